Context: an optimization exercise on an open-source flow, tuned for small area. The choices shown serve that exercise and are no tape-out recipe. Only simulation tests tie the RTL to the original design; equivalence was not proved. The runs stand in the order in which they began. Some may have run side by side, so a run need not build on the results above it, and the first need not be the original design. Some runs may be left out. An edit can pass the tests and still lose a function that they never use. The clock port is modelled as an ideal driver; clocking choices that lean on that would not hold on a real chip.

[flow/run.sh]
#!/bin/bash
# synth_recipe.tcl (not shown) runs the flow's synth.tcl, then flattens the netlist and writes it again
# the make line also repeats each setting of config.mk as NAME=value (left out here)
make -C /OpenROAD-flow-scripts/flow DESIGN_CONFIG=/design/flow/config.mk WORK_HOME=/design/flow/orfs CLKGATE_MAP_FILE= SYNTH_SCRIPT=/design/flow/synth_recipe.tcl finish
[flow/config.mk]
export PLATFORM = sky130hd
export DESIGN_NAME = ld19_rx_top
export DESIGN_NICKNAME = ld19_rx_top
export VERILOG_FILES = /design/flow/design.v
export SDC_FILE = /design/flow/constraint.sdc
export NUM_CORES = 4
export LEC_CHECK = 0
export CAP_MARGIN = 20
export CORE_MARGIN = 2
export CORE_UTILIZATION = 40
export SLEW_MARGIN = 20
[flow/constraint.sdc]
create_clock -name core_clock -period 10.0 [get_ports {sysclk}]
set_input_delay 2.0000 -clock core_clock [delete_from_list [all_inputs] [get_ports {sysclk}]]
set_output_delay 2.0000 -clock core_clock [all_outputs]
set_load 0.01 [all_outputs]
[flow/design.v]
`timescale 1ns / 1ps
module ld19_rx_top( uart_rx, sysclk, rst, led, led0_r, led0_g, led0_b );
    input uart_rx;
    input sysclk;
    input rst;
    output [1:0] led;
    output led0_r;
    output led0_g;
    output led0_b;
    localparam [4:0] INIT = 5'd8, INIT_HIGH = 5'd9, RDY = 5'd10,
                     H0 = 5'd11, H19 = 5'd30, H20 = 5'd31;
    localparam [4:0] TSTART = 5'd5, TEND = 5'd31;
    localparam [7:0] header = 8'h54;
    reg [4:0] ph;
    reg [4:0] tm;
    reg       mm;
    wire run  = (ph >= H0);
    wire tick = (tm == TEND);
    wire ev   = (ph == H19) && (tm == TSTART + 5'd1);
    wire [4:0] rel  = ph - 5'd13;
    wire samp = tick && (ph >= 5'd13) && (ph <= 5'd27) && ph[0];
    wire expb = header[rel[3:1]];
    always @(posedge sysclk) begin
        tm <= (!run || tick) ? TSTART : tm + 1'b1;
        if (rst)
            ph <= INIT;
        else if (ph == INIT) begin
            if (uart_rx) ph <= INIT_HIGH;
        end else if (ph == INIT_HIGH || ph == RDY) begin
            if (!uart_rx) ph <= ph + 1'b1;
        end else if (tick)
            ph <= (ph == H20) ? RDY : ph + 1'b1;
        if (rst || ev)
            mm <= 1'b0;
        else if (samp && (uart_rx != expb))
            mm <= 1'b1;
    end
    reg [8:0] pb;      
    reg [2:0] pk;      
    reg [2:0] se;      
    reg       tog;
    always @(posedge sysclk) begin
        if (rst) begin
            pb <= 9'd0;
            pk <= 3'd0;
            se <= 3'd0;
            tog <= 1'b0;
        end else if (ev) begin
            if (pk == 3'd6) begin
                pk <= 3'd0;
                se <= 3'd0;
                tog <= ~tog;
            end else if (pk == 3'd5)
                pk <= 3'd6;
            else if (pb == 9'd300) begin
                pk <= pk + 1'b1;
                pb <= 9'd0;
            end else begin
                pb <= pb + 1'b1;
                if (pb == 9'd0 && mm)
                    se <= (se == 3'd0) ? 3'd2 : se + 1'b1;
            end
        end
    end
    assign led = (pk == 3'd6) ? se[2:1] : 2'b00;
    assign led0_r = tog;
    assign led0_g = 1'b1;
    assign led0_b = 1'b1;
endmodule
==> notes.md, run 1 <==
### Global route
• **pin count of the biggest net entering global routing** 17
• **via count of the first global-routing pass** 1,259
• **remaining global-route overflow** 0
• **global-route wire length before repair** 5330 µm
• **initial antenna violation count** 0
• **total track usage** 14.9%

### STA
• **setup TNS** 0 ps
• **number of hold-slack violations in the final timing report** 0
• **Max-Slew Margin vs Limit** 56.3%
• **final number of setup-violating endpoints** 0
• **Worst Clk Skew** 6.24 ps
• **final worst path period share** 37.3%
• **Final Critical Period** 3730 ps
• **Least-Margin Pin Slew** 655 ps
• **Achievable Freq** 268 MHz
• **RSZ-0062 raised after global routing** no
• **number of pins exceeding their max-slew limit in the final report** 0

### Critical path
• **CP cell instances** nand2_1 > nor2_1 > and2_1 > clkdlybuf4s50_1
• **capture point of the critical path** led[1]
• **Slowest-stage cell, CP** clkdlybuf4s50_1
• **type of the worst setup path** reg -> out
• **crit path capture type** primary output
• **slack of the worst reg-to-reg path** 7710 ps
• **largest fanout on the critical path** 8
• **Top Family by Delay on Critical Path** buffers and inverters
• **critical path arrival** 1730 ps
• **critical path startpoint category** flip-flop
• **required time of the critical path** 8000 ps
• **FF-to-FF Start** ph[0]
• **destination of the worst register-to-register timing path** pb[6]
• **Worst setup startpoint** pk[2]
• **critical path buffer and inverter count** 1
• **number of cells on the critical path** 4
• **worst reg2reg path depth** 6
• **Largest stage delay, worst path** 520 ps

### Detailed routing
• **number of design rule violations left after detail routing** 0
• **via count** 1,281
• **total wire length** 2980 µm
• **antenna violation net count after detailed routing** 0
• **Via density** 5.27
• **DR iter-0 viols** 79
• **first-pass iteration count of the detailed router** 4
• **wire per inst** 12.2 µm

### Synthesis
• **number of storage elements in the synthesis netlist** 27
• **post-synth design cell area** 0.00164 mm²
• **number of unique standard cell types used by synthesis** 51
• **cell accounting for the most synthesized area** dfxtp_1
• **sequential-to-total area share from yosys stat** 33.0%
• **Avg Synthesized Cell Area** 8.59 µm²
• **Primary FF master, synth** dfxtp_1
• **area share of the largest cell type after synthesis** 33.0%
• **post-synthesis async set-or-reset flop share** 0%
• **Syn Inst Count** 191
• **Post-synth EDFFs** 0
• **cell types with the largest area share after synthesis** dfxtp_1 (33%), ha_1 (9.9%), nor2_1 (5.0%), xor2_1 (4.8%), nand2_1 (3.9%)
• **number of warnings issued by yosys** 1

### Die
• **height of the die** 68.0 µm
• **die area** 0.00463 mm²
• **number of top-level pins** 8
• **initial cell density of the core** 41.3%
• **Die Wd** 68.0 µm
• **placeable core region** 0.00397 mm²
• **site row count** 23

### Flow run
• **MaxCap Viol Count** 0

### Clock network
• **clock latency on the worst-skew pair** 270 ps
• **total number of clock tree sinks** 27
• **CTS tree** built
• **Clk Tree Root Cell** clkbuf_8
• **maximum clock insertion buffer count** 2
• **Clk pin slew, worst setup/hold paths** 90 ps
• **cts repair resizes** 0
• **Post-CTS Repair Setup Buffers** 0
• **CTS Hold Bufs** 0
• **Max H-tree Level** 1
• **TritonCTS buffer count** 3

### Finish
• **area growth from synthesis to final layout** 7.09%
• **Fillers** 386
• **commonest non-fill, non-tap cell in the layout** dfxtp_1
• **total inserted antenna cells** 0
• **most frequent cells in the layout** dfxtp_1 (27), nor2_1 (22), nand2_1 (17), ha_1 (13), inv_1 (12)
• **share of final-layout standard cells stronger than drive strength 1** 8.81%
• **# nets final** 210

### Place
• **Post-DP HPWL** 2280 µm
• **Final GP Congestion** 0.811
• **Port Buf Inserts** 5

### Status
• **status** finished clean

### Worst hold path
• **hold-critical path depth** 1
• **path category of the worst min-delay check** reg -> reg

-- metal layers --
layer	vias up	global-route usage, %	share of wire [%]
met3	4	3.95	3.4
met2	14	26.1	47
li1	664	-	-
met5	-	0	0
met4	0	3.00	0.71
met1	599	18.2	49
-- per-stage QoR --
| stage | hold slack (ps) | setup WS [ps] | utilization (%) | instances | area (µm²) |
|---|---|---|---|---|---|
| after global placement | 400 | 6490 | 43.1 | 239 | 1710 |
| after detailed placement | 407 | 6450 | 43.1 | 239 | 1710 |
| after global routing | 459 | 6170 | 44.2 | 243 | 1760 |
| after CTS | 428 | 6270 | 44.2 | 243 | 1760 |
| final | 425 | 6270 | 44.2 | 243 | 1760 |
| after floorplan | 388 | 7060 | - | 192 | 1640 |
-- worst min-delay path by stage --
stage | from | endpoint | slack, ps
floorplan | tm[0] | tm[0] | 390
global placement | tm[0] | tm[0] | 400
detailed placement | tm[0] | tm[0] | 410
CTS | tm[0] | tm[0] | 430
global route | tm[0] | tm[0] | 460
finish | tm[0] | tm[0] | 420
-- cells in the mapped netlist (4+ instances only) --
master,n
ha_1,13
nand3_1,8
inv_1,12
a21oi_1,9
xor2_1,9
dfxtp_1,27
o21ai_0,5
nor2_1,22
nor3_1,4
nand2_1,17
-- kinds of logic after synthesis --
logic type | synth area share, %
AO/OA/AOI/OAI | 16.2
AND/OR/NAND/NOR | 28.8
adder cells (fa/ha/maj) | 9.92
buffers and inverters | 5.49
flip-flops | 33.0
other | 0.229
XOR/XNOR | 6.41
-- sequential cells by signal, summed over array words and instances (netlist names) --
| name | flops |
|---|---|
| mm | 1 |
| pb | 9 |
| ph | 5 |
| pk | 3 |
| se | 3 |
| tm | 5 |
| tog | 1 |
-- layout make-up --
| cell class | instances | area (µm²) | share of cell area (%) |
|---|---|---|---|
| clock buffer | 4 | 45.0 | 2.56 |
| inverter | 12 | 45.0 | 2.56 |
| multi-input combinational | 145 | 1010 | 57.7 |
| sequential | 27 | 541 | 30.8 |
| tap | 50 | 62.6 | 3.56 |
| timing repair buffer | 5 | 50.0 | 2.85 |
Power of run 1 is not shown: the default activity estimate is doubtful for this run.
==> run 2: changes to the inputs <==
==> flow/design.v (replaced) <==
`timescale 1ns / 1ps
module ld19_rx_top( uart_rx, sysclk, rst, led, led0_r, led0_g, led0_b );
    input uart_rx;
    input sysclk;
    input rst;
    output [1:0] led;
    output led0_r;
    output led0_g;
    output led0_b;
    localparam [4:0] INIT = 5'd8, INIT_HIGH = 5'd9, RDY = 5'd10,
                     H0 = 5'd11, H19 = 5'd30, H20 = 5'd31;
    localparam [4:0] TSTART = 5'd0, TEND = 5'd19, TEV = 5'd1;
    localparam [7:0] header = 8'h54;
    reg [4:0] ph;
    reg [4:0] tm;
    reg       mm;
    wire run  = (ph >= H0);
    wire tick = (tm == TEND);
    wire ev   = (ph == H19) && (tm == TEV);
    wire [4:0] rel  = ph - 5'd13;
    wire samp = tick && (ph >= 5'd13) && (ph <= 5'd27) && ph[0];
    wire expb = header[rel[3:1]];
    always @(posedge sysclk) begin
        tm <= (!run || tick) ? TSTART : {tm[3:0], ~(tm[4] ^ tm[2])};
        if (rst)
            ph <= INIT;
        else if (ph == INIT) begin
            if (uart_rx) ph <= INIT_HIGH;
        end else if (ph == INIT_HIGH || ph == RDY) begin
            if (!uart_rx) ph <= ph + 1'b1;
        end else if (tick)
            ph <= (ph == H20) ? RDY : ph + 1'b1;
        if (rst || ev)
            mm <= 1'b0;
        else if (samp && (uart_rx != expb))
            mm <= 1'b1;
    end
    reg [8:0] pb;
    reg [2:0] pk;
    reg [2:0] se;
    reg       tog;
    wire       pb0  = (pb[7:0] == 8'd0);
    wire       pend = pb[8] & pb[7] & !pb[6] & !pb[3] & pb[2] & pb[1] & pb[0];
    wire [8:0] pbn  = {pb[7:0], ~(pb[8] ^ pb[4])};
    wire       pk5  = !pk[2] & pk[1] & !pk[0];
    wire       pk6  = pk[2] & !pk[1] & !pk[0];
    wire [2:0] pkn  = {pk[1:0], ~(pk[2] ^ pk[1])};
    wire [2:0] sen  = {se[1:0], ~se[2]};
    wire [1:0] lvl  = {se[2], se[2] ? ~se[1] : se[0]};
    always @(posedge sysclk) begin
        if (rst) begin
            pb <= 9'd0;
            pk <= 3'd0;
            se <= 3'd0;
            tog <= 1'b0;
        end else if (ev) begin
            if (pk6 || pend) pb <= 9'd0; else pb <= pbn;
            if (pk6 || pk5 || pend) pk <= pkn;
            if (pk6) se <= 3'd0; else if (pb0 && mm && !pk5) se <= sen;
            if (pk6) tog <= ~tog;
        end
    end
    assign led = pk6 ? lvl : 2'b00;
    assign led0_r = tog;
    assign led0_g = 1'b1;
    assign led0_b = 1'b1;
endmodule
==> flow/flow/run.sh (new file) <==
#!/bin/bash
# Own layout flow: the standard flow (standard.sh) with these changes:
#  - synthesis: the same ORFS synthesis script (my_synth.tcl wraps it like
#    synth_recipe.tcl), but ABC maps with several area-oriented scripts
#    (abc/*.abc) and the smallest result is kept; yosys's full-adder
#    extraction is skipped (ADDER_MAP_FILE empty);
#  - port buffers use the smallest buffer cell;
#  - the clock is distributed by a single clock buffer (clkbuf.tcl, run
#    before CTS) instead of a two-level tree.
# Each tool's full output is in orfs/logs/sky130hd/ld19_rx_top/base/; make's own
# output is in standard.log.
W=$(pwd)
export MY_ABC_DIR=$W/flow/abc
bash standard.sh \
  SYNTH_SCRIPT=$W/flow/my_synth.tcl \
  ADDER_MAP_FILE= \
  "BUFFER_PORTS_ARGS=-buffer_cell sky130_fd_sc_hd__buf_1" \
  PRE_CTS_TCL=$W/flow/clkbuf.tcl \
  "CTS_ARGS=-sink_clustering_enable -repair_clock_nets -clk_nets sysclk" \
  finish > standard.log 2>&1
==> flow/flow/abc/a1.abc (new file) <==
strash; &get -n; &fraig -x; &put; scorr; dc2; strash; &get -n; &dch -f; &nf -R 1000; &put
==> flow/flow/abc/a2.abc (new file) <==
strash; dch; map -a; topo
==> flow/flow/abc/a3.abc (new file) <==
strash; dc2; strash; dch -f; map -a; mfs2; strash; dch -f; map -a; topo
==> flow/flow/abc/a4.abc (new file) <==
strash; ifraig; scorr; dc2; strash; dch -f; amap; topo
==> flow/flow/abc/a5.abc (new file) <==
strash; balance; rewrite; refactor; balance; rewrite; rewrite -z; balance; refactor -z; rewrite -z; balance; dch -f; map -a; topo
==> flow/flow/abc/a6.abc (new file) <==
strash; balance; rewrite; refactor; balance; rewrite; rewrite -z; balance; refactor -z; rewrite -z; balance; balance; resub -K 6; rewrite; resub -K 6 -N 2; refactor; resub -K 8; balance; resub -K 8 -N 2; rewrite; resub -K 10; rewrite -z; resub -K 10 -N 2; balance; resub -K 12; refactor -z; resub -K 12 -N 2; rewrite -z; balance; &get -n; &dch -f; &nf -R 1000; &put
==> flow/flow/abc/a7.abc (new file) <==
strash; balance; resub -K 6; rewrite; resub -K 6 -N 2; refactor; resub -K 8; balance; resub -K 8 -N 2; rewrite; resub -K 10; rewrite -z; resub -K 10 -N 2; balance; resub -K 12; refactor -z; resub -K 12 -N 2; rewrite -z; balance; balance; resub -K 6; rewrite; resub -K 6 -N 2; refactor; resub -K 8; balance; resub -K 8 -N 2; rewrite; resub -K 10; rewrite -z; resub -K 10 -N 2; balance; resub -K 12; refactor -z; resub -K 12 -N 2; rewrite -z; balance; dch -f; map -a; topo
==> flow/flow/abc/d0_20.abc (new file) <==
strash; &get -n; &deepsyn -J 20 -S 0; &put; &get -n; &dch -f; &nf -R 1000; &put
==> flow/flow/abc/d0_50.abc (new file) <==
strash; &get -n; &deepsyn -J 50 -S 0; &put; &get -n; &dch -f; &nf -R 1000; &put
==> flow/flow/abc/d3_20.abc (new file) <==
strash; &get -n; &deepsyn -J 20 -S 3; &put; &get -n; &dch -f; &nf -R 1000; &put
==> flow/flow/abc/d3_50.abc (new file) <==
strash; &get -n; &deepsyn -J 50 -S 3; &put; &get -n; &dch -f; &nf -R 1000; &put
==> flow/flow/abc/d5_20.abc (new file) <==
strash; &get -n; &deepsyn -J 20 -S 5; &put; &get -n; &dch -f; &nf -R 1000; &put
==> flow/flow/abc/d5_50.abc (new file) <==
strash; &get -n; &deepsyn -J 50 -S 5; &put; &get -n; &dch -f; &nf -R 1000; &put
==> flow/flow/abc/e0_20.abc (new file) <==
strash; &get -n; &deepsyn -J 20 -S 0; &put; &get -n; &nf -R 1000; &put
==> flow/flow/abc/e0_50.abc (new file) <==
strash; &get -n; &deepsyn -J 50 -S 0; &put; &get -n; &nf -R 1000; &put
==> flow/flow/abc/e3_20.abc (new file) <==
strash; &get -n; &deepsyn -J 20 -S 3; &put; &get -n; &nf -R 1000; &put
==> flow/flow/abc/e3_50.abc (new file) <==
strash; &get -n; &deepsyn -J 50 -S 3; &put; &get -n; &nf -R 1000; &put
==> flow/flow/abc/e5_20.abc (new file) <==
strash; &get -n; &deepsyn -J 20 -S 5; &put; &get -n; &nf -R 1000; &put
==> flow/flow/abc/e5_50.abc (new file) <==
strash; &get -n; &deepsyn -J 50 -S 5; &put; &get -n; &nf -R 1000; &put
==> flow/flow/clkbuf.tcl (new file) <==
# PRE_CTS hook: drive every clock sink from one clock buffer, placed at the
# sinks' centroid (detailed placement in cts.tcl legalizes it). The clock
# port then feeds only this buffer, and clock_tree_synthesis (run with
# -clk_nets sysclk) finds no further net to build a tree on.
set block [ord::get_db_block]
set db [ord::get_db]
set clk [$block findNet sysclk]
set master [$db findMaster sky130_fd_sc_hd__clkbuf_16]
set newnet [odb::dbNet_create $block clknet_root]
$newnet setSigType CLOCK
set inst [odb::dbInst_create $block $master clkbuf_root]
set sx 0; set sy 0; set n 0
foreach it [$clk getITerms] {
  set i [$it getInst]
  set bb [$i getBBox]
  incr sx [expr {([$bb xMin]+[$bb xMax])/2}]
  incr sy [expr {([$bb yMin]+[$bb yMax])/2}]
  incr n
  $it disconnect
  $it connect $newnet
}
$inst setLocation [expr {$sx/$n}] [expr {$sy/$n}]
$inst setPlacementStatus PLACED
[$inst findITerm A] connect $clk
[$inst findITerm X] connect $newnet
puts "clkbuf.tcl: one clock buffer drives $n sinks"
==> flow/flow/my_synth.tcl (new file) <==
# The standard synthesis (synth_recipe.tcl), except that ABC's technology
# mapping tries several area-oriented scripts and keeps the smallest result.
proc synth {args} { yosys synth -nofsm -noshare {*}$args }
proc abc {args} {
  set i [lsearch -exact $args -script]
  if {$i >= 0} { set args [lreplace $args $i [expr {$i+1}]] }
  set i [lsearch -exact $args -D]
  if {$i >= 0} { set args [lreplace $args $i [expr {$i+1}]] }
  set lib [lindex $args [expr {[lsearch -exact $args -liberty] + 1}]]
  set scripts [lsort [glob $::env(MY_ABC_DIR)/*.abc]]
  yosys design -save preabc
  set best ""
  set besta 1e99
  foreach s $scripts {
    yosys design -load preabc
    if {[catch {yosys abc -script $s {*}$args} err]} { puts "ABC script $s failed"; continue }
    yosys opt_clean
    yosys tee -q -o $::env(RESULTS_DIR)/abc_try.txt stat -liberty $lib
    set f [open $::env(RESULTS_DIR)/abc_try.txt r]; set t [read $f]; close $f
    if {[regexp {Chip area for module [^:]*: ([0-9.]+)} $t -> a]} {
      puts "ABC script $s: area $a"
      if {$a < $besta} { set besta $a; set best $s; yosys design -save bestabc }
    }
  }
  puts "ABC best script $best: area $besta"
  yosys design -load bestabc
}
source $::env(SCRIPTS_DIR)/synth.tcl
# left out here: clear keep_hierarchy, flatten, clean up, hide names made inside functions, write 1_2_yosys.v
==> flow/standard.sh (new file) <==
#!/bin/bash
# synth_recipe.tcl (not shown) runs the flow's synth.tcl, then flattens the netlist and writes it again
# the make line also repeats each setting of config.mk as NAME=value (left out here)
make -C /OpenROAD-flow-scripts/flow DESIGN_CONFIG=/design/flow/config.mk WORK_HOME=/design/flow/orfs CLKGATE_MAP_FILE= SYNTH_SCRIPT=/design/flow/synth_recipe.tcl "${@:-finish}"
--- a/flow/config.mk
+++ b/flow/config.mk
@@ -6,6 +6,6 @@
 export NUM_CORES = 4
 export LEC_CHECK = 0
 export CAP_MARGIN = 20
-export CORE_MARGIN = 2
-export CORE_UTILIZATION = 40
+export CORE_AREA = 2.3 2.7 67.7 67.3
+export DIE_AREA = 0 0 70 70
 export SLEW_MARGIN = 20
removed: flow/run.sh
==> notes.md, run 2 <==
### Status
• **status** finished clean

### Place
• **Final GP Congestion** 0.750, -7.6%
• **Post-DP HPWL** 1410 µm, -38%
• **Port Buf Inserts** 5, unchanged

### Detailed routing
• **first-pass iteration count of the detailed router** 4, unchanged
• **routed length on met3** 55 µm, -45%
• **Via density** 5.03, -4.6%
• **DR iter-0 viols** 47, -41%
• **top sig layer** met4
• **wire per inst** 11.4 µm, -6.7%
• **met1 WL** 885 µm, -40%
• **antenna violation net count after detailed routing** 0, unchanged
• **total wire length** 1910 µm, -36%
• **routed wl met2** 940 µm, -32%
• **number of design rule violations left after detail routing** 0, unchanged
• **via count** 840, -34%

### Flow run
• **MaxCap Viol Count** 0, unchanged

### Finish
• **commonest non-fill, non-tap cell in the layout** dfxtp_1
• **Post-Route Utilization** 28.4%, -16 points
• **# nets final** 122, -42%
• **share of final-layout standard cells stronger than drive strength 1** 1.71%, -7.1 points
• **area growth from synthesis to final layout** 9.68%
• **largest register by flop count** pb
• **most frequent cells in the layout** dfxtp_1 (27), nor2_1 (17), a22o_1 (12), a21oi_1 (6)
• **total inserted antenna cells** 0, unchanged
• **flip-flop count of the largest register after layout** 9, unchanged
• **Regs by FF count** pb: 9 flops, ph: 5 flops, tm: 5 flops
• **Fillers** 442, +15%

### Synthesis
• **number of warnings issued by yosys** 1, unchanged
• **Primary FF master, synth** dfxtp_1
• **post-synthesis async set-or-reset flop share** 0%, unchanged
• **number of unique standard cell types used by synthesis** 29, -43%
• **number of storage elements in the synthesis netlist** 27, unchanged
• **most frequent cell after synthesis** dfxtp_1
• **post-synth design cell area** 0.00106 mm², -35%
• **cell accounting for the most synthesized area** dfxtp_1
• **Synth top cells by count** dfxtp_1 (27), nor2_1 (17), a22o_1 (12)
• **cell types with the largest area share after synthesis** dfxtp_1 (51%), a22o_1 (9.9%), nor2_1 (6.0%), xnor2_1 (4.1%), a21oi_1 (2.8%)
• **Syn Inst Count** 111, -42%
• **Post-synth EDFFs** 0, unchanged
• **sequential-to-total area share from yosys stat** 51.0%, +18 points
• **area share of the largest cell type after synthesis** 51.0%, +18 points
• **Avg Synthesized Cell Area** 9.55 µm², +11%

### STA
• **Final Critical Period** 3370 ps, -355 ps
• **Max-Slew Margin vs Limit** 58.0%, +1.8 points
• **number of pins exceeding their max-slew limit in the final report** 0, unchanged
• **number of hold-slack violations in the final timing report** 0, unchanged
• **Achievable Freq** 297 MHz, +11%
• **Least-Margin Pin Slew** 628 ps, -26.5 ps
• **Worst Clk Skew** 2.42 ps, -3.83 ps
• **setup TNS** 0 ps, unchanged
• **final number of setup-violating endpoints** 0, unchanged
• **RSZ-0062 raised after global routing** no
• **final worst path period share** 33.7%, -3.6 points

### Die
• **Die Wd** 70 µm, +2.9%
• **die area** 0.00490 mm², +5.9%
• **initial cell density of the core** 25.9%, -15 points
• **placeable core region** 0.00409 mm², +2.9%
• **height of the die** 70 µm, +2.9%
• **number of top-level pins** 8, unchanged
• **site row count** 23, unchanged

### Clock network
• **clock latency on the worst-skew pair** 160 ps, -110 ps
• **cts repair resizes** 0, unchanged
• **Clk pin slew, worst setup/hold paths** 100 ps, about the same
• **CTS Hold Bufs** 0, unchanged
• **Post-CTS Repair Setup Buffers** 0, unchanged

### Critical path
• **crit path capture type** primary output
• **required time of the critical path** 8000 ps, about the same
• **largest fanout on the critical path** 4, -4
• **critical path startpoint category** flip-flop
• **type of the worst setup path** reg -> out
• **critical path arrival** 1370 ps, -360 ps

### Global route
• **total track usage** 7.69%, -7.2 points
• **remaining global-route overflow** 0, unchanged
• **global-route wire length before repair** 3350 µm, -37%
• **pin count of the biggest net entering global routing** 28, +11
• **initial antenna violation count** 0, unchanged
• **via count of the first global-routing pass** 766, -39%

### Worst hold path
• **path category of the worst min-delay check** reg -> reg

-- run 2: cell count changes in the layout (fill, tap and decap cells not counted), sizes merged, moves of 7 or more --
cell and change:
ha -13, nand2 -14, o21ai -7, a22o +12, inv -12, nor2 -7
xor2 -8
-- run 2: critical path, cell delays in order, from the launching register on --
cell and delay (ps):
dfxtp_1 410, or3b_1 420, a211oi_1 210, buf_1 170
-- run 2: per-stage QoR --
stage	worst slack, ps	hold slack, ps	std cells	cell area [µm²]
2_1_floorplan	6860	429	112	1060
5_1_grt	6540	509	167	1160
3_3_place_gp	6760	446	166	1140
6_report	6630	480	167	1160
3_5_place_dp	6710	469	166	1140
4_1_cts	6700	472	167	1160
-- run 2: layout make-up --
| type | count | area (µm²) | share of cell area (%) |
|---|---|---|---|
| plain buffers | 1 | 25.0 | 2.15 |
| inverters | 3 | 11.3 | 0.969 |
| flip-flops and latches | 27 | 541 | 46.5 |
| repair buffers | 6 | 26.3 | 2.26 |
| well taps | 50 | 62.6 | 5.38 |
| multi-input cells | 80 | 497 | 42.7 |
-- run 2: path summary, 6_finish.rpt --
path,from,endpoint,slack [ps],cells past startpoint
max,pk[2],led[0],6630,3
min reg2reg,tm[3],tm[4],480,1
min,tm[3],tm[4],480,1
max reg2reg,ph[1],pb[8],7800,6
-- run 2: logic make-up (layout without fill, tap and decap cells) --
group	count (synthesis)	count (layout)	share of synthesized area [%]
other	1	2	0.354
xor gates and xnor gates	6	6	4.96
muxes	1	1	0.945
and+or+nand+nor	45	45	22.0
buffers and inverters	5	10	2.48
AOI/OAI and AO/OA	26	26	18.3
DFF	27	27	51.0
-- run 2: layer usage --
layer  global-route usage [%]  up-vias
met3                    0.433        2
met2                     14.3       13
met4                    0.855        0
met5                        0        -
met1                     10.1      408
li1                         -      417
Power of run 2 is not shown: the default activity estimate is doubtful for this run.
==> run 3: changes to the inputs <==
--- a/flow/config.mk
+++ b/flow/config.mk
@@ -5,7 +5,7 @@
 export SDC_FILE = /design/flow/constraint.sdc
 export NUM_CORES = 4
 export LEC_CHECK = 0
-export CAP_MARGIN = 20
+export CAP_MARGIN = 0
 export CORE_AREA = 2.3 2.7 67.7 67.3
 export DIE_AREA = 0 0 70 70
-export SLEW_MARGIN = 20
+export SLEW_MARGIN = 0
==> notes.md, run 3 <==
### Status
• **status** finished clean

### Critical path
• **critical path arrival** 1370 ps, about the same
• **type of the worst setup path** reg -> out
• **critical path buffer and inverter count** 1, unchanged
• **CP cell instances** or3b_1 > a211oi_1 > buf_1
• **critical path startpoint category** flip-flop
• **largest fanout on the critical path** 4, unchanged
• **required time of the critical path** 8000 ps, about the same
• **crit path capture type** primary output
• **Top Family by Delay on Critical Path** simple AND/OR/NAND/NOR gates
• **Slowest-stage cell, CP** or3b_1
• **Largest stage delay, worst path** 420 ps, about the same

### Finish
• **# nets final** 122, unchanged
• **area growth from synthesis to final layout** 9.68%, unchanged
• **final design instance area without fill** 0.00116 mm², unchanged
• **flip-flop count of the largest register after layout** 9, unchanged
• **total inserted antenna cells** 0, unchanged
• **share of final-layout standard cells stronger than drive strength 1** 1.71%, unchanged
• **most frequent cells in the layout** dfxtp_1 (27), nor2_1 (17), a22o_1 (12), a21oi_1 (6)
• **Finished Layout Cells** 167, unchanged
• **largest register by flop count** pb
• **Regs by FF count** pb: 9 flops, ph: 5 flops, tm: 5 flops
• **Fillers** 442, unchanged
• **commonest non-fill, non-tap cell in the layout** dfxtp_1

### Detailed routing
• **antenna violation net count after detailed routing** 0, unchanged
• **total wire length** 1910 µm, unchanged
• **number of design rule violations left after detail routing** 0, unchanged
• **via count** 840, unchanged
• **wire per inst** 11.4 µm, unchanged
• **Via density** 5.03, unchanged
• **DR iter-0 viols** 47, unchanged
• **first-pass iteration count of the detailed router** 4, unchanged

### STA
• **final worst path period share** 33.7%, unchanged
• **number of pins exceeding their max-slew limit in the final report** 0, unchanged
• **final number of setup-violating endpoints** 0, unchanged
• **setup TNS** 0 ps, unchanged
• **Worst Clk Skew** 2.42 ps, unchanged
• **Least-Margin Pin Slew** 628 ps, unchanged
• **number of hold-slack violations in the final timing report** 0, unchanged
• **Final Critical Period** 3370 ps, unchanged
• **RSZ-0062 raised after global routing** no
• **Achievable Freq** 297 MHz, unchanged
• **Max-Slew Margin vs Limit** 58.0%, unchanged

### Die
• **die area** 0.00490 mm², unchanged
• **initial cell density of the core** 25.9%, unchanged
• **Die Wd** 70 µm, unchanged
• **site row count** 23, unchanged
• **number of top-level pins** 8, unchanged
• **placeable core region** 0.00409 mm², unchanged
• **height of the die** 70 µm, unchanged

### Place
• **# placed instances** 166, unchanged
• **total cell area at the placement stage** 0.00114 mm², unchanged
• **Final GP Congestion** 0.750, unchanged
• **Port Buf Inserts** 5, unchanged
• **Post-DP HPWL** 1410 µm, unchanged

### Clock network
• **cts repair resizes** 0, unchanged
• **clock latency on the worst-skew pair** 160 ps, about the same
• **Clk pin slew, worst setup/hold paths** 100 ps, about the same
• **CTS Hold Bufs** 0, unchanged
• **Post-CTS Repair Setup Buffers** 0, unchanged

### Synthesis
• **number of warnings issued by yosys** 1, unchanged
• **most frequent cell after synthesis** dfxtp_1
• **cell types with the largest area share after synthesis** dfxtp_1 (51%), a22o_1 (9.9%), nor2_1 (6.0%), xnor2_1 (4.1%), a21oi_1 (2.8%)
• **area share of the largest cell type after synthesis** 51.0%, unchanged
• **number of storage elements in the synthesis netlist** 27, unchanged
• **sequential-to-total area share from yosys stat** 51.0%, unchanged
• **Syn Inst Count** 111, unchanged
• **Primary FF master, synth** dfxtp_1
• **post-synth design cell area** 0.00106 mm², unchanged
• **cell accounting for the most synthesized area** dfxtp_1
• **post-synthesis async set-or-reset flop share** 0%, unchanged
• **Synth top cells by count** dfxtp_1 (27), nor2_1 (17), a22o_1 (12)
• **Avg Synthesized Cell Area** 9.55 µm², unchanged
• **number of unique standard cell types used by synthesis** 29, unchanged
• **Post-synth EDFFs** 0, unchanged

### Global route
• **via count of the first global-routing pass** 766, unchanged
• **remaining global-route overflow** 0, unchanged
• **pin count of the biggest net entering global routing** 28, unchanged
• **global-route wire length before repair** 3350 µm, unchanged
• **global route hottest layer** met2
• **total track usage** 7.69%, unchanged
• **initial antenna violation count** 0, unchanged
• **Global Route met2 Usage** 14.3%, unchanged
• **met3 global-route usage** 0.433%, unchanged
• **global routing usage on met1** 10.1%, unchanged

### Flow run
• **MaxCap Viol Count** 0, unchanged

### Worst hold path
• **path category of the worst min-delay check** reg -> reg

-- run 3: cell counts in the layout (fill, tap and decap cells not counted) --
Identical to the previous run, type by type.
-- run 3: cell families after synthesis --
family	synth area share, %
simple gates	22.0
flops	51.0
compound gates	18.3
xor+xnor	4.96
buf+inv	2.48
mux	0.945
other cells	0.354
-- run 3: layout make-up --
type	count	area, µm²	share of cell area (%)
Buffer	1	25.0	2.15
Tap cell	50	62.6	5.38
Multi-Input combinational cell	80	497	42.7
Inverter	3	11.3	0.969
Timing Repair Buffer	6	26.3	2.26
Sequential cell	27	541	46.5
-- run 3: worst paths after layout --
check	startpoint	cells past startpoint	slack (ps)	to
worst min register to register	tm[3]	1	480	tm[4]
worst max-delay path	pk[2]	3	6630	led[0]
worst min-delay path	tm[3]	1	480	tm[4]
worst max register to register	ph[1]	6	7800	pb[8]
-- run 3: through the flow --
stage          util [%]  hold slack, ps  setup slack [ps]
2_1_floorplan         -             429              6860
3_3_place_gp       27.8             446              6760
3_5_place_dp       27.8             469              6710
4_1_cts            28.4             472              6700
5_1_grt            28.4             509              6540
6_report           28.4             480              6630
-- run 3: per-layer routing --
layer	wire [µm]	up-vias
li1	-	417
met1	885	408
met2	940	13
met3	55	2
met4	27	0
met5	0	-
Power of run 3 is not shown: the default activity estimate is doubtful for this run.
==> run 4: changes to the inputs <==
--- a/flow/flow/run.sh
+++ b/flow/flow/run.sh
@@ -14,6 +14,7 @@
 bash standard.sh \
   SYNTH_SCRIPT=$W/flow/my_synth.tcl \
   ADDER_MAP_FILE= \
+  SYNTH_INSBUF=0 \
   "BUFFER_PORTS_ARGS=-buffer_cell sky130_fd_sc_hd__buf_1" \
   PRE_CTS_TCL=$W/flow/clkbuf.tcl \
   "CTS_ARGS=-sink_clustering_enable -repair_clock_nets -clk_nets sysclk" \
--- a/flow/config.mk
+++ b/flow/config.mk
@@ -5,7 +5,8 @@
 export SDC_FILE = /design/flow/constraint.sdc
 export NUM_CORES = 4
 export LEC_CHECK = 0
-export CAP_MARGIN = 0
+export CAP_MARGIN = 20
 export CORE_AREA = 2.3 2.7 67.7 67.3
 export DIE_AREA = 0 0 70 70
-export SLEW_MARGIN = 0
+export GPL_TIMING_DRIVEN = 0
+export SLEW_MARGIN = 20
==> notes.md, run 4 <==
### Critical path
• **slack of the worst reg-to-reg path** 7600 ps, -200 ps
• **FF-to-FF Start** ph[1]
• **worst reg2reg path depth** 4, -2
• **largest fanout on the critical path** 4, unchanged
• **critical path startpoint category** flip-flop
• **critical path arrival** 1390 ps, +20 ps
• **required time of the critical path** 8000 ps, about the same
• **type of the worst setup path** reg -> out
• **crit path capture type** primary output
• **destination of the worst register-to-register timing path** pb[1]

### Place
• **Post-DP HPWL** 1350 µm, -4.0%
• **Final GP Congestion** 0.755, +0.64%
• **Port Buf Inserts** 5, unchanged
• **total cell area at the placement stage** 0.00114 mm², -0.11%

### Global route
• **total track usage** 7.90%, +0.22 points
• **remaining global-route overflow** 0, unchanged
• **pin count of the biggest net entering global routing** 28, unchanged
• **initial antenna violation count** 0, unchanged
• **via count of the first global-routing pass** 773, +0.91%
• **global-route wire length before repair** 3480 µm, +3.7%

### Flow run
• **MaxCap Viol Count** 0, unchanged

### Synthesis
• **Synth top cells by count** dfxtp_1 (27), nor2_1 (17), a22o_1 (12)
• **Primary FF master, synth** dfxtp_1
• **cell accounting for the most synthesized area** dfxtp_1
• **most frequent cell after synthesis** dfxtp_1
• **cell types with the largest area share after synthesis** dfxtp_1 (52%), a22o_1 (10%), nor2_1 (6.1%), xnor2_1 (4.2%), a21oi_1 (2.9%)
• **Avg Synthesized Cell Area** 9.58 µm², +0.39%
• **sequential-to-total area share from yosys stat** 51.7%, +0.73 points
• **number of storage elements in the synthesis netlist** 27, unchanged
• **area share of the largest cell type after synthesis** 51.7%, +0.73 points
• **Post-synth EDFFs** 0, unchanged
• **Syn Inst Count** 109, -1.8%
• **number of unique standard cell types used by synthesis** 28, -3.4%
• **number of warnings issued by yosys** 1, unchanged
• **post-synth design cell area** 0.00104 mm², -1.4%
• **post-synthesis async set-or-reset flop share** 0%, unchanged

### STA
• **final number of setup-violating endpoints** 0, unchanged
• **setup TNS** 0 ps, unchanged
• **final worst path period share** 33.9%, +0.19 points
• **Max-Slew Margin vs Limit** 46.0%, -12 points
• **Worst Clk Skew** 3.73 ps, +1.32 ps
• **Final Critical Period** 3390 ps, +19.1 ps
• **Achievable Freq** 295 MHz, -0.56%
• **RSZ-0062 raised after global routing** no
• **Least-Margin Pin Slew** 807 ps, +179 ps
• **hold slack final** 472 ps, -7.84 ps
• **number of pins exceeding their max-slew limit in the final report** 0, unchanged
• **number of hold-slack violations in the final timing report** 0, unchanged

### Clock network
• **cts repair resizes** 0, unchanged
• **Clk pin slew, worst setup/hold paths** 100 ps, about the same
• **CTS Hold Bufs** 0, unchanged
• **clock latency on the worst-skew pair** 160 ps, about the same
• **Post-CTS Repair Setup Buffers** 0, unchanged

### Worst hold path
• **sink of the worst hold path** tm[1]
• **hold-critical path depth** 1, unchanged
• **Worst Hold Launch** tm[0]
• **path category of the worst min-delay check** reg -> reg

### Finish
• **# nets final** 121, -0.82%
• **Post-Route Utilization** 28.4%, -0.031 points
• **area taken by flip-flops and latches** 541 µm², unchanged
• **Regs by FF count** pb: 9 flops, ph: 5 flops, tm: 5 flops
• **flip-flop count of the largest register after layout** 9, unchanged
• **Fillers** 457, +3.4%
• **share of final-layout standard cells stronger than drive strength 1** 1.72%, +0.015 points
• **most frequent cells in the layout** dfxtp_1 (27), nor2_1 (17), a22o_1 (12), a21oi_1 (6)
• **total inserted antenna cells** 0, unchanged
• **commonest non-fill, non-tap cell in the layout** dfxtp_1
• **area growth from synthesis to final layout** 11.1%
• **final design instance area without fill** 0.00116 mm², -0.11%
• **largest register by flop count** pb
• **area of the multi-input gates** 503 µm², +1.3%

### Die
• **Die Wd** 70 µm, unchanged
• **number of top-level pins** 8, unchanged
• **placeable core region** 0.00409 mm², unchanged
• **die area** 0.00490 mm², unchanged
• **height of the die** 70 µm, unchanged
• **site row count** 23, unchanged
• **initial cell density of the core** 25.6%, -0.37 points

### Status
• **status** finished clean

### Detailed routing
• **wire per inst** 11.2 µm, -2.2%
• **DR iter-0 viols** 14, -70%
• **first-pass iteration count of the detailed router** 4, unchanged
• **Via density** 4.80, -4.7%
• **via count** 796, -5.2%
• **total wire length** 1860 µm, -2.8%
• **antenna violation net count after detailed routing** 0, unchanged
• **number of design rule violations left after detail routing** 0, unchanged

[run 4: cell types whose count changed in the layout (fill, tap and decap cells not counted), sizes merged]
cell | before | now
buf | 6 | 5
[run 4: worst max-delay path, stage by stage (launching register included)]
cell      delay, ps
dfxtp_1         380
or3b_1          410
a211oi_1        260
buf_1           180
[run 4: logic make-up after synthesis]
family	after synthesis	synth area share, %
buf+inv	3	1.08
flops	27	51.7
simple gates	45	22.3
xor+xnor	6	5.03
other cells	1	0.359
compound gates	26	18.6
mux	1	0.958
[run 4: per-layer routing]
layer	GRT usage [%]	share of wire, %
met1	11.5	50
met2	13.2	45
met3	0.433	3.4
met4	1.07	1.6
met5	0	0
[run 4: worst max-delay path by stage]
| stage | cells past startpoint | to | slack (ps) | from |
|---|---|---|---|---|
| 3_3_place_gp | 3 | pb[5] | 6260 | rst |
| 5_1_grt | 3 | led[0] | 6500 | pk[2] |
| 4_1_cts | 6 | se[1] | 6620 | rst |
| 6_report | 3 | led[0] | 6610 | pk[2] |
| 2_1_floorplan | 2 | pb[0] | 6860 | rst |
| 3_5_place_dp | 6 | se[2] | 6630 | rst |
[run 4: area by class of cell]
class                   count  share of cell area [%]
plain buffers               1                    2.16
inverters                   3                   0.970
multi-input cells          80                    43.3
flip-flops and latches     27                    46.6
well taps                  50                    5.39
repair buffers              5                    1.62
[run 4: through the flow]
step	cells	worst slack, ps
2_1_floorplan	110	6860
3_3_place_gp	165	6260
3_5_place_dp	165	6630
4_1_cts	166	6620
5_1_grt	166	6500
6_report	166	6610
Power of run 4 is not shown: the default activity estimate is doubtful for this run.
==> run 5: changes to the inputs <==
--- a/flow/flow/clkbuf.tcl
+++ b/flow/flow/clkbuf.tcl
@@ -5,7 +5,7 @@
 set block [ord::get_db_block]
 set db [ord::get_db]
 set clk [$block findNet sysclk]
-set master [$db findMaster sky130_fd_sc_hd__clkbuf_16]
+set master [$db findMaster sky130_fd_sc_hd__buf_12]
 set newnet [odb::dbNet_create $block clknet_root]
 $newnet setSigType CLOCK
 set inst [odb::dbInst_create $block $master clkbuf_root]
==> notes.md, run 5 <==
### Global route
• **pin count of the biggest net entering global routing** 28, unchanged
• **total track usage** 7.90%, unchanged
• **remaining global-route overflow** 0, unchanged
• **via count of the first global-routing pass** 773, unchanged
• **initial antenna violation count** 0, unchanged
• **global-route wire length before repair** 3480 µm, unchanged

### Synthesis
• **Primary FF master, synth** dfxtp_1
• **cell types with the largest area share after synthesis** dfxtp_1 (52%), a22o_1 (10%), nor2_1 (6.1%), xnor2_1 (4.2%), a21oi_1 (2.9%)
• **most frequent cell after synthesis** dfxtp_1
• **Synth top cells by count** dfxtp_1 (27), nor2_1 (17), a22o_1 (12)
• **area share of the largest cell type after synthesis** 51.7%, unchanged
• **Post-synth EDFFs** 0, unchanged
• **number of warnings issued by yosys** 1, unchanged
• **number of unique standard cell types used by synthesis** 28, unchanged
• **cell accounting for the most synthesized area** dfxtp_1
• **post-synthesis async set-or-reset flop share** 0%, unchanged
• **Avg Synthesized Cell Area** 9.58 µm², unchanged
• **sequential-to-total area share from yosys stat** 51.7%, unchanged
• **number of storage elements in the synthesis netlist** 27, unchanged
• **post-synth design cell area** 0.00104 mm², unchanged
• **Syn Inst Count** 109, unchanged

### Critical path
• **destination of the worst register-to-register timing path** pb[1]
• **Worst setup startpoint** pk[2]
• **critical path startpoint category** flip-flop
• **required time of the critical path** 8000 ps, about the same
• **Largest stage delay, worst path** 410 ps, about the same
• **worst reg2reg path depth** 4, unchanged
• **capture point of the critical path** led[0]
• **CP cell instances** or3b_1 > a211oi_1 > buf_1
• **Slowest-stage cell, CP** or3b_1
• **FF-to-FF Start** ph[1]
• **type of the worst setup path** reg -> out
• **critical path arrival** 1370 ps, -20 ps
• **slack of the worst reg-to-reg path** 7600 ps, about the same
• **crit path capture type** primary output
• **largest fanout on the critical path** 4, unchanged

### Status
• **status** finished clean

### Die
• **Die Wd** 70 µm, unchanged
• **site row count** 23, unchanged
• **placeable core region** 0.00409 mm², unchanged
• **initial cell density of the core** 25.6%, unchanged
• **number of top-level pins** 8, unchanged
• **die area** 0.00490 mm², unchanged
• **height of the die** 70 µm, unchanged

### Finish
• **area taken by flip-flops and latches** 541 µm², unchanged
• **largest register by flop count** pb
• **commonest non-fill, non-tap cell in the layout** dfxtp_1
• **share of final-layout standard cells stronger than drive strength 1** 1.72%, unchanged
• **Fillers** 457, unchanged
• **total inserted antenna cells** 0, unchanged
• **flip-flop count of the largest register after layout** 9, unchanged
• **most frequent cells in the layout** dfxtp_1 (27), nor2_1 (17), a22o_1 (12), a21oi_1 (6)
• **Regs by FF count** pb: 9 flops, ph: 5 flops, tm: 5 flops
• **# nets final** 121, unchanged
• **area growth from synthesis to final layout** 10.7%
• **area of the multi-input gates** 503 µm², unchanged
• **Post-Route Utilization** 28.3%, -0.12 points

### Worst hold path
• **path category of the worst min-delay check** reg -> reg

### STA
• **number of pins exceeding their max-slew limit in the final report** 0, unchanged
• **Final Critical Period** 3370 ps, -25.0 ps
• **hold slack final** 473 ps, +0.678 ps
• **setup TNS** 0 ps, unchanged
• **number of hold-slack violations in the final timing report** 0, unchanged
• **Max-Slew Margin vs Limit** 46.0%, about the same
• **final worst path period share** 33.7%, -0.25 points
• **Least-Margin Pin Slew** 807 ps, +0.139 ps
• **RSZ-0062 raised after global routing** no
• **final number of setup-violating endpoints** 0, unchanged
• **Achievable Freq** 297 MHz, +0.74%
• **Worst Clk Skew** 2.33 ps, -1.40 ps

### Detailed routing
• **antenna violation net count after detailed routing** 0, unchanged
• **via count** 799, +0.38%
• **first-pass iteration count of the detailed router** 4, unchanged
• **DR iter-0 viols** 14, unchanged
• **total wire length** 1850 µm, about the same
• **wire per inst** 11.2 µm, about the same
• **Via density** 4.81, +0.38%
• **number of design rule violations left after detail routing** 0, unchanged

### Place
• **Final GP Congestion** 0.755, unchanged
• **Port Buf Inserts** 5, unchanged
• **Post-DP HPWL** 1350 µm, unchanged

### Clock network
• **Post-CTS Repair Setup Buffers** 0, unchanged
• **CTS Hold Bufs** 0, unchanged
• **Clk pin slew, worst setup/hold paths** 100 ps, about the same
• **clock latency on the worst-skew pair** 130 ps, -30 ps
• **cts repair resizes** 0, unchanged

### Flow run
• **MaxCap Viol Count** 0, unchanged

-- run 5: cell counts after synthesis --
No cell type changed its count.
-- run 5: how the worst min path moves through the flow --
stage | startpoint | end | cells after the start
after floorplan | tm[3] | tm[4] | 1
after global placement | tm[3] | tm[4] | 1
after detailed placement | tm[0] | tm[1] | 1
after CTS | tm[0] | tm[1] | 1
after global routing | tm[3] | tm[4] | 1
final | tm[0] | tm[1] | 1
-- run 5: worst max-delay path, delay by kind of cell, from the launching register on --
family,cells,cell delay [ps]
compound gates,1,260
buf+inv,1,180
simple gates,1,410
flops,1,390
-- run 5: through the flow --
step           worst slack (ps)  area, µm²  std cells
5_1_grt                    6520       1160        166
3_5_place_dp               6630       1140        165
3_3_place_gp               6260       1130        165
6_report                   6630       1160        166
4_1_cts                    6620       1160        166
2_1_floorplan              6860       1050        110
-- run 5: final cells by class --
class | instances | area share (%)
sequential | 27 | 46.8
timing repair buffer | 5 | 1.62
multi-input combinational | 80 | 43.5
buffer | 1 | 1.73
tap | 50 | 5.41
inverter | 3 | 0.974
-- run 5: kinds of logic (layout without fill, tap and decap cells) --
family / after synthesis / count (layout) / synth area share (%)
xor gates and xnor gates: 6 / 6 / 5.03
DFF: 27 / 27 / 51.7
buffers and inverters: 3 / 9 / 1.08
other: 1 / 2 / 0.359
muxes: 1 / 1 / 0.958
AOI/OAI and AO/OA: 26 / 26 / 18.6
and+or+nand+nor: 45 / 45 / 22.3
-- run 5: metal layers --
| metal | GRT usage (%) | share of wire [%] | vias to the layer above |
|---|---|---|---|
| met3 | 0.433 | 3.4 | 2 |
| li1 | - | - | 411 |
| met4 | 1.07 | 1.6 | 0 |
| met5 | 0 | 0 | - |
| met1 | 11.5 | 49 | 374 |
| met2 | 13.2 | 46 | 12 |
Power of run 5 is not shown: the default activity estimate is doubtful for this run.
==> run 6: changes to the inputs <==
--- a/flow/design.v
+++ b/flow/design.v
@@ -7,30 +7,30 @@
     output led0_r;
     output led0_g;
     output led0_b;
-    localparam [4:0] INIT = 5'd8, INIT_HIGH = 5'd9, RDY = 5'd10,
-                     H0 = 5'd11, H19 = 5'd30, H20 = 5'd31;
-    localparam [4:0] TSTART = 5'd0, TEND = 5'd19, TEV = 5'd1;
-    localparam [7:0] header = 8'h54;
     reg [4:0] ph;
     reg [4:0] tm;
     reg       mm;
-    wire run  = (ph >= H0);
-    wire tick = (tm == TEND);
-    wire ev   = (ph == H19) && (tm == TEV);
-    wire [4:0] rel  = ph - 5'd13;
-    wire samp = tick && (ph >= 5'd13) && (ph <= 5'd27) && ph[0];
-    wire expb = header[rel[3:1]];
+    wire run  = (ph[2]) | (ph[4]) | (ph[0] & ph[1]);
+    wire isinit = (!ph[0] & !ph[1] & !ph[2] & !ph[4]);
+    wire waitlow = (!ph[0] & ph[1] & !ph[2] & !ph[4]) | (ph[0] & !ph[1] & !ph[2] & !ph[4]);
+    wire h20  = (ph[0] & ph[1] & ph[2] & ph[3] & ph[4]);
+    wire h19  = (!ph[0] & ph[1] & ph[2] & ph[3] & ph[4]);
+    wire tick = (tm[0] & tm[1] & tm[2] & tm[4]);
+    wire tev  = (tm[0] & tm[2] & tm[3]);
+    wire ev   = h19 && tev;
+    wire samp = tick && ((ph[0] & !ph[3]) | (ph[0] & !ph[2] & ph[4]) | (ph[0] & ph[2] & !ph[4]));
+    wire expb = (!ph[1] & ph[4]);
     always @(posedge sysclk) begin
-        tm <= (!run || tick) ? TSTART : {tm[3:0], ~(tm[4] ^ tm[2])};
+        tm <= (!run || tick) ? 5'd22 : {tm[3:0], ~(tm[4] ^ tm[2])};
         if (rst)
-            ph <= INIT;
-        else if (ph == INIT) begin
-            if (uart_rx) ph <= INIT_HIGH;
-        end else if (ph == INIT_HIGH || ph == RDY) begin
+            ph <= 5'd8;
+        else if (isinit) begin
+            if (uart_rx) ph <= ph + 1'b1;
+        end else if (waitlow) begin
             if (!uart_rx) ph <= ph + 1'b1;
         end else if (tick)
-            ph <= (ph == H20) ? RDY : ph + 1'b1;
-        if (rst || ev)
+            ph <= h20 ? 5'd10 : ph + 1'b1;
+        if (!run)
             mm <= 1'b0;
         else if (samp && (uart_rx != expb))
             mm <= 1'b1;
--- a/flow/flow/clkbuf.tcl
+++ b/flow/flow/clkbuf.tcl
@@ -1,4 +1,4 @@
-# PRE_CTS hook: drive every clock sink from one clock buffer, placed at the
+# PRE_CTS hook: drive every clock sink from one clock buffer (buf_12), placed at the
 # sinks' centroid (detailed placement in cts.tcl legalizes it). The clock
 # port then feeds only this buffer, and clock_tree_synthesis (run with
 # -clk_nets sysclk) finds no further net to build a tree on.
@@ -23,4 +23,4 @@
 $inst setPlacementStatus PLACED
 [$inst findITerm A] connect $clk
 [$inst findITerm X] connect $newnet
-puts "clkbuf.tcl: one clock buffer drives $n sinks"
+puts "clkbuf.tcl: one clock buffer (buf_12) drives $n sinks"
==> notes.md, run 6 <==
### Die
• **placeable core region** 0.00409 mm², unchanged
• **die area** 0.00490 mm², unchanged
• **Die Wd** 70 µm, unchanged
• **initial cell density of the core** 25.0%, -0.58 points
• **height of the die** 70 µm, unchanged
• **site row count** 23, unchanged
• **number of top-level pins** 8, unchanged

### Synthesis
• **post-synth design cell area** 0.00102 mm², -2.3%
• **most frequent cell after synthesis** dfxtp_1
• **number of unique standard cell types used by synthesis** 28, unchanged
• **area share of the largest cell type after synthesis** 52.9%, +1.2 points
• **post-synthesis async set-or-reset flop share** 0%, unchanged
• **cell types with the largest area share after synthesis** dfxtp_1 (53%), a22o_1 (11%), nor2_1 (4.8%), nand3_1 (2.9%), a21oi_1 (2.5%)
• **cell accounting for the most synthesized area** dfxtp_1
• **Primary FF master, synth** dfxtp_1
• **Syn Inst Count** 106, -2.8%
• **number of warnings issued by yosys** 1, unchanged
• **Avg Synthesized Cell Area** 9.63 µm², +0.49%
• **number of storage elements in the synthesis netlist** 27, unchanged
• **Synth top cells by count** dfxtp_1 (27), a22o_1 (13), nor2_1 (13)
• **Post-synth EDFFs** 0, unchanged
• **sequential-to-total area share from yosys stat** 52.9%, +1.2 points

### Critical path
• **critical path arrival** 3300 ps, +1930 ps
• **Largest stage delay, worst path** 450 ps, +40 ps
• **critical path buffer and inverter count** 1, unchanged
• **CP cell instances** buf_1 > nor2_1 > nand2_1 > nor3_1 > nor2_1 > a22o_1
• **largest fanout on the critical path** 10, +6
• **Slowest-stage cell, CP** nor3_1
• **CP most frequent cell** nor2_1
• **crit path capture type** flip-flop
• **critical path startpoint category** input port
• **type of the worst setup path** in -> reg
• **Top Family by Delay on Critical Path** simple AND/OR/NAND/NOR gates
• **required time of the critical path** 10,040 ps, +2040 ps

### Clock network
• **Clk pin slew, worst setup/hold paths** 100 ps, about the same
• **cts repair resizes** 0, unchanged
• **Post-CTS Repair Setup Buffers** 0, unchanged
• **clock latency on the worst-skew pair** 130 ps, about the same
• **CTS Hold Bufs** 0, unchanged

### Finish
• **share of final-layout standard cells stronger than drive strength 1** 0.885%, -0.84 points
• **area growth from synthesis to final layout** 10.3%
• **most frequent cells in the layout** dfxtp_1 (27), nor2_1 (13), a22o_1 (13), nand3_1 (6)
• **largest register by flop count** pb
• **total inserted antenna cells** 0, unchanged
• **# nets final** 118, -2.5%
• **commonest non-fill, non-tap cell in the layout** dfxtp_1
• **Regs by FF count** pb: 9 flops, ph: 5 flops, tm: 5 flops
• **flip-flop count of the largest register after layout** 9, unchanged
• **Fillers** 431, -5.7%
• **Post-Route Utilization** 27.6%, -0.73 points

### STA
• **setup TNS** 0 ps, unchanged
• **final number of setup-violating endpoints** 0, unchanged
• **number of hold-slack violations in the final timing report** 0, unchanged
• **Max-Slew Margin vs Limit** 45.3%, -0.74 points
• **RSZ-0062 raised after global routing** no
• **Worst Clk Skew** 2.71 ps, +0.380 ps
• **Achievable Freq** 306 MHz, +3.0%
• **number of pins exceeding their max-slew limit in the final report** 0, unchanged
• **Least-Margin Pin Slew** 816 ps, +8.24 ps
• **Final Critical Period** 3270 ps, -99.5 ps
• **final worst path period share** 32.7%, -0.99 points

### Detailed routing
• **total wire length** 1920 µm, +3.5%
• **Via density** 4.91, +2.1%
• **number of design rule violations left after detail routing** 0, unchanged
• **antenna violation net count after detailed routing** 0, unchanged
• **via count** 801, +0.25%
• **first-pass iteration count of the detailed router** 4, unchanged
• **wire per inst** 11.8 µm, +5.4%
• **DR iter-0 viols** 17, +3

### Global route
• **pin count of the biggest net entering global routing** 28, unchanged
• **via count of the first global-routing pass** 780, +0.91%
• **total track usage** 7.92%, +0.012 points
• **global-route wire length before repair** 3440 µm, -1.2%
• **remaining global-route overflow** 0, unchanged
• **initial antenna violation count** 0, unchanged

### Worst hold path
• **path category of the worst min-delay check** reg -> reg

### Place
• **Port Buf Inserts** 5, unchanged
• **Final GP Congestion** 0.888, +18%
• **Post-DP HPWL** 1490 µm, +10%

### Flow run
• **MaxCap Viol Count** 0, unchanged

### Status
• **status** finished clean

-- run 6: changes by cell type after synthesis, sizes merged, moves of 2 or more --
cell / previous run / this run
nand3: 3 / 6
nor2: 17 / 13
nor2b: 4 / 1
nor3b: 0 / 2
o21ai: 1 / 4
or3b: 2 / 0
xnor2: 5 / 2
-- run 6: worst min-delay path: stages, from the launching register on --
cell     delay [ps]
dfxtp_1         340
a31oi_1          40
nor2_1           70
-- run 6: cell type report --
cell class	count	area (µm²)	share of cell area (%)
Sequential cell	27	541	48.0
Multi-Input combinational cell	77	473	42.0
Tap cell	50	62.6	5.56
Buffer	1	20.0	1.78
Timing Repair Buffer	5	18.8	1.67
Inverter	3	11.3	1.00
-- run 6: cells by family (layout without fill, tap and decap cells) --
| group | count (synthesis) | after routing | share of synthesized area [%] |
|---|---|---|---|
| AO/OA/AOI/OAI | 29 | 29 | 21.1 |
| XOR/XNOR | 4 | 4 | 3.43 |
| buffers and inverters | 3 | 9 | 1.10 |
| flip-flops | 27 | 27 | 52.9 |
| other | 1 | 2 | 0.367 |
| AND/OR/NAND/NOR | 42 | 42 | 21.1 |
-- run 6: through the flow --
step	hold WS [ps]	instances	cell area (µm²)	worst slack, ps
final	478	163	1130	6730
after CTS	462	163	1130	6570
after global routing	516	163	1130	6580
after floorplan	410	107	1020	7010
after detailed placement	462	162	1110	6570
after global placement	422	162	1110	6620
-- run 6: path summary, 6_finish.rpt --
check                            from     to  slack [ps]  depth (start not counted)
worst max register to register  ph[4]  se[1]        7850                          6
worst min register to register     mm     mm         480                          2
worst min-delay path               mm     mm         480                          2
worst max-delay path              rst  se[1]        6730                          6
-- run 6: layer usage --
metal	part of all wire, %	global-route usage (%)	wire length (µm)
met4	0.52	1.07	10
met1	47	9.83	893
met2	50	15.1	964
met3	2.6	0.577	50
met5	0	0	0
Power of run 6 is not shown: the default activity estimate is doubtful for this run.
==> run 7: changes to the inputs <==
==> flow/flow/abc/m0_100.abc (new file) <==
strash; &get -n; &deepsyn -J 100 -S 0; &put; &get -n; &dch -f; &nf -R 1000; &put; mfs3 -ae
==> flow/flow/abc/m0_20.abc (new file) <==
strash; &get -n; &deepsyn -J 20 -S 0; &put; &get -n; &dch -f; &nf -R 1000; &put; mfs3 -ae
==> flow/flow/abc/m14_100.abc (new file) <==
strash; &get -n; &deepsyn -J 100 -S 14; &put; &get -n; &dch -f; &nf -R 1000; &put; mfs3 -ae
==> flow/flow/abc/m14_20.abc (new file) <==
strash; &get -n; &deepsyn -J 20 -S 14; &put; &get -n; &dch -f; &nf -R 1000; &put; mfs3 -ae
==> flow/flow/abc/m3_100.abc (new file) <==
strash; &get -n; &deepsyn -J 100 -S 3; &put; &get -n; &dch -f; &nf -R 1000; &put; mfs3 -ae
==> flow/flow/abc/m3_20.abc (new file) <==
strash; &get -n; &deepsyn -J 20 -S 3; &put; &get -n; &dch -f; &nf -R 1000; &put; mfs3 -ae
==> flow/flow/abc/m5_100.abc (new file) <==
strash; &get -n; &deepsyn -J 100 -S 5; &put; &get -n; &dch -f; &nf -R 1000; &put; mfs3 -ae
==> flow/flow/abc/m5_20.abc (new file) <==
strash; &get -n; &deepsyn -J 20 -S 5; &put; &get -n; &dch -f; &nf -R 1000; &put; mfs3 -ae
==> notes.md, run 7 <==
### Finish
• **largest register by flop count** pb
• **area of the multi-input gates** 464 µm², -1.9%
• **total inserted antenna cells** 0, unchanged
• **Fillers** 448, +3.9%
• **# nets final** 121, +2.5%
• **most frequent cells in the layout** dfxtp_1 (27), nor2_1 (16), a22o_1 (13), nand2_1 (7), a21oi_1 (7)
• **Post-Route Utilization** 27.4%, -0.12 points
• **Regs by FF count** pb: 9 flops, ph: 5 flops, tm: 5 flops
• **commonest non-fill, non-tap cell in the layout** dfxtp_1
• **share of final-layout standard cells stronger than drive strength 1** 0.862%, -0.023 points
• **area growth from synthesis to final layout** 10.3%, about the same
• **flip-flop count of the largest register after layout** 9, unchanged
• **area taken by flip-flops and latches** 541 µm², unchanged

### Clock network
• **cts repair resizes** 0, unchanged
• **clock latency on the worst-skew pair** 140 ps, about the same
• **CTS Hold Bufs** 0, unchanged
• **Clk pin slew, worst setup/hold paths** 100 ps, about the same
• **Post-CTS Repair Setup Buffers** 0, unchanged

### Detailed routing
• **first-pass iteration count of the detailed router** 3, -1
• **wire per inst** 10.5 µm, -11%
• **total wire length** 1740 µm, -9.1%
• **antenna violation net count after detailed routing** 0, unchanged
• **number of design rule violations left after detail routing** 0, unchanged
• **via count** 755, -5.7%
• **Via density** 4.55, -7.4%
• **DR iter-0 viols** 11, -6

### Global route
• **remaining global-route overflow** 0, unchanged
• **initial antenna violation count** 0, unchanged
• **total track usage** 7.23%, -0.69 points
• **via count of the first global-routing pass** 768, -1.5%
• **global-route wire length before repair** 3190 µm, -7.2%
• **pin count of the biggest net entering global routing** 28, unchanged

### Die
• **die area** 0.00490 mm², unchanged
• **placeable core region** 0.00409 mm², unchanged
• **number of top-level pins** 8, unchanged
• **initial cell density of the core** 24.9%, -0.12 points
• **height of the die** 70 µm, unchanged
• **Die Wd** 70 µm, unchanged
• **site row count** 23, unchanged

### Status
• **status** finished clean

### Critical path
• **type of the worst setup path** reg -> out
• **destination of the worst register-to-register timing path** se[2]
• **critical path startpoint category** flip-flop
• **slack of the worst reg-to-reg path** 7860 ps, about the same
• **largest fanout on the critical path** 4, -6
• **critical path arrival** 1370 ps, -1930 ps
• **FF-to-FF Start** ph[4]
• **crit path capture type** primary output
• **required time of the critical path** 8000 ps, -2040 ps
• **worst reg2reg path depth** 6, unchanged

### Worst hold path
• **Worst Hold Launch** tm[1]
• **path category of the worst min-delay check** reg -> reg
• **sink of the worst hold path** tm[2]
• **hold-critical path depth** 1, -1

### Flow run
• **MaxCap Viol Count** 0, unchanged

### Synthesis
• **number of storage elements in the synthesis netlist** 27, unchanged
• **post-synthesis async set-or-reset flop share** 0%, unchanged
• **most frequent cell after synthesis** dfxtp_1
• **Primary FF master, synth** dfxtp_1
• **Post-synth EDFFs** 0, unchanged
• **cell types with the largest area share after synthesis** dfxtp_1 (53%), a22o_1 (11%), nor2_1 (5.9%), a21oi_1 (3.4%), nand3_1 (3.0%)
• **cell accounting for the most synthesized area** dfxtp_1
• **sequential-to-total area share from yosys stat** 53.2%, +0.26 points
• **number of warnings issued by yosys** 1, unchanged
• **area share of the largest cell type after synthesis** 53.2%, +0.26 points
• **Syn Inst Count** 109, +2.8%
• **Synth top cells by count** dfxtp_1 (27), nor2_1 (16), a22o_1 (13)
• **post-synth design cell area** 0.00102 mm², -0.49%
• **Avg Synthesized Cell Area** 9.32 µm², -3.2%
• **number of unique standard cell types used by synthesis** 24, -14%

### Place
• **Post-DP HPWL** 1330 µm, -11%
• **worst setup slack after placement** 6560 ps, -8.56 ps
• **Port Buf Inserts** 5, unchanged
• **Final GP Congestion** 0.793, -11%

### STA
• **number of pins exceeding their max-slew limit in the final report** 0, unchanged
• **number of hold-slack violations in the final timing report** 0, unchanged
• **Achievable Freq** 296 MHz, -3.2%
• **Max-Slew Margin vs Limit** 57.3%, +12 points
• **least setup slack across all paths after layout** 6630 ps, -108 ps
• **setup TNS** 0 ps, unchanged
• **Final Critical Period** 3370 ps, +108 ps
• **Least-Margin Pin Slew** 638 ps, -178 ps
• **Worst Clk Skew** 3.80 ps, +1.09 ps
• **RSZ-0062 raised after global routing** no
• **hold slack final** 455 ps, -23.2 ps
• **final number of setup-violating endpoints** 0, unchanged
• **final worst path period share** 33.7%, +1.1 points

[run 7: cell count changes after synthesis, sizes merged, moves of 2 or more]
cell | previous run | this run
a21oi | 5 | 7
nand2 | 4 | 7
nor2 | 13 | 16
nor3 | 5 | 3
nor3b | 2 | 0
[run 7: cell families after synthesis]
group                     share of synthesized area, %
and+or+nand+nor                                   19.6
AOI/OAI and AO/OA                                 21.9
DFF                                               53.2
xor gates and xnor gates                          3.45
buffers and inverters                             1.48
other                                            0.369
[run 7: worst max-delay path by stage]
stage | cells past startpoint | slack, ps | from | endpoint
2_1_floorplan | 5 | 7010 | rst | se[1]
3_3_place_gp | 6 | 6600 | rst | se[1]
3_5_place_dp | 6 | 6560 | rst | se[2]
4_1_cts | 6 | 6560 | rst | se[2]
5_1_grt | 5 | 6470 | pk[1] | led[1]
6_report | 5 | 6630 | pk[1] | led[0]
[run 7: area by class of cell]
cell class	instances	area share [%]
multi-input cells	79	41.4
repair buffers	5	1.67
flip-flops and latches	27	48.2
plain buffers	1	1.79
well taps	50	5.58
inverters	4	1.34
[run 7: stage by stage]
stage,area (µm²),std cells
after floorplan,1020,110
after global placement,1100,165
after detailed placement,1100,165
after CTS,1120,166
after global routing,1120,166
final,1120,166
[run 7: routing by layer]
metal	GRT usage, %	vias to the layer above	wire length, µm
li1	-	403	-
met2	13.5	6	825
met1	9.48	344	875
met5	0	-	0
met4	0.855	0	19
met3	0.144	2	23
[run 7: worst max-delay path: stages, from the launching register on]
cell and delay (ps):
dfxtp_1 400, xnor2_1 110, nor2_1 160, nor2b_1 240, o211a_1 180, buf_1 150
Power of run 7 is not shown: the default activity estimate is doubtful for this run.
==> run 8: changes to the inputs <==
--- a/flow/design.v
+++ b/flow/design.v
@@ -39,12 +39,12 @@
     reg [2:0] pk;
     reg [2:0] se;
     reg       tog;
-    wire       pb0  = (pb[7:0] == 8'd0);
-    wire       pend = pb[8] & pb[7] & !pb[6] & !pb[3] & pb[2] & pb[1] & pb[0];
+    wire       pb0  = !pb[0] & !pb[1] & !pb[2] & !pb[3] & !pb[4] & !pb[5] & !pb[6] & !pb[7];
+    wire       pend = pb[0] & pb[1] & pb[2] & !pb[3] & !pb[6] & pb[7] & pb[8];
     wire [8:0] pbn  = {pb[7:0], ~(pb[8] ^ pb[4])};
-    wire       pk5  = !pk[2] & pk[1] & !pk[0];
-    wire       pk6  = pk[2] & !pk[1] & !pk[0];
-    wire [2:0] pkn  = {pk[1:0], ~(pk[2] ^ pk[1])};
+    wire       pk5  = pk[2] & pk[0];
+    wire       pk6  = pk[2] & pk[1];
+    wire [2:0] pkn  = pk6 ? 3'd0 : pk + 1'b1;
     wire [2:0] sen  = {se[1:0], ~se[2]};
     wire [1:0] lvl  = {se[2], se[2] ? ~se[1] : se[0]};
     always @(posedge sysclk) begin
--- a/flow/flow/run.sh
+++ b/flow/flow/run.sh
@@ -2,7 +2,7 @@
 # Own layout flow: the standard flow (standard.sh) with these changes:
 #  - synthesis: the same ORFS synthesis script (my_synth.tcl wraps it like
 #    synth_recipe.tcl), but ABC maps with several area-oriented scripts
-#    (abc/*.abc) and the smallest result is kept; yosys's full-adder
+#    (abc_scripts.txt) and the smallest result is kept; yosys's full-adder
 #    extraction is skipped (ADDER_MAP_FILE empty);
 #  - port buffers use the smallest buffer cell;
 #  - the clock is distributed by a single clock buffer (clkbuf.tcl, run
@@ -10,7 +10,7 @@
 # Each tool's full output is in orfs/logs/sky130hd/ld19_rx_top/base/; make's own
 # output is in standard.log.
 W=$(pwd)
-export MY_ABC_DIR=$W/flow/abc
+export MY_ABC_SCRIPTS=$W/flow/abc_scripts.txt
 bash standard.sh \
   SYNTH_SCRIPT=$W/flow/my_synth.tcl \
   ADDER_MAP_FILE= \
==> flow/flow/abc_scripts.txt (new file) <==
strash; &get -n; &fraig -x; &put; scorr; dc2; strash; &get -n; &dch -f; &nf -R 1000; &put
strash; dch; map -a; topo
strash; dc2; strash; dch -f; map -a; mfs2; strash; dch -f; map -a; topo
strash; ifraig; scorr; dc2; strash; dch -f; amap; topo
strash; balance; rewrite; refactor; balance; rewrite; rewrite -z; balance; refactor -z; rewrite -z; balance; dch -f; map -a; topo
strash; balance; rewrite; refactor; balance; rewrite; rewrite -z; balance; refactor -z; rewrite -z; balance; balance; resub -K 6; rewrite; resub -K 6 -N 2; refactor; resub -K 8; balance; resub -K 8 -N 2; rewrite; resub -K 10; rewrite -z; resub -K 10 -N 2; balance; resub -K 12; refactor -z; resub -K 12 -N 2; rewrite -z; balance; &get -n; &dch -f; &nf -R 1000; &put
strash; balance; resub -K 6; rewrite; resub -K 6 -N 2; refactor; resub -K 8; balance; resub -K 8 -N 2; rewrite; resub -K 10; rewrite -z; resub -K 10 -N 2; balance; resub -K 12; refactor -z; resub -K 12 -N 2; rewrite -z; balance; balance; resub -K 6; rewrite; resub -K 6 -N 2; refactor; resub -K 8; balance; resub -K 8 -N 2; rewrite; resub -K 10; rewrite -z; resub -K 10 -N 2; balance; resub -K 12; refactor -z; resub -K 12 -N 2; rewrite -z; balance; dch -f; map -a; topo
strash; &get -n; &deepsyn -J 20 -S 0; &put; &get -n; &dch -f; &nf -R 1000; &put
strash; &get -n; &deepsyn -J 50 -S 0; &put; &get -n; &dch -f; &nf -R 1000; &put
strash; &get -n; &deepsyn -J 20 -S 3; &put; &get -n; &dch -f; &nf -R 1000; &put
strash; &get -n; &deepsyn -J 50 -S 3; &put; &get -n; &dch -f; &nf -R 1000; &put
strash; &get -n; &deepsyn -J 20 -S 5; &put; &get -n; &dch -f; &nf -R 1000; &put
strash; &get -n; &deepsyn -J 50 -S 5; &put; &get -n; &dch -f; &nf -R 1000; &put
strash; &get -n; &deepsyn -J 20 -S 0; &put; &get -n; &nf -R 1000; &put
strash; &get -n; &deepsyn -J 50 -S 0; &put; &get -n; &nf -R 1000; &put
strash; &get -n; &deepsyn -J 20 -S 3; &put; &get -n; &nf -R 1000; &put
strash; &get -n; &deepsyn -J 50 -S 3; &put; &get -n; &nf -R 1000; &put
strash; &get -n; &deepsyn -J 20 -S 5; &put; &get -n; &nf -R 1000; &put
strash; &get -n; &deepsyn -J 50 -S 5; &put; &get -n; &nf -R 1000; &put
strash; &get -n; &deepsyn -J 100 -S 0; &put; &get -n; &dch -f; &nf -R 1000; &put; mfs3 -ae
strash; &get -n; &deepsyn -J 20 -S 0; &put; &get -n; &dch -f; &nf -R 1000; &put; mfs3 -ae
strash; &get -n; &deepsyn -J 100 -S 14; &put; &get -n; &dch -f; &nf -R 1000; &put; mfs3 -ae
strash; &get -n; &deepsyn -J 20 -S 14; &put; &get -n; &dch -f; &nf -R 1000; &put; mfs3 -ae
strash; &get -n; &deepsyn -J 100 -S 3; &put; &get -n; &dch -f; &nf -R 1000; &put; mfs3 -ae
strash; &get -n; &deepsyn -J 20 -S 3; &put; &get -n; &dch -f; &nf -R 1000; &put; mfs3 -ae
strash; &get -n; &deepsyn -J 100 -S 5; &put; &get -n; &dch -f; &nf -R 1000; &put; mfs3 -ae
strash; &get -n; &deepsyn -J 20 -S 5; &put; &get -n; &dch -f; &nf -R 1000; &put; mfs3 -ae
strash; &get -n; &deepsyn -J 100 -S 10; &put; &get -n; &dch -f; &nf -R 1000; &put; mfs3 -ae
strash; &get -n; &deepsyn -J 100 -S 20; &put; &get -n; &dch -f; &nf -R 1000; &put; mfs3 -ae
strash; &get -n; &deepsyn -J 100 -S 23; &put; &get -n; &dch -f; &nf -R 1000; &put; mfs3 -ae
strash; &get -n; &deepsyn -J 100 -S 30; &put; &get -n; &dch -f; &nf -R 1000; &put; mfs3 -ae
strash; &get -n; &deepsyn -J 100 -S 35; &put; &get -n; &dch -f; &nf -R 1000; &put; mfs3 -ae
strash; &get -n; &deepsyn -J 100 -S 37; &put; &get -n; &dch -f; &nf -R 1000; &put; mfs3 -ae
strash; &get -n; &deepsyn -J 100 -S 38; &put; &get -n; &dch -f; &nf -R 1000; &put; mfs3 -ae
strash; &get -n; &deepsyn -J 100 -S 39; &put; &get -n; &dch -f; &nf -R 1000; &put; mfs3 -ae
strash; &get -n; &deepsyn -J 100 -S 46; &put; &get -n; &dch -f; &nf -R 1000; &put; mfs3 -ae
strash; &get -n; &deepsyn -J 100 -S 50; &put; &get -n; &dch -f; &nf -R 1000; &put; mfs3 -ae
strash; &get -n; &deepsyn -J 100 -S 60; &put; &get -n; &dch -f; &nf -R 1000; &put; mfs3 -ae
strash; &get -n; &deepsyn -J 100 -S 70; &put; &get -n; &dch -f; &nf -R 1000; &put; mfs3 -ae
strash; &get -n; &deepsyn -J 100 -S 80; &put; &get -n; &dch -f; &nf -R 1000; &put; mfs3 -ae
strash; &get -n; &deepsyn -J 100 -S 90; &put; &get -n; &dch -f; &nf -R 1000; &put; mfs3 -ae
--- a/flow/flow/my_synth.tcl
+++ b/flow/flow/my_synth.tcl
@@ -7,7 +7,15 @@
   set i [lsearch -exact $args -D]
   if {$i >= 0} { set args [lreplace $args $i [expr {$i+1}]] }
   set lib [lindex $args [expr {[lsearch -exact $args -liberty] + 1}]]
-  set scripts [lsort [glob $::env(MY_ABC_DIR)/*.abc]]
+  # one ABC script per line of abc_scripts.txt, passed inline ("+...",
+  # with commas standing for blanks)
+  set f [open $::env(MY_ABC_SCRIPTS) r]
+  set scripts {}
+  foreach line [split [read $f] "\n"] {
+    set line [string trim $line]
+    if {$line ne ""} { lappend scripts "+[string map {{ } ,} $line]" }
+  }
+  close $f
   yosys design -save preabc
   set best ""
   set besta 1e99
removed: flow/flow/abc/a1.abc
removed: flow/flow/abc/a2.abc
removed: flow/flow/abc/a3.abc
removed: flow/flow/abc/a4.abc
removed: flow/flow/abc/a5.abc
removed: flow/flow/abc/a6.abc
removed: flow/flow/abc/a7.abc
removed: flow/flow/abc/d0_20.abc
removed: flow/flow/abc/d0_50.abc
removed: flow/flow/abc/d3_20.abc
removed: flow/flow/abc/d3_50.abc
removed: flow/flow/abc/d5_20.abc
removed: flow/flow/abc/d5_50.abc
removed: flow/flow/abc/e0_20.abc
removed: flow/flow/abc/e0_50.abc
removed: flow/flow/abc/e3_20.abc
removed: flow/flow/abc/e3_50.abc
removed: flow/flow/abc/e5_20.abc
removed: flow/flow/abc/e5_50.abc
removed: flow/flow/abc/m0_100.abc
removed: flow/flow/abc/m0_20.abc
removed: flow/flow/abc/m14_100.abc
removed: flow/flow/abc/m14_20.abc
removed: flow/flow/abc/m3_100.abc
removed: flow/flow/abc/m3_20.abc
removed: flow/flow/abc/m5_100.abc
removed: flow/flow/abc/m5_20.abc
==> notes.md, run 8 <==
### Status
• **status** finished clean

### Detailed routing
• **number of design rule violations left after detail routing** 0, unchanged
• **wire per inst** 10.7 µm, +1.5%
• **DR iter-0 viols** 59, +48
• **antenna violation net count after detailed routing** 0, unchanged
• **via count** 761, +0.79%
• **total wire length** 1760 µm, +0.92%
• **first-pass iteration count of the detailed router** 4, +1
• **Via density** 4.61, +1.4%

### Finish
• **area taken by flip-flops and latches** 541 µm², unchanged
• **area growth from synthesis to final layout** 10.4%, about the same
• **largest register by flop count** pb
• **share of final-layout standard cells stronger than drive strength 1** 0.870%, +0.0075 points
• **Regs by FF count** pb: 9 flops, ph: 5 flops, tm: 5 flops
• **area of the multi-input gates** 458 µm², -1.3%
• **commonest non-fill, non-tap cell in the layout** dfxtp_1
• **flip-flop count of the largest register after layout** 9, unchanged
• **total inserted antenna cells** 0, unchanged
• **# nets final** 120, -0.83%
• **Fillers** 436, -2.7%
• **most frequent cells in the layout** dfxtp_1 (27), nor2_1 (14), a22o_1 (11), nand2_1 (9), nor3_1 (8)

### Die
• **initial cell density of the core** 24.6%, -0.24 points
• **placeable core region** 0.00409 mm², unchanged
• **site row count** 23, unchanged
• **die area** 0.00490 mm², unchanged
• **height of the die** 70 µm, unchanged
• **Die Wd** 70 µm, unchanged
• **number of top-level pins** 8, unchanged

### Synthesis
• **number of unique standard cell types used by synthesis** 23, -4.2%
• **Avg Synthesized Cell Area** 9.31 µm², about the same
• **area share of the largest cell type after synthesis** 53.7%, +0.53 points
• **Post-synth EDFFs** 0, unchanged
• **post-synthesis async set-or-reset flop share** 0%, unchanged
• **Syn Inst Count** 108, -0.92%
• **Primary FF master, synth** dfxtp_1
• **cell accounting for the most synthesized area** dfxtp_1
• **sequential-to-total area share from yosys stat** 53.7%, +0.53 points
• **Synth top cells by count** dfxtp_1 (27), nor2_1 (14), a22o_1 (11)
• **number of storage elements in the synthesis netlist** 27, unchanged
• **post-synth design cell area** 0.00101 mm², -0.99%
• **most frequent cell after synthesis** dfxtp_1
• **cell types with the largest area share after synthesis** dfxtp_1 (54%), a22o_1 (9.6%), nor2_1 (5.2%), nor3_1 (4.0%), a21oi_1 (3.5%)
• **number of warnings issued by yosys** 1, unchanged

### Critical path
• **Top Family by Delay on Critical Path** simple AND/OR/NAND/NOR gates
• **critical path buffer and inverter count** 1, unchanged
• **crit path capture type** flip-flop
• **critical path startpoint category** input port
• **required time of the critical path** 10,080 ps, +2080 ps
• **Worst setup startpoint** rst
• **type of the worst setup path** in -> reg
• **Largest stage delay, worst path** 720 ps, +320 ps
• **FF-to-FF Start** ph[4]
• **Slowest-stage cell, CP** nor3_1
• **CP cell instances** buf_1 > or2_0 > nor3_1 > a22o_1
• **critical path arrival** 3490 ps, +2120 ps
• **largest fanout on the critical path** 9, +5

### STA
• **final number of setup-violating endpoints** 0, unchanged
• **final worst path period share** 34.1%, +0.35 points
• **Final Critical Period** 3410 ps, +35.3 ps
• **Worst Clk Skew** 3.25 ps, -0.548 ps
• **setup TNS** 0 ps, unchanged
• **number of pins exceeding their max-slew limit in the final report** 0, unchanged
• **Max-Slew Margin vs Limit** 43.6%, -14 points
• **Achievable Freq** 293 MHz, -1.0%
• **Least-Margin Pin Slew** 840 ps, +201 ps
• **number of hold-slack violations in the final timing report** 0, unchanged
• **RSZ-0062 raised after global routing** no

### Clock network
• **CTS Hold Bufs** 0, unchanged
• **cts repair resizes** 0, unchanged
• **clock latency on the worst-skew pair** 130 ps, about the same
• **Clk pin slew, worst setup/hold paths** 100 ps, about the same
• **Post-CTS Repair Setup Buffers** 0, unchanged

### Worst hold path
• **Worst Hold Launch** tm[1]
• **path category of the worst min-delay check** reg -> reg

### Global route
• **pin count of the biggest net entering global routing** 28, unchanged
• **initial antenna violation count** 0, unchanged
• **via count of the first global-routing pass** 743, -3.3%
• **remaining global-route overflow** 0, unchanged
• **global-route wire length before repair** 3150 µm, -1.3%
• **total track usage** 7.15%, -0.073 points

### Place
• **Final GP Congestion** 0.785, -1.0%
• **Port Buf Inserts** 5, unchanged
• **Post-DP HPWL** 1350 µm, +1.5%

### Flow run
• **MaxCap Viol Count** 0, unchanged

==> run 8: layout make-up <==
class | count | share of cell area [%]
Inverter | 3 | 1.01
Sequential cell | 27 | 48.6
Buffer | 1 | 1.80
Tap cell | 50 | 5.63
Timing Repair Buffer | 5 | 1.69
Multi-Input combinational cell | 79 | 41.2
==> run 8: cell families (layout without fill, tap and decap cells) <==
kind of cell,Yosys count,after routing,share of synthesized area [%]
flops,27,27,53.7
other cells,1,2,0.373
xor+xnor,5,5,4.35
simple gates,45,45,21.0
buf+inv,3,9,1.12
compound gates,27,27,19.4
==> run 8: final timing paths <==
path | cells past startpoint | slack, ps | endpoint
setup / recovery | 4 | 6590 | pb[8]
hold / removal | 1 | 470 | tm[2]
setup reg to reg | 9 | 7400 | se[1]
hold reg to reg | 1 | 470 | tm[2]
==> run 8: through the flow <==
stage	utilization (%)	setup slack, ps	cell area [µm²]	hold WS (ps)	instances
finish	27.2	6590	1110	465	165
global route	27.2	6420	1110	486	165
CTS	27.2	6460	1110	444	165
floorplan	-	6940	1010	416	109
global placement	26.7	6500	1090	434	164
detailed placement	26.7	6470	1090	443	164
==> run 8: layer usage <==
layer | vias to the layer above | global-route usage, % | share of wire [%]
met2 | 7 | 13.5 | 49
li1 | 399 | - | -
met3 | 0 | 0.433 | 2.2
met5 | - | 0 | 0
met4 | 0 | 0.427 | 0
met1 | 355 | 9.26 | 49
Power of run 8 is not shown: the default activity estimate is doubtful for this run.
==> run 9: changes to the inputs <==
--- a/flow/design.v
+++ b/flow/design.v
@@ -7,29 +7,28 @@
     output led0_r;
     output led0_g;
     output led0_b;
-    reg [4:0] ph;
-    reg [4:0] tm;
+    reg [3:0] ph;
+    reg [5:0] tm;
     reg       mm;
-    wire run  = (ph[2]) | (ph[4]) | (ph[0] & ph[1]);
-    wire isinit = (!ph[0] & !ph[1] & !ph[2] & !ph[4]);
-    wire waitlow = (!ph[0] & ph[1] & !ph[2] & !ph[4]) | (ph[0] & !ph[1] & !ph[2] & !ph[4]);
-    wire h20  = (ph[0] & ph[1] & ph[2] & ph[3] & ph[4]);
-    wire h19  = (!ph[0] & ph[1] & ph[2] & ph[3] & ph[4]);
-    wire tick = (tm[0] & tm[1] & tm[2] & tm[4]);
-    wire tev  = (tm[0] & tm[2] & tm[3]);
-    wire ev   = h19 && tev;
-    wire samp = tick && ((ph[0] & !ph[3]) | (ph[0] & !ph[2] & ph[4]) | (ph[0] & ph[2] & !ph[4]));
-    wire expb = (!ph[1] & ph[4]);
+    wire run  = (ph[2]) | (ph[3]);
+    wire isinit = (!ph[1] & !ph[2] & !ph[3]);
+    wire waitlow = (ph[1] & !ph[2] & !ph[3]);
+    wire b10  = (ph[1] & ph[2] & ph[3]);
+    wire tick = (!tm[0] & tm[1] & !tm[2] & !tm[3] & tm[4] & tm[5]);
+    wire tev  = (tm[0] & tm[1] & !tm[2] & !tm[3] & !tm[4] & !tm[5]);
+    wire ev   = b10 && tev;
+    wire samp = tick && ((!ph[2] & ph[3]) | (!ph[0] & !ph[1] & ph[3]) | (ph[0] & ph[2] & !ph[3]) | (ph[1] & ph[2] & !ph[3]));
+    wire expb = (ph[0] & ph[1]) | (ph[0] & !ph[2]);
     always @(posedge sysclk) begin
-        tm <= (!run || tick) ? 5'd22 : {tm[3:0], ~(tm[4] ^ tm[2])};
+        tm <= !run ? 6'd11 : tick ? 6'd1 : {tm[4:0], ~(tm[5] ^ tm[4])};
         if (rst)
-            ph <= 5'd8;
+            ph <= 4'd1;
         else if (isinit) begin
             if (uart_rx) ph <= ph + 1'b1;
         end else if (waitlow) begin
             if (!uart_rx) ph <= ph + 1'b1;
         end else if (tick)
-            ph <= h20 ? 5'd10 : ph + 1'b1;
+            ph <= b10 ? 4'd3 : ph + 1'b1;
         if (!run)
             mm <= 1'b0;
         else if (samp && (uart_rx != expb))
==> flow/flow/my_synth.tcl (replaced) <==
# The standard synthesis (synth_recipe.tcl), except that ABC's technology
# mapping tries several area-oriented scripts and keeps the smallest result.
proc synth {args} { yosys synth -nofsm -noshare {*}$args }
proc abc {args} {
  set i [lsearch -exact $args -script]
  if {$i >= 0} { set args [lreplace $args $i [expr {$i+1}]] }
  set i [lsearch -exact $args -D]
  if {$i >= 0} { set args [lreplace $args $i [expr {$i+1}]] }
  set lib [lindex $args [expr {[lsearch -exact $args -liberty] + 1}]]
  set xargs ""
  for {set i 0} {$i < [llength $args]} {incr i} {
    if {[lindex $args $i] eq "-dont_use"} { append xargs " -X [lindex $args [expr {$i+1}]]" }
  }
  # one ABC script per line of abc_scripts.txt
  set f [open $::env(MY_ABC_SCRIPTS) r]
  set scripts {}
  foreach line [split [read $f] "\n"] {
    set line [string trim $line]
    if {$line ne ""} { lappend scripts $line }
  }
  close $f
  set blif $::env(RESULTS_DIR)/abc_in.blif
  yosys design -save preabc
  yosys abc -script "+write_blif,$blif;,strash;,map" {*}$args
  yosys design -load preabc
  set abcexe [file join [file dirname $::env(YOSYS_EXE)] yosys-abc]
  set best ""
  set besta 1e99
  foreach s $scripts {
    if {[catch {exec $abcexe -c "read_lib -w$xargs $lib; read_blif $blif; $s; topo; print_stats"} out]} {
      puts "ABC script failed: $s"
      continue
    }
    if {[regexp {area =([0-9.]+)} $out -> a]} {
      puts "ABC script area $a: $s"
      if {$a < $besta} { set besta $a; set best $s }
    }
  }
  puts "ABC best script (area $besta): $best"
  if {$best eq ""} {
    yosys abc -script $::env(SCRIPTS_DIR)/abc_speed.script {*}$args
  } else {
    yosys abc -script "+[string map {{ } ,} $best]" {*}$args
  }
}
source $::env(SCRIPTS_DIR)/synth.tcl
# left out here: clear keep_hierarchy, flatten, clean up, hide names made inside functions, write 1_2_yosys.v
==> notes.md, run 9 <==
### STA
• **RSZ-0062 raised after global routing** no
• **number of hold-slack violations in the final timing report** 0, unchanged
• **final worst path period share** 32.0%, -2.1 points
• **setup TNS** 0 ps, unchanged
• **Max-Slew Margin vs Limit** 54.7%, +11 points
• **Least-Margin Pin Slew** 676 ps, -163 ps
• **Final Critical Period** 3200 ps, -213 ps
• **Achievable Freq** 313 MHz, +6.7%
• **number of pins exceeding their max-slew limit in the final report** 0, unchanged
• **final number of setup-violating endpoints** 0, unchanged
• **Worst Clk Skew** 2.93 ps, -0.320 ps

### Finish
• **largest register by flop count** pb
• **Fillers** 448, +2.8%
• **total inserted antenna cells** 0, unchanged
• **flip-flop count of the largest register after layout** 9, unchanged
• **share of final-layout standard cells stronger than drive strength 1** 0.909%, +0.040 points
• **Regs by FF count** pb: 9 flops, tm: 6 flops, ph: 4 flops
• **most frequent cells in the layout** dfxtp_1 (27), nor2_1 (13), a22o_1 (11), a21oi_1 (7), o21ai_0 (7)
• **area growth from synthesis to final layout** 10.6%
• **commonest non-fill, non-tap cell in the layout** dfxtp_1
• **# nets final** 115, -4.2%

### Place
• **Post-DP HPWL** 1250 µm, -7.4%
• **Port Buf Inserts** 5, unchanged
• **Final GP Congestion** 0.808, +3.0%

### Synthesis
• **post-synthesis async set-or-reset flop share** 0%, unchanged
• **post-synth design cell area** 993 µm², -1.2%
• **cell accounting for the most synthesized area** dfxtp_1
• **area share of the largest cell type after synthesis** 54.4%, +0.68 points
• **Post-synth EDFFs** 0, unchanged
• **Syn Inst Count** 103, -4.6%
• **multiplexer fraction of the synthesized cell area** 0%, unchanged
• **number of warnings issued by yosys** 1, unchanged
• **area share of and/or/nand/nor cells after synthesis** 20.8%, -0.24 points
• **sequential-to-total area share from yosys stat** 54.4%, +0.68 points
• **adder-cell share of the synthesized area** 0%, unchanged
• **complex-gate fraction of the synthesized area** 22.3%, +2.9 points
• **Synth top cells by count** dfxtp_1 (27), nor2_1 (13), a22o_1 (11)
• **most frequent cell after synthesis** dfxtp_1
• **dominant combinational cell family by area after synthesis** compound AO/OA/AOI/OAI gates
• **cell types with the largest area share after synthesis** dfxtp_1 (54%), a22o_1 (9.7%), nor2_1 (4.9%), a21oi_1 (3.5%), o21ai_0 (3.5%)
• **Avg Synthesized Cell Area** 9.65 µm², +3.6%
• **Primary FF master, synth** dfxtp_1
• **post-synthesis xor/xnor area fraction** 1.76%, -2.6 points
• **number of storage elements in the synthesis netlist** 27, unchanged
• **number of unique standard cell types used by synthesis** 25, +8.7%

### Critical path
• **crit path capture type** flip-flop
• **critical path startpoint category** input port
• **required time of the critical path** 10,080 ps, about the same
• **worst reg2reg path depth** 6, -3
• **destination of the worst register-to-register timing path** pb[6]
• **critical path arrival** 3280 ps, -210 ps
• **FF-to-FF Start** tm[2]
• **largest fanout on the critical path** 7, -2
• **type of the worst setup path** in -> reg
• **slack of the worst reg-to-reg path** 7920 ps, +520 ps

### Global route
• **remaining global-route overflow** 0, unchanged
• **global-route wire length before repair** 2990 µm, -5.1%
• **total track usage** 6.81%, -0.34 points
• **via count of the first global-routing pass** 693, -6.7%
• **pin count of the biggest net entering global routing** 28, unchanged
• **initial antenna violation count** 0, unchanged

### Clock network
• **Clk pin slew, worst setup/hold paths** 100 ps, about the same
• **clock latency on the worst-skew pair** 130 ps, about the same
• **cts repair resizes** 0, unchanged
• **Post-CTS Repair Setup Buffers** 0, unchanged
• **CTS Hold Bufs** 0, unchanged

### Status
• **status** finished clean

### Die
• **site row count** 23, unchanged
• **placeable core region** 0.00409 mm², unchanged
• **initial cell density of the core** 24.3%, -0.31 points
• **number of top-level pins** 8, unchanged
• **die area** 0.00490 mm², unchanged
• **height of the die** 70 µm, unchanged
• **Die Wd** 70 µm, unchanged

### Worst hold path
• **Worst Hold Launch** tm[2]
• **hold-critical path depth** 1, unchanged
• **sink of the worst hold path** tm[3]
• **path category of the worst min-delay check** reg -> reg

### Detailed routing
• **wire per inst** 10.6 µm, -1.1%
• **DR iter-0 viols** 9, -85%
• **number of design rule violations left after detail routing** 0, unchanged
• **total wire length** 1690 µm, -4.1%
• **via count** 763, +0.26%
• **Via density** 4.77, +3.4%
• **antenna violation net count after detailed routing** 0, unchanged
• **first-pass iteration count of the detailed router** 4, unchanged

### Flow run
• **MaxCap Viol Count** 0, unchanged

==> run 9: cell families (layout without fill, tap and decap cells) <==
| group | Yosys count | after routing |
|---|---|---|
| other cells | 1 | 2 |
| simple gates | 40 | 40 |
| flops | 27 | 27 |
| buf+inv | 1 | 7 |
| compound gates | 32 | 32 |
| xor+xnor | 2 | 2 |
==> run 9: metal layers <==
| metal | GRT usage, % | up-vias | routed length (µm) |
|---|---|---|---|
| met1 | 9.43 | 363 | 876 |
| li1 | - | 391 | - |
| met4 | 0.855 | 0 | 29 |
| met5 | 0 | - | 0 |
| met2 | 12.0 | 7 | 746 |
| met3 | 0.433 | 2 | 36 |
==> run 9: metrics by stage <==
stage          cell area [µm²]  hold WS, ps  cells  setup WS, ps  util (%)
3_3_place_gp              1080          429    159          6680      26.4
6_report                  1100          465    160          6800      26.9
4_1_cts                   1100          456    160          6660      26.9
2_1_floorplan              997          420    104          6930         -
5_1_grt                   1100          500    160          6630      26.9
3_5_place_dp              1080          448    159          6660      26.4
==> run 9: worst max path at each step <==
| stage | from | end | slack, ps | depth (start not counted) |
|---|---|---|---|---|
| 2_1_floorplan | uart_rx | ph[3] | 6930 | 7 |
| 3_3_place_gp | rst | pb[1] | 6680 | 5 |
| 3_5_place_dp | rst | pb[6] | 6660 | 5 |
| 4_1_cts | rst | pb[6] | 6660 | 5 |
| 5_1_grt | rst | se[0] | 6630 | 6 |
| 6_report | rst | pb[6] | 6800 | 5 |
==> run 9: worst max-delay path, stage by stage <==
cell,delay [ps]
buf_1,140
a21oi_1,230
and2_0,280
nor2b_1,440
a22o_1,200
==> run 9: cell type report <==
cell class / count / area [µm²] / area share (%)
Multi-Input combinational cell: 76 / 453 / 41.2
Inverter: 1 / 3.75 / 0.342
Sequential cell: 27 / 541 / 49.2
Timing Repair Buffer: 5 / 18.8 / 1.71
Buffer: 1 / 20.0 / 1.82
Tap cell: 50 / 62.6 / 5.69
Power of run 9 is not shown: the default activity estimate is doubtful for this run.

-- port drivers added, routing unchanged --
How much do the figures lean on ideal ports? The routed layouts below were timed once more, with nothing changed but the port constraints.
Step 1 assumes that a clkbuf_16 drives the clock port and a buf_2 every other input.
Step 2, shift: input delay + t, output delay - t, t = (earliest + latest rising clock arrival at the registers) / 2. This alone moves slack from input paths to output paths.
Three values: ideal ports, drivers, drivers and shift; two values: the first two.
run	t, ns	setup WS [ns]	hold slack, ns	latest minus earliest clock arrival (ns)	cell pins on the clock port's net
run 1	0.293	6.274 / 6.248 / 6.452	0.425 / 0.425 / 0.425	0.006 / 0.007	1
run 2	0.190	6.629 / 6.598 / 6.693	0.480 / 0.480 / 0.480	0.002 / 0.002	1
run 3	0.190	6.629 / 6.598 / 6.693	0.480 / 0.480 / 0.480	0.002 / 0.002	1
run 4	0.188	6.610 / 6.579 / 6.635	0.472 / 0.472 / 0.472	0.004 / 0.004	1
run 5	0.165	6.635 / 6.602 / 6.634	0.473 / 0.473 / 0.473	0.002 / 0.003	1
run 6	0.160	6.734 / 6.744 / 6.584	0.478 / 0.478 / 0.478	0.003 / 0.003	1
run 7	0.164	6.627 / 6.598 / 6.557	0.455 / 0.455 / 0.455	0.004 / 0.004	1
run 8	0.163	6.591 / 6.600 / 6.437	0.465 / 0.465 / 0.465	0.003 / 0.003	1
run 9	0.165	6.804 / 6.817 / 6.653	0.465 / 0.465 / 0.465	0.003 / 0.003	1
After both steps setup and hold are still met in every run listed. For run 8, which loses most, drivers alone change the setup slack by +0.009 ns; drivers and shift together by -0.154 ns.
